Context: an optimization exercise on an open-source flow, tuned for a short achievable clock period and few clock cycles. The choices shown serve that exercise and are no tape-out recipe. Where RTL was checked, it was by simulation tests only, not by an equivalence proof against the original. Order is by start time. A run may have started before the one above it ended, and the first run may already hold edits. The series may have gaps, and a smaller design here may also do less where the tests do not look. For runs 3 and 4, only the layout was checked, not whether the RTL still works. Power figures rest on the tool's default switching activity, not on a simulated workload.

**flow/design.v**
```verilog
module alu (
	input logic signed [31:0] a,
	input logic signed [31:0] b,
	input logic [4:0] shamt,
	input logic [3:0] op,
	output logic signed [31:0] result,
	output logic cout,
	output logic zero,
	output logic over,
	output logic neg
);
	assign zero = (result == 32'b0);
	assign neg = result[31];
	always_comb begin	
		result = 0;
		cout = 0;
		over = 0;
		case (op)
			4'b0000 : 
			begin
				{cout, result} = {1'b0, a} + {1'b0, b}; 				
				over = (~(a[31] ^ b[31])) & (a[31] ^ result[31]);
			end 
			4'b0001 : 
			begin 
				{cout, result} = {1'b0, a} - {1'b0, b}; 				
				over = (a[31] ^ b[31]) & (a[31] ^ result[31]);
			end
			4'b0010 : 
			 begin 
				result = b << shamt;
				if (shamt != 0) cout = b[32 - shamt];
			end
			4'b0011 : 
			begin 
				result = $unsigned(b) >> shamt;
				if (shamt != 0) cout = b[shamt - 1];
			end
			4'b0100 : 
			begin 
				result = b >>> shamt;
				if (shamt != 0) cout = b[shamt - 1];
			end	
			4'b0101 : result = a & b;   
			4'b0110 : result = a | b;  
			4'b0111 : result = a ^ b;  
			default : 
			begin
				result = 0;
				cout = 0;
				over = 0;
			end
		endcase
	end
endmodule 
module imm_signed(
    input logic [15:0] imm_val,
    input logic upbound,
    output logic signed [31:0] b_val
);
    always_comb begin
        if (upbound)
            b_val = {imm_val, 16'b0};             
        else 
            b_val = {{16{imm_val[15]}}, imm_val};   
    end
endmodule
module program_count(
	input logic clk,
	input logic clr,
	input logic ld,
	input logic [31:0] d,
	output logic [31:0] q
);
	always_ff @ (posedge clk) begin
		if (clr) q <= 0;
		else if (ld) q <= d;
	end
endmodule
module instr_reg(
    input logic clk,
    input logic clr_ir,
    input logic ld_ir,
    input logic [31:0] instr_data,
    output logic [31:0] IR
);
    always_ff @(posedge clk) begin
        if (clr_ir)
            IR <= 0;
        else if (ld_ir)
            IR <= instr_data;
    end
endmodule
module general_reg(
	input logic clk,
	input logic [3:0] dbg_addr,
	input logic up_reg_sel,
	input logic [4:0] rs_addr,
	input logic [4:0] rt_addr,
	input logic [4:0] rd_addr,
	input logic [31:0] data,
	input logic reg_we,
	output logic [15:0] dbg_data,
    output logic [31:0] rs_data,
    output logic [31:0] rt_data
);
    logic [31:0] Register [15:0];
	always_comb begin
	    if (up_reg_sel) dbg_data = (dbg_addr == 0) ? 0 : Register[dbg_addr][31:16];
	    else dbg_data = (dbg_addr == 0) ? 0 : Register[dbg_addr][15:0];
        rs_data = (rs_addr[3:0]==0) ? 0 : Register[rs_addr[3:0]];
        rt_data = (rt_addr[3:0]==0) ? 0 : Register[rt_addr[3:0]];
    end
    always_ff @ (posedge clk) begin
        if (reg_we && rd_addr[3:0] != 0)
            Register[rd_addr[3:0]] <= data; 
    end
endmodule
module multiplier_blk(
    input logic clk,
    input logic rst_n,
    input logic lo_hi,
    input logic valid_in,
    input logic signed [31:0] a,
    input logic signed [31:0] b,
    output logic signed [31:0] result,
    output logic valid_out
);
    logic signed [63:0] prod;
    logic lo_hi_q;
    typedef enum logic [1:0] {
        BUSY,
        DONE,
        IDLE
    }status_t;
    status_t status;
    always_ff @(posedge clk or negedge rst_n) begin
        if (!rst_n) begin
            status <= IDLE;
            prod <= 0;
            result <= 0;
            valid_out <= 0;
            lo_hi_q <= 0;
        end else begin 
            valid_out <= 0;
            if (valid_in && status != BUSY) begin
                prod <= a * b;
                lo_hi_q <= lo_hi;
                status <= BUSY;
            end else if (status == BUSY) begin
                if (lo_hi_q) result <= prod[31:0];
                else result <= prod[63:32];
                valid_out <= 1;
                status <= DONE;
            end else if (status == DONE) begin
                valid_out <= 0;
                status <= IDLE;
            end  
        end
    end
endmodule
module status_flag(
	input logic clk,
	input logic rst_n,
	input logic [3:0] clr_flag,
	input logic flag_en,
	input logic [3:0] flag_val,
	input logic mode,
	output logic [31:0] status_reg
);
	int i;
	logic [3:0] flag_stats;
	assign status_reg = {flag_stats, 27'b0, mode};
	always_ff @(posedge clk or negedge rst_n) begin
		if (!rst_n)
			flag_stats <= 0;
		else begin
			for (i = 0; i < 4; i = i + 1) begin
				if (clr_flag[i])
					flag_stats[i] <= 0;
				else if (flag_en) 
					flag_stats[i] <= flag_val[i];
			end
		end
	end
endmodule 
module datapath_multi (
    input logic clk,
    input logic rst_n,
    input logic mode,
    output logic [12:0] imem_addr,
    input logic [31:0] imem_rdata,
    output logic [12:0] dmem_addr,     
    output logic [31:0] dmem_wdata,
    output logic dmem_wen,  
    output logic dmem_en,
    input logic [31:0] dmem_rdata,
    input logic [4:0] rs_addr,
    input logic [4:0] rt_addr,
    input logic [4:0] rd_addr,
    input logic [15:0] imm_val,
    input logic upbound,
    input logic clr_pc,
    input logic ld_pc,
    input logic [1:0] pc_sel,  
    input logic clr_ir,
    input logic ld_ir,
    input logic ld_a,
    input logic ld_b,
    input logic ld_aluout,
    input logic ld_mdr,
    input logic alu_b_sel,  
    input logic use_slt,
    input logic [3:0] alu_op,
    input logic [4:0] shamt,
    input logic mul_valid_in,
    input logic lo_hi,
    input logic use_mul,  
    output logic mul_valid_out,
    input logic br_sel,  
    input logic mem_en_ctrl,
    input logic mem_wen_ctrl,  
    input logic [1:0] mem_size,
    input logic mem_unsigned,
    input logic reg_we,
    input logic [1:0] waddr_sel,  
    input logic [1:0] wdata_sel,  
    input logic [3:0] clr_flag,
    input logic flag_en,
    input logic up_reg_sel,
    input logic [3:0] dbg_reg_addr,
	output logic [15:0] dbg_reg_data,
    output logic [31:0] IR_dbg,
    output logic [31:0] PC_dbg,
    output logic [31:0] ALUOut_dbg,
    output logic [31:0] status_reg,
    output logic zero,
    output logic neg,
    output logic cout,
    output logic over
);
    logic [31:0] PC_q;
    logic [31:0] pc_d;
    logic [31:0] IR;
    logic signed [31:0] A_q;
    logic signed [31:0] B_q;
    logic signed [31:0] alu_result;
    logic [31:0] ALUOut;
    logic [31:0] register_mem;  
    assign PC_dbg = PC_q;
    assign IR_dbg = IR;
    assign ALUOut_dbg = ALUOut;
    assign imem_addr = PC_q[12:0];
    program_count PC0 (
        .clk (clk),
        .clr (clr_pc),
        .ld (ld_pc),
        .d (pc_d),
        .q (PC_q)
    );
    instr_reg IR0 (
        .clk (clk),
        .clr_ir (clr_ir),
        .ld_ir (ld_ir),
        .instr_data (imem_rdata),
        .IR (IR)
    );
    logic [25:0] jump_target26;
    assign jump_target26 = IR[25:0];
    logic signed [31:0] imm_ext;
    imm_signed IMM0 (
        .imm_val (imm_val),
        .upbound (upbound),
        .b_val (imm_ext)
    );
    logic [31:0] pc_plus4;
    assign pc_plus4 = PC_q + 4;
    logic [31:0] branch_target;
    assign branch_target = {14'b0, imm_val, 2'b00};
    logic [4:0] rs_s, rt_s, wa_s;
    assign rs_s = rs_addr[4:0];
    assign rt_s = rt_addr[4:0];
    localparam logic [4:0] LINK_REG = 5'd15;
    always_comb begin
        unique case (waddr_sel)
            2'd0: wa_s = rd_addr[4:0];
            2'd1: wa_s = rt_addr[4:0];
            2'd2: wa_s = LINK_REG;
            default: wa_s = rd_addr[4:0];
        endcase
    end
    logic [31:0] rs_data_u, rt_data_u;
    logic [31:0] rf_wdata;
    general_reg RF0 (
        .clk (clk),
        .dbg_addr(dbg_reg_addr),
	    .up_reg_sel(up_reg_sel),
        .rs_addr (rs_s),
        .rt_addr (rt_s),
        .rd_addr (wa_s),
        .data (rf_wdata),
        .reg_we (reg_we),
        .dbg_data(dbg_reg_data),
        .rs_data (rs_data_u),
        .rt_data (rt_data_u)
    );
    always_ff @(posedge clk or negedge rst_n) begin
        if (!rst_n) begin
            A_q <= 32'sd0;
            B_q <= 32'sd0;
        end else begin
            if (ld_a) A_q <= $signed(rs_data_u);
            if (ld_b) B_q <= $signed(rt_data_u);
        end
    end
    logic signed [31:0] alu_b_in;
    assign alu_b_in = (alu_b_sel) ? imm_ext : B_q;
    alu ALU0 (
        .a (A_q),
        .b (alu_b_in),
        .shamt (shamt),
        .op (alu_op),
        .result (alu_result),
        .cout (cout),
        .zero (zero),
        .over (over),
        .neg (neg)
    );
    logic signed [31:0] mul_result;
    multiplier_blk MUL0 (
        .clk (clk),
        .rst_n (rst_n),
        .lo_hi (lo_hi),
        .valid_in (mul_valid_in),
        .a (A_q),
        .b (B_q),
        .result (mul_result),
        .valid_out (mul_valid_out)
    );
    logic signed [31:0] exec_result;
    logic slt_bit;
    logic signed [31:0] alu_or_slt;
    always_comb begin
        slt_bit = (neg ^ over);
        alu_or_slt = use_slt ? $signed({31'b0, slt_bit}) : alu_result;
        exec_result = use_mul ? mul_result : alu_or_slt;
    end
    always_ff @(posedge clk or negedge rst_n) begin
        if (!rst_n) ALUOut <= 32'd0;
        else if (ld_aluout) ALUOut <= exec_result;
    end
    always_ff @(posedge clk or negedge rst_n) begin
        if (!rst_n) register_mem <= 32'd0;
        else if (ld_mdr) register_mem <= dmem_rdata;
    end
    assign dmem_en = mem_en_ctrl;
    assign dmem_wen = mem_wen_ctrl;
    assign dmem_addr = ALUOut[12:0];
    logic [1:0] byte_off;
    logic half_sel;
    assign byte_off = ALUOut[1:0];
    assign half_sel = ALUOut[1];
    logic signed [7:0] load_b;
    logic signed [15:0] load_h;
    logic signed [31:0] load_data;
    always_comb begin
        load_b = register_mem[7:0];
        load_h = register_mem[15:0];
        case (byte_off)
            2'b00: load_b = register_mem[7:0];
            2'b01: load_b = register_mem[15:8];
            2'b10: load_b = register_mem[23:16];
            2'b11: load_b = register_mem[31:24];
            default: load_b = register_mem[7:0];
        endcase
        load_h = half_sel ? register_mem[31:16] : register_mem[15:0];
        unique case (mem_size)
            2'b00: load_data = mem_unsigned ? {24'b0, $unsigned(load_b)} : {{24{load_b[7]}}, load_b};
            2'b01: load_data = mem_unsigned ? {16'b0, $unsigned(load_h)} : {{16{load_h[15]}}, load_h};
            2'b10: load_data = register_mem;
            default: load_data = register_mem;
        endcase
    end
    logic [31:0] store_word;
    always_comb begin
        store_word = B_q;
        unique case (mem_size)
            2'b10: store_word = B_q;
            2'b00: begin
                case (byte_off)
                    2'b00: store_word = {register_mem[31:8],  B_q[7:0]};
                    2'b01: store_word = {register_mem[31:16], B_q[7:0], register_mem[7:0]};
                    2'b10: store_word = {register_mem[31:24], B_q[7:0], register_mem[15:0]};
                    2'b11: store_word = {B_q[7:0], register_mem[23:0]};
                    default: store_word = {register_mem[31:8], B_q[7:0]};
                endcase
            end
            2'b01: begin
                store_word = half_sel ? {B_q[15:0], register_mem[15:0]} : {register_mem[31:16], B_q[15:0]};
            end
            default: store_word = B_q;
        endcase
    end
    assign dmem_wdata = store_word;
    status_flag SF0 (
        .clk (clk),
        .rst_n (rst_n),
        .clr_flag (clr_flag),
        .flag_en (flag_en),
        .flag_val ({neg, zero, cout, over}),
        .mode (mode),
        .status_reg (status_reg)
    );
    always_comb begin
        unique case (wdata_sel)
            2'd0: rf_wdata = ALUOut;
            2'd1: rf_wdata = load_data;
            2'd2: rf_wdata = pc_plus4;
            2'd3: rf_wdata = status_reg;
            default: rf_wdata = ALUOut;
        endcase
    end
    logic take_branch;
    assign take_branch = br_sel ? zero : ~zero; 
    always_comb begin
        unique case (pc_sel)
            2'd0: pc_d = pc_plus4;
            2'd1: pc_d = take_branch ? branch_target : pc_plus4;
            2'd2: pc_d = $unsigned(A_q);
            2'd3: pc_d = {jump_target26, 2'b00};
            default: pc_d = pc_plus4;
        endcase
    end
endmodule
module control_unit_multi (
    input logic clk,
    input logic rst_n,
    input logic mode,
    input logic [31:0] IR,
    input logic zero,
    input logic over,
    input logic carry,
    input logic neg,
    input logic mul_valid_out,
    output logic [4:0] rs_addr,
    output logic [4:0] rt_addr,
    output logic [4:0] rd_addr,
    output logic [15:0]imm_val,
    output logic upbound,
    output logic clr_pc,
    output logic ld_pc,
    output logic [1:0] pc_sel,
    output logic clr_ir,
    output logic ld_ir,
    output logic ld_a,
    output logic ld_b,
    output logic ld_aluout,
    output logic ld_mdr,
    output logic alu_b_sel,
    output logic [3:0] alu_op,
    output logic use_slt,
    output logic [4:0] shamt,
    output logic mul_valid_in,
    output logic lo_hi,
    output logic use_mul,
    output logic br_sel,
    output logic mem_en_ctrl,
    output logic mem_wen_ctrl, 
    output logic [1:0] mem_size,
    output logic mem_unsigned,
    output logic reg_we,
    output logic [1:0] waddr_sel,
    output logic [1:0] wdata_sel,
    output logic [3:0] clr_flag,
    output logic flag_en
);
    logic [5:0] opcode, funct;
    logic [4:0] shamt_dec;
    assign opcode = IR[31:26];
    assign rs_addr = IR[25:21];
    assign rt_addr = IR[20:16];
    assign rd_addr = IR[15:11];
    assign shamt_dec = IR[10:6];
    assign funct = IR[5:0];
    assign imm_val = IR[15:0];
    localparam logic [5:0] OP_RTYPE = 6'b000000;
    localparam logic [5:0] OP_JMP = 6'b000001;
    localparam logic [5:0] OP_JAL = 6'b000011;
    localparam logic [5:0] OP_BEQ = 6'b000100;
    localparam logic [5:0] OP_BNE = 6'b000101;
    localparam logic [5:0] OP_LW = 6'b000110;
    localparam logic [5:0] OP_SW = 6'b000111;
    localparam logic [5:0] OP_LB = 6'b001000;
    localparam logic [5:0] OP_LBU = 6'b001001;
    localparam logic [5:0] OP_SB = 6'b001010;
    localparam logic [5:0] OP_LH = 6'b001011;
    localparam logic [5:0] OP_LHU = 6'b001100;
    localparam logic [5:0] OP_SH = 6'b001101;
    localparam logic [5:0] OP_LUI = 6'b001110;
    localparam logic [5:0] OP_SLTI = 6'b001111;
    localparam logic [5:0] OP_ADDI = 6'b010000;
    localparam logic [5:0] OP_ANDI = 6'b010001;
    localparam logic [5:0] OP_ORI = 6'b010010;
    localparam logic [5:0] OP_XORI = 6'b010011;
    localparam logic [5:0] FN_JR = 6'b000010;
    localparam logic [5:0] FN_SLT = 6'b001111;
    localparam logic [5:0] FN_ADD = 6'b010000;
    localparam logic [5:0] FN_AND = 6'b010001;
    localparam logic [5:0] FN_OR = 6'b010010;
    localparam logic [5:0] FN_XOR = 6'b010011;
    localparam logic [5:0] FN_SUB = 6'b010100;
    localparam logic [5:0] FN_SLL = 6'b010101;
    localparam logic [5:0] FN_SRL = 6'b010110;
    localparam logic [5:0] FN_SRA = 6'b010111;
    localparam logic [5:0] FN_MULLO = 6'b011000;
    localparam logic [5:0] FN_MULHI = 6'b011001;
    localparam logic [3:0] ALU_ADD = 4'b0000;
    localparam logic [3:0] ALU_SUB = 4'b0001;
    localparam logic [3:0] ALU_SLL = 4'b0010;
    localparam logic [3:0] ALU_SRL = 4'b0011;
    localparam logic [3:0] ALU_SRA = 4'b0100;
    localparam logic [3:0] ALU_AND = 4'b0101;
    localparam logic [3:0] ALU_OR = 4'b0110;
    localparam logic [3:0] ALU_XOR = 4'b0111;
    logic is_rtype, is_nop;
    logic is_jmp, is_jal, is_branch, is_beq, is_bne, is_jr;
    logic is_alu_imm;
    logic is_load, is_store, is_store_rmw;
    logic is_mul, is_mul_lo, is_mul_hi;
    logic is_slt, is_slti;
    assign is_rtype = (opcode == OP_RTYPE);
    assign is_nop = (IR == 32'd0);
    assign is_jmp = (opcode == OP_JMP);
    assign is_jal = (opcode == OP_JAL);
    assign is_beq = (opcode == OP_BEQ);
    assign is_bne = (opcode == OP_BNE);
    assign is_branch = is_beq | is_bne;
    assign is_jr = is_rtype && (funct == FN_JR);
    assign is_load = (opcode == OP_LW) | (opcode == OP_LB)  | (opcode == OP_LBU) | (opcode == OP_LH)  | (opcode == OP_LHU);
    assign is_store = (opcode == OP_SW) | (opcode == OP_SB)  | (opcode == OP_SH);
    assign is_store_rmw = (opcode == OP_SB) | (opcode == OP_SH);
    assign is_alu_imm = (opcode == OP_ADDI) | (opcode == OP_ANDI) | (opcode == OP_ORI) | (opcode == OP_XORI) | (opcode == OP_LUI) | (opcode == OP_SLTI);
    assign is_mul_lo = is_rtype && (funct == FN_MULLO);
    assign is_mul_hi = is_rtype && (funct == FN_MULHI);
    assign is_mul = is_mul_lo | is_mul_hi;
    assign is_slt = is_rtype && (funct == FN_SLT);
    assign is_slti = (opcode == OP_SLTI);
    assign upbound = (opcode == OP_LUI);
    always_comb begin
        mem_size = 2'b10;
        mem_unsigned = 1'b0;
        unique case (opcode)
            OP_LB: begin mem_size = 2'b00; mem_unsigned = 1'b0; end
            OP_LBU: begin mem_size = 2'b00; mem_unsigned = 1'b1; end
            OP_LH: begin mem_size = 2'b01; mem_unsigned = 1'b0; end
            OP_LHU: begin mem_size = 2'b01; mem_unsigned = 1'b1; end
            OP_LW: begin mem_size = 2'b10; mem_unsigned = 1'b0; end
            OP_SB: begin mem_size = 2'b00; end
            OP_SH: begin mem_size = 2'b01; end
            OP_SW: begin mem_size = 2'b10; end
            default: begin end
        endcase
    end
    typedef enum logic [4:0] {
        S_RESET,
        S_IF,
        S_ID,
        S_EX_R,
        S_EX_I,
        S_EX_ADDR,
        S_EX_BR,
        S_JUMP,
        S_MEM_RD1,
        S_MEM_RD2,
        S_WB_LD,
        S_MEM_WR,
        S_RMW_RD1,
        S_RMW_RD2,
        S_RMW_WR,
        S_MUL_START,
        S_MUL_WAIT1,
        S_MUL_CAP,
        S_WB_R
    } state_t;
    state_t state, state_n;
    always_ff @(posedge clk or negedge rst_n) begin
        if (!rst_n) state <= S_RESET;
        else state <= state_n;
    end
    always_comb begin
        clr_pc = 1'b0;
        ld_pc = 1'b0;
        pc_sel = 2'd0;
        clr_ir = 1'b0;
        ld_ir = 1'b0;
        ld_a = 1'b0;
        ld_b = 1'b0;
        ld_aluout = 1'b0;
        use_slt = 1'b0;
        ld_mdr = 1'b0;
        alu_b_sel = 1'b0;
        alu_op = ALU_ADD;
        shamt = 5'd0;
        mul_valid_in = 1'b0;
        lo_hi = 1'b0;
        use_mul = 1'b0;
        br_sel = 1'b0;
        mem_en_ctrl = 1'b0;
        mem_wen_ctrl = 1'b0;
        reg_we = 1'b0;
        waddr_sel = 2'd0;
        wdata_sel = 2'd0;
        clr_flag = 4'b0000;
        flag_en = 1'b0;
        state_n = state;
        unique case (state)
            S_RESET: begin
                clr_pc  = 1'b1;
                clr_ir  = 1'b1;
                state_n = S_IF;
            end
            S_IF: begin
                ld_ir   = 1'b1;
                state_n = S_ID;
            end
            S_ID: begin
                ld_a = 1'b1;
                ld_b = 1'b1;
                if (is_nop) begin
                    ld_pc = 1'b1;
                    pc_sel = 2'd0;
                    state_n = S_IF;                    
                end else if (is_jmp | is_jal) state_n = S_JUMP;
                else if (is_jr | is_branch) state_n = S_EX_BR;
                else if (is_load | is_store) state_n = S_EX_ADDR;
                else if (is_mul) state_n = S_MUL_START;
                else if (is_alu_imm) state_n = S_EX_I;
                else if (is_rtype) state_n = S_EX_R;
                else begin
                    ld_pc = 1'b1;
                    pc_sel = 2'd0;
                    state_n = S_IF;
                end
            end
            S_EX_R: begin
                alu_b_sel = 1'b0;
                shamt = shamt_dec;
                unique case (funct)
                    FN_ADD: alu_op = ALU_ADD;
                    FN_SUB: alu_op = ALU_SUB;
                    FN_AND: alu_op = ALU_AND;
                    FN_OR : alu_op = ALU_OR;
                    FN_XOR: alu_op = ALU_XOR;
                    FN_SLL: alu_op = ALU_SLL;
                    FN_SRL: alu_op = ALU_SRL;
                    FN_SRA: alu_op = ALU_SRA;
                    FN_SLT: begin
                        alu_op = ALU_SUB;
                        use_slt = 1'b1; 
                    end
                    default: alu_op = ALU_ADD;
                endcase
                use_mul = 1'b0;
                ld_aluout = 1'b1;
                if (!(funct == FN_SLT)) flag_en = 1'b1;
                state_n = S_WB_R;
            end
            S_EX_I: begin
                alu_b_sel = 1'b1;
                shamt = 5'd0;
                unique case (opcode)
                    OP_ADDI: alu_op = ALU_ADD;
                    OP_ANDI: alu_op = ALU_AND;
                    OP_ORI : alu_op = ALU_OR;
                    OP_XORI: alu_op = ALU_XOR;
                    OP_LUI : alu_op = ALU_ADD;
                    OP_SLTI: begin
                        alu_op = ALU_SUB;
                        use_slt = 1'b1;
                    end
                    default: alu_op = ALU_ADD;
                endcase
                use_mul = 1'b0;
                ld_aluout = 1'b1;
                if (opcode != OP_SLTI) flag_en = 1'b1;
                state_n = S_WB_R;
            end
            S_EX_BR: begin
                if (is_jr) begin
                    ld_pc = 1'b1;
                    pc_sel = 2'd2;
                    state_n = S_IF;
                end else begin
                    alu_b_sel = 1'b0;
                    alu_op = ALU_SUB;
                    br_sel = is_beq ? 1'b1 : 1'b0;
                    ld_pc = 1'b1;
                    pc_sel = 2'd1;
                    state_n = S_IF;
                end
            end
            S_JUMP: begin
                ld_pc = 1'b1;
                pc_sel = 2'd3;
                if (is_jal) begin
                    reg_we = 1'b1;
                    waddr_sel = 2'd2;  
                    wdata_sel = 2'd2;  
                end
                state_n = S_IF;
            end
            S_EX_ADDR: begin
                alu_b_sel = 1'b1;
                alu_op = ALU_ADD;
                use_mul = 1'b0;
                ld_aluout = 1'b1;
                if (is_load) state_n = S_MEM_RD1;
                else if (is_store) state_n = (is_store_rmw ? S_RMW_RD1 : S_MEM_WR);
                else state_n = S_IF;
            end
            S_MEM_RD1: begin
                mem_en_ctrl = 1'b1;
                mem_wen_ctrl = 1'b0;
                state_n = S_MEM_RD2;
            end
            S_MEM_RD2: begin
                ld_mdr = 1'b1;
                state_n = S_WB_LD;
            end
            S_WB_LD: begin
                reg_we = 1'b1;
                waddr_sel = 2'd1;  
                wdata_sel = 2'd1;  
                ld_pc = 1'b1;
                pc_sel = 2'd0;
                state_n = S_IF;
            end
            S_MEM_WR: begin
                mem_en_ctrl = 1'b1;
                mem_wen_ctrl = 1'b1;  
                ld_pc = 1'b1;
                pc_sel = 2'd0;
                state_n = S_IF;
            end
            S_RMW_RD1: begin
                mem_en_ctrl = 1'b1;
                mem_wen_ctrl = 1'b0;
                state_n = S_RMW_RD2;
            end
            S_RMW_RD2: begin
                ld_mdr = 1'b1;
                state_n = S_RMW_WR;
            end
            S_RMW_WR: begin
                mem_en_ctrl = 1'b1;
                mem_wen_ctrl = 1'b1;
                ld_pc = 1'b1;
                pc_sel = 2'd0;
                state_n = S_IF;
            end
            S_MUL_START: begin
                use_mul = 1'b1;
                mul_valid_in = 1'b1;
                lo_hi = is_mul_lo ? 1'b1 : 1'b0;
                state_n = S_MUL_WAIT1;
            end
            S_MUL_WAIT1: begin
                use_mul = 1'b1;
                lo_hi = is_mul_lo ? 1'b1 : 1'b0;
                state_n = S_MUL_CAP;
            end
            S_MUL_CAP: begin
                use_mul = 1'b1;
                lo_hi = is_mul_lo ? 1'b1 : 1'b0;
                ld_aluout = 1'b1;
                state_n = S_WB_R;
            end
            S_WB_R: begin
                reg_we = 1'b1;
                wdata_sel = 2'd0;
                if (is_alu_imm) waddr_sel = 2'd1;
                else waddr_sel = 2'd0;
                ld_pc = 1'b1;
                pc_sel = 2'd0;
                state_n = S_IF;
            end
            default: state_n = S_IF;
        endcase
    end
endmodule
module cpu_top (
    input logic clk,
    input logic rst_n,
    input logic mode,
    input logic [3:0] REG_addr_dbg,
    input logic reg_sel_dbg,
    output logic [12:0] imem_addr,
    input logic [31:0] imem_rdata,
    output logic [12:0] dmem_addr,
    output logic [31:0] dmem_wdata,
    output logic dmem_wen,
    output logic dmem_en,
    input logic [31:0] dmem_rdata,
    output logic [31:0] status_reg,
    output logic [15:0] REG_dbg
);
    logic [31:0] PC_dbg;
    logic [31:0] IR_dbg;
    logic [31:0] ALUOut_dbg;
    logic zero, over, carry, neg;
    logic mul_valid_out;
    logic [4:0] rs_addr, rt_addr, rd_addr;
    logic [15:0] imm_val;
    logic upbound;
    logic clr_pc, ld_pc;
    logic [1:0] pc_sel;
    logic clr_ir, ld_ir;
    logic ld_a, ld_b, ld_aluout, ld_mdr;
    logic alu_b_sel;
    logic [3:0] alu_op;
    logic use_slt;
    logic [4:0] shamt;
    logic mul_valid_in;
    logic lo_hi;
    logic use_mul;
    logic br_sel;
    logic mem_en_ctrl;
    logic mem_wen_ctrl;
    logic [1:0]  mem_size;
    logic mem_unsigned;
    logic reg_we;
    logic [1:0] waddr_sel;
    logic [1:0] wdata_sel;
    logic [3:0] clr_flag;
    logic flag_en;
    datapath_multi DP (
        .clk (clk),
        .rst_n (rst_n),
        .mode (mode),
        .imem_addr (imem_addr),
        .imem_rdata (imem_rdata),
        .dmem_addr (dmem_addr),
        .dmem_wdata (dmem_wdata),
        .dmem_wen (dmem_wen),
        .dmem_en (dmem_en),
        .dmem_rdata (dmem_rdata),
        .rs_addr (rs_addr),
        .rt_addr (rt_addr),
        .rd_addr (rd_addr),
        .imm_val (imm_val),
        .upbound (upbound),
        .clr_pc (clr_pc),
        .ld_pc (ld_pc),
        .pc_sel (pc_sel),
        .clr_ir (clr_ir),
        .ld_ir (ld_ir),
        .ld_a (ld_a),
        .ld_b (ld_b),
        .ld_aluout (ld_aluout),
        .ld_mdr (ld_mdr),
        .alu_b_sel (alu_b_sel),
        .use_slt (use_slt),
        .alu_op (alu_op),
        .shamt (shamt),
        .mul_valid_in (mul_valid_in),
        .lo_hi (lo_hi),
        .use_mul (use_mul),
        .mul_valid_out (mul_valid_out),
        .br_sel (br_sel),
        .mem_en_ctrl (mem_en_ctrl),
        .mem_wen_ctrl (mem_wen_ctrl),
        .mem_size (mem_size),
        .mem_unsigned (mem_unsigned),
        .reg_we (reg_we),
        .waddr_sel (waddr_sel),
        .wdata_sel (wdata_sel),
        .clr_flag (clr_flag),
        .flag_en (flag_en),
        .up_reg_sel(reg_sel_dbg),
        .dbg_reg_addr(REG_addr_dbg),
        .dbg_reg_data(REG_dbg),
        .IR_dbg (IR_dbg),
        .PC_dbg (PC_dbg),
        .ALUOut_dbg (ALUOut_dbg),
        .status_reg (status_reg),
        .zero (zero),
        .neg (neg),
        .cout (carry),
        .over (over)
    );
    control_unit_multi CU (
        .clk (clk),
        .rst_n (rst_n),
        .mode (mode),
        .IR (IR_dbg),
        .zero (zero),
        .over (over),
        .carry (carry),
        .neg (neg),
        .mul_valid_out (mul_valid_out),
        .rs_addr (rs_addr),
        .rt_addr (rt_addr),
        .rd_addr (rd_addr),
        .imm_val (imm_val),
        .upbound (upbound),
        .clr_pc (clr_pc),
        .ld_pc (ld_pc),
        .pc_sel (pc_sel),
        .clr_ir (clr_ir),
        .ld_ir (ld_ir),
        .ld_a (ld_a),
        .ld_b (ld_b), 
        .ld_aluout (ld_aluout),
        .ld_mdr (ld_mdr),
        .alu_b_sel (alu_b_sel),
        .alu_op (alu_op),
        .use_slt (use_slt),
        .shamt (shamt),
        .mul_valid_in (mul_valid_in),
        .lo_hi (lo_hi),
        .use_mul (use_mul),
        .br_sel (br_sel),
        .mem_en_ctrl (mem_en_ctrl),
        .mem_wen_ctrl (mem_wen_ctrl),
        .mem_size (mem_size),
        .mem_unsigned (mem_unsigned),
        .reg_we (reg_we),
        .waddr_sel (waddr_sel),
        .wdata_sel (wdata_sel),
        .clr_flag (clr_flag),
        .flag_en (flag_en)
    );
endmodule
```
**flow/run.sh**
```bash
#!/bin/bash
# synth_recipe.tcl (not shown) runs the flow's synth.tcl, then flattens the netlist and writes it again
# the make line also repeats each setting of config.mk as NAME=value (left out here)
make -C /OpenROAD-flow-scripts/flow DESIGN_CONFIG=/design/flow/config.mk WORK_HOME=/design/flow/orfs CLKGATE_MAP_FILE= SYNTH_SCRIPT=/design/flow/synth_recipe.tcl finish
```
**flow/config.mk**
```make
export PLATFORM = sky130hd
export DESIGN_NAME = cpu_top
export DESIGN_NICKNAME = cpu_top
export VERILOG_FILES = /design/flow/design.v
export SDC_FILE = /design/flow/constraint.sdc
export NUM_CORES = 4
export LEC_CHECK = 0
export CAP_MARGIN = 20
export CORE_MARGIN = 2
export CORE_UTILIZATION = 40
export SLEW_MARGIN = 20
```
**flow/constraint.sdc**
```tcl
create_clock -name core_clock -period 12.0 [get_ports {clk}]
set_input_delay 2.4000 -clock core_clock [delete_from_list [all_inputs] [get_ports {clk}]]
set_output_delay 2.4000 -clock core_clock [all_outputs]
set_load 0.01 [all_outputs]
```
==> flow_summary.yaml, run 1 <==
detailed_routing:
  via_per_inst: 6.223
  drcViolationCount: 0
  finalWirelength_mm: 379.5
  drtAntennaViolNets: 0
  drt_iter0_markers: 9178
  first_pass_iters: 8
  post_drt_wl_per_cell_microns: 32.10
  vias: 73582
global_route:
  grt_pass1_vias: 75285
  grt_start_max_net_pins: 126
  grt_use_total_pct: 32.75
  antenna_found_initial: 27
  overflow: 0
  grt_pass1_wl_mm: 542.5
place:
  dp_hpwl_mm: 281.7
  place_worst_setup_slack_ns: 2.442
  io_buffers: 150
  gp_congestion: 1.052
  place_area_sq_um: 95120
floorplanning:
  ios: 180
  die-area_sq_um: 229200
  start_util_pct: 40.16
  coreArea_sq_um: 224500
  die_w_microns: 478.7
  die_h_microns: 478.7
  rows: 174
critical_path:
  critical_path_buf_inv_count: 6
  path_delay_family: "adder cells"
  critical_path.max_stage_delay_ns: 0.93
  regToRegSetupSlack_ns: 2.29
  cp.arrival_ns: 10.26
  path_common_cell: "fa_1"
  path_max_fanout: 17
  cp_data_required_time_ns: 12.55
  r2r-start: "DP.A_q[31]"
  regToRegEndpoint: "DP.MUL0.prod[63]"
  path_class: "reg2reg"
  startpoint_type: "register"
  ff2ff_path_depth: 26
  cpMaxStageDelayCell: "fa_1"
  end_kind: "register"
finish:
  register_area_sq_um: 22910
  drive_above_1_share_pct: 11.55
  multiInputGateArea_sq_um: 60530
  syn2layout_area_growth_pct: 9.327
  largest_register_ffs: 512
  final_nets: 10186
  n_fill_cell: 21144
  stdcell_area_sq_um: 98560
clock_tree:
  cts-htree-levels: 3
  postCtsHoldBufs: 0
  clk_pin_slew_worst_paths_ns: 0.07
  post_cts_buffers: 0
  cts_root_buffer: "clkbuf_16"
  cts_sinks: 827
  cts_tree: "built"
  cts_resized: 0
  cts_buffer_depth: 3
  clkLatencyLatePin_ns: 0.78
  cts_buffers: 94
synthesis:
  async_flop_share_pct: 28.54
  yosysWarningCount: 9
  synthFlopType: "edfxtp_1"
  syn_inst: 8853
  seq_area_frac_synth_pct: 25.36
  synth_edf_count: 512
  netlist_area_sq_um: 90150
  synth_cell_types: 113
  avgSynthCellArea_sq_um: 10.18
  synth-seq-cells: 827
run_status:
  status: "complete, no violations"
sta:
  hold_violations: 0
  grt_setup_unrepaired: "false"
  finalClockSkew_ns: 0.09018
  setup_viol: 0
  worst_slack_ns: 2.286
  fmax_ghz: 0.1029
  worst_pin_slew_ns: 1.204
  relSlewSlack_pct: 19.72
  tns_ns: 0
  fin_crit_sh_pct: 80.95
  period_minus_slack_ns: 9.714
  drv_slew: 0
min_path:
  hp-start: "DP.IR0.IR[9]"
  min_delay_worst_endpoint: "DP.IR0.IR[9]"
  hold_path_depth: 2
  hp-class: "reg2reg"
run:
  drv_cap: 0
cells by family after synthesis:
logic type,after synthesis,synth area share (%)
buffers and inverters,1864,8.122
and+or+nand+nor,2426,12.79
AOI/OAI and AO/OA,1523,10.90
muxes,700,13.37
adders and majority gates,1372,28.07
xor gates and xnor gates,140,1.381
other,1,0.004160
DFF,827,25.36
placed cells by master, fill, tap and decap left out, types with 36 or more instances in the layout:
| master | n |
|---|---|
| nor4_1 | 49 |
| inv_1 | 1175 |
| clkdlybuf4s50_1 | 145 |
| mux2_2 | 60 |
| dfrtp_1 | 217 |
| o221ai_1 | 54 |
| and2_1 | 532 |
| mux2i_1 | 242 |
| a221oi_1 | 37 |
| nand2_1 | 932 |
| a21oi_1 | 347 |
| a21o_1 | 61 |
| clkbuf_16 | 96 |
| xor2_1 | 42 |
| mux4_2 | 396 |
| ha_1 | 288 |
| nand2b_1 | 38 |
| o21ai_0 | 368 |
| xnor2_1 | 96 |
| fa_1 | 1084 |
| o22ai_1 | 150 |
| a31oi_1 | 73 |
| and3_1 | 36 |
| nand3_1 | 110 |
| nor2_1 | 451 |
| a211oi_1 | 44 |
| o211ai_1 | 63 |
| dfxtp_1 | 71 |
| nor3_1 | 98 |
| edfxtp_1 | 512 |
| conb_1 | 59 |
| a22oi_1 | 43 |
| buf_4 | 254 |
synth_stat cells (22+ instances only):
cell | n | area, sq um
and2_1 | 532 | 3328
dfxtp_1 | 79 | 1582
nor3_1 | 106 | 530.5
mux4_2 | 396 | 8919
mux2_2 | 60 | 675.7
mux2i_1 | 242 | 2422
ha_1 | 288 | 3603
edfxtp_1 | 512 | 15370
and3_1 | 36 | 225.2
nor4_1 | 50 | 312.8
xnor2_1 | 97 | 849.6
buf_2 | 41 | 205.2
fa_1 | 1084 | 21700
xor2_1 | 42 | 367.9
nand2b_1 | 39 | 244.0
o221ai_1 | 54 | 473.0
o31ai_1 | 22 | 165.2
clkbuf_1 | 497 | 1866
nand2_1 | 934 | 3506
nand3_1 | 111 | 555.5
buf_4 | 58 | 435.4
a21oi_1 | 351 | 1757
nor2_1 | 476 | 1787
a221oi_1 | 37 | 324.1
nand4_1 | 31 | 193.9
inv_1 | 1175 | 4410
o211ai_1 | 63 | 473.0
a21o_1 | 61 | 457.9
o22ai_1 | 150 | 938.4
o21bai_1 | 27 | 202.7
o21ai_0 | 371 | 1857
buf_1 | 76 | 285.3
dfrtp_1 | 235 | 5881
a31oi_1 | 74 | 462.9
a211oi_1 | 45 | 337.8
a22oi_1 | 43 | 322.8
layer usage:
layer / track usage, % / vias up / part of all wire [%]
met1: 41.32 / 37624 / 37
met5: 0 / - / 0.043
met2: 49.99 / 4779 / 44
met4: 22.84 / 26 / 8.5
li1: - / 29883 / -
met3: 7.382 / 1270 / 11
worst max-delay path by stage:
stage                           from                to  slack (ns)  cells after the start
final                     DP.A_q[31]  DP.MUL0.prod[63]        2.29                     26
after global routing      DP.A_q[31]  DP.MUL0.prod[61]        1.86                     26
after global placement    DP.A_q[31]  DP.MUL0.prod[63]        2.55                     26
after CTS                 DP.A_q[31]  DP.MUL0.prod[63]        2.32                     24
after detailed placement  DP.A_q[31]  DP.MUL0.prod[63]        2.44                     24
after floorplan           DP.A_q[31]  DP.MUL0.prod[57]        3.50                     27
area by class of cell:
type	count	share of cell area [%]
inverters	1185	4.513
multi-input cells	6220	61.42
clock buffers	116	2.625
diodes	11	0.02793
clock inverters	60	0.7287
flip-flops and latches	827	23.24
well taps	2992	3.798
repair buffers	414	3.644
worst reg2reg max path, cell delays in order (launching register included):
cell and delay [ns]:
dfrtp_1 0.72, buf_4 0.37, nand2_1 0.20, inv_1 0.12
fa_1 0.39, inv_1 0.23, fa_1 0.56, fa_1 0.57
inv_1 0.07, fa_1 0.93, inv_1 0.43, fa_1 0.59
inv_1 0.06, fa_1 0.55, fa_1 0.43, fa_1 0.48
ha_1 0.36, a21o_1 0.21, a21o_1 0.18, a21o_1 0.21
or4b_2 0.62, a211oi_1 0.32, nor2_1 0.15, a21oi_1 0.27
o21ai_0 0.17, xnor2_1 0.19, o21ai_0 0.09
per-stage QoR:
| step | util, % | hold slack, ns | std cells |
|---|---|---|---|
| finish | 43.91 | 0.4434 | 11825 |
| floorplan | - | 0.4311 | 8911 |
| global route | 43.90 | 0.4767 | 11814 |
| detailed placement | 42.38 | 0.4383 | 11635 |
| global placement | 42.36 | 0.4339 | 11633 |
| CTS | 43.85 | 0.4463 | 11811 |
Testbench counts, summed over its fixed seeds: cycles 178,520.
Power of run 1 is not shown: default switching activity piles up to over one toggle a cycle in this logic, so the estimate is an artifact.
==> run 2: too many edits to list; what changed since run 1 <==
flow/design.v: 933 -> 4227 lines; modules unchanged: 0
  alu: edited, 55 -> 37 lines
  imm_signed: edited, 12 -> 7 lines
  program_count: edited, 12 -> 18 lines
  instr_reg: edited, 14 -> 24 lines
  general_reg: edited, 25 -> 33 lines
  mul_csa: new, 3855 lines, shown in part
  status_flag: edited, 25 -> 12 lines
  datapath_multi: edited, 248 -> 22 lines
  control_unit_multi: edited, 356 -> 69 lines
  cpu_top: edited, 143 -> 150 lines
  removed: multiplier_blk
==> module alu as of run 2 <==
module alu (
    input  logic [31:0] a,
    input  logic [31:0] b,
    input  logic [31:0] link,
    input  logic [4:0]  shamt,
    input  logic [9:0]  cls,
    output logic [31:0] result,
    output logic [3:0]  nzcv
);
    logic [32:0] sum, dif, sl;
    logic [32:0] sr, sa;
    logic va, vs, c, v, z;
    assign sum = {1'b0, a} + {1'b0, b};
    assign dif = {1'b0, a} - {1'b0, b};
    assign va = (a[31] == b[31]) & (sum[31] != a[31]);
    assign vs = (a[31] != b[31]) & (dif[31] != a[31]);
    assign sl = {1'b0, b} << shamt;
    assign sr = {b, 1'b0} >> shamt;
    assign sa = $signed({b, 1'b0}) >>> shamt;
    always_comb begin
        result = ({32{cls[0]}} & sum[31:0])
               | ({32{cls[1]}} & dif[31:0])
               | ({32{cls[2]}} & {31'b0, dif[31] ^ vs})
               | ({32{cls[3]}} & (a & b))
               | ({32{cls[4]}} & (a | b))
               | ({32{cls[5]}} & (a ^ b))
               | ({32{cls[6]}} & sl[31:0])
               | ({32{cls[7]}} & sr[32:1])
               | ({32{cls[8]}} & sa[32:1])
               | ({32{cls[9]}} & link);
        c = (cls[0] & sum[32]) | (cls[1] & dif[32]) | (cls[6] & sl[32])
          | (cls[7] & sr[0]) | (cls[8] & sa[0]);
        v = (cls[0] & va) | (cls[1] & vs);
    end
    assign z = (result == 32'd0);
    assign nzcv = {result[31], z, c, v};
endmodule
==> module imm_signed as of run 2 <==
module imm_signed (
    input  logic [15:0] imm_val,
    input  logic        upbound,
    output logic [31:0] b_val
);
    assign b_val = upbound ? {imm_val, 16'b0} : {{16{imm_val[15]}}, imm_val};
endmodule
==> module program_count as of run 2 <==
module program_count (
    input  logic [31:0] pc,
    input  logic [31:0] ins,
    input  logic        jump,
    input  logic        bne,
    input  logic        jr,
    input  logic [31:0] ras,
    output logic [31:0] pc4,
    output logic [31:0] next
);
    assign pc4 = pc + 32'd4;
    always_comb begin
        if (jump) next = {4'b0, ins[25:0], 2'b00};
        else if (bne) next = {14'b0, ins[15:0], 2'b00};
        else if (jr) next = ras;
        else next = pc4;
    end
endmodule
==> module instr_reg as of run 2 <==
module instr_reg (
    input  logic [31:0] word,
    input  logic [1:0]  off,
    input  logic [1:0]  msize,
    input  logic        munsigned,
    output logic [31:0] data
);
    logic [7:0] b;
    logic [15:0] h;
    always_comb begin
        case (off)
            2'd0: b = word[7:0];
            2'd1: b = word[15:8];
            2'd2: b = word[23:16];
            default: b = word[31:24];
        endcase
        h = off[1] ? word[31:16] : word[15:0];
        case (msize)
            2'd0: data = {{24{b[7] & ~munsigned}}, b};
            2'd1: data = {{16{h[15] & ~munsigned}}, h};
            default: data = word;
        endcase
    end
endmodule
==> module general_reg as of run 2 <==
module general_reg (
    input  logic        clk,
    input  logic [3:0]  rs_addr,
    input  logic [3:0]  rt_addr,
    output logic [31:0] rs_data,
    output logic [31:0] rt_data,
    input  logic        we_e,
    input  logic [3:0]  wa_e,
    input  logic [31:0] wd_e,
    input  logic        we_w,
    input  logic [3:0]  wa_w,
    input  logic [31:0] wd_w,
    input  logic [3:0]  dbg_addr,
    input  logic        dbg_sel,
    output logic [15:0] dbg_data
);
    logic [511:0] R;
    assign R[31:0] = 32'd0;
    genvar i;
    generate
        for (i = 1; i < 16; i = i + 1) begin : g_r
            logic [31:0] q;
            always_ff @(posedge clk) begin
                if (we_e && wa_e == i) q <= wd_e;
                else if (we_w && wa_w == i) q <= wd_w;
            end
            assign R[i*32 +: 32] = q;
        end
    endgenerate
    assign rs_data = R[rs_addr*32 +: 32];
    assign rt_data = R[rt_addr*32 +: 32];
    assign dbg_data = R[{dbg_addr, dbg_sel}*16 +: 16];
endmodule
==> module mul_csa as of run 2, first 133 of 3855 lines <==
module mul_csa (
    input logic [31:0] a,
    input logic [31:0] b,
    output logic [63:0] s,
    output logic [63:0] c
);
  logic s1;
  logic k2;
  logic s3;
  logic k4;
  logic s5;
  logic k6;
  logic s7;
  logic k8;
  logic s9;
  logic k10;
  logic s11;
  logic k12;
  logic s13;
  logic k14;
  logic s15;
  logic k16;
  logic s17;
  logic k18;
  logic s19;
  logic k20;
  logic s21;
  logic k22;
  logic s23;
  logic k24;
  logic s25;
  logic k26;
  logic s27;
  logic k28;
  logic s29;
  logic k30;
  logic s31;
  logic k32;
  logic s33;
  logic k34;
  logic s35;
  logic k36;
  logic s37;
  logic k38;
  logic s39;
  logic k40;
  logic s41;
  logic k42;
  logic s43;
  logic k44;
  logic s45;
  logic k46;
  logic s47;
  logic k48;
  logic s49;
  logic k50;
  logic s51;
  logic k52;
  logic s53;
  logic k54;
  logic s55;
  logic k56;
  logic s57;
  logic k58;
  logic s59;
  logic k60;
  logic s61;
  logic k62;
  logic s63;
  logic k64;
  logic s65;
  logic k66;
  logic s67;
  logic k68;
  logic s69;
  logic k70;
  logic s71;
  logic k72;
  logic s73;
  logic k74;
  logic s75;
  logic k76;
  logic s77;
  logic k78;
  logic s79;
  logic k80;
  logic s81;
  logic k82;
  logic s83;
  logic k84;
  logic s85;
  logic k86;
  logic s87;
  logic k88;
  logic s89;
  logic k90;
  logic s91;
  logic k92;
  logic s93;
  logic k94;
  logic s95;
  logic k96;
  logic s97;
  logic k98;
  logic s99;
  logic k100;
  logic s101;
  logic k102;
  logic s103;
  logic k104;
  logic s105;
  logic k106;
  logic s107;
  logic k108;
  logic s109;
  logic k110;
  logic s111;
  logic k112;
  logic s113;
  logic k114;
  logic s115;
  logic k116;
  logic s117;
  logic k118;
  logic s119;
  logic k120;
  logic s121;
  logic k122;
  logic s123;
  logic k124;
  logic s125;
  logic k126;
  logic s127;
==> module status_flag as of run 2 <==
module status_flag (
    input  logic       clk,
    input  logic       rst_n,
    input  logic       en,
    input  logic [3:0] nzcv,
    output logic [3:0] flags
);
    always_ff @(posedge clk or negedge rst_n) begin
        if (!rst_n) flags <= 4'd0;
        else if (en) flags <= nzcv;
    end
endmodule
==> module datapath_multi as of run 2 <==
module datapath_multi (
    input  logic [31:0] word,
    input  logic [31:0] sdata,
    input  logic [1:0]  off,
    input  logic [1:0]  msize,
    output logic [31:0] merged
);
    always_comb begin
        merged = word;
        if (msize == 2'd1) begin
            if (off[1]) merged[31:16] = sdata[15:0];
            else merged[15:0] = sdata[15:0];
        end else begin
            case (off)
                2'd0: merged[7:0] = sdata[7:0];
                2'd1: merged[15:8] = sdata[7:0];
                2'd2: merged[23:16] = sdata[7:0];
                default: merged[31:24] = sdata[7:0];
            endcase
        end
    end
endmodule
==> module control_unit_multi as of run 2 <==
module control_unit_multi (
    input  logic [31:0] ins,
    output logic        uses_rs,
    output logic        uses_rt,
    output logic        wr_e,       
    output logic        wr_w,       
    output logic [3:0]  wd,         
    output logic        jump,       
    output logic        jal,
    output logic        beq,
    output logic        bne,
    output logic        jr,
    output logic        ld,
    output logic        sw,
    output logic        rmw,        
    output logic        mem,
    output logic        mul,
    output logic        mul_lo,
    output logic        set_flags,
    output logic        use_imm,
    output logic        lui,
    output logic [9:0]  cls,        
    output logic [1:0]  msize,
    output logic        munsigned
);
    logic [5:0] op, fn, code;
    logic rtype, nop, r_alu, i_alu, alu;
    logic c_slt, c_and, c_or, c_xor, c_sub, c_sll, c_srl, c_sra, c_add;
    assign op = ins[31:26];
    assign fn = ins[5:0];
    assign rtype = (op == 6'h00);
    assign nop = (ins == 32'd0);
    assign jr = rtype & (fn == 6'h02);
    assign mul = rtype & ((fn == 6'h18) | (fn == 6'h19));
    assign mul_lo = (fn == 6'h18);
    assign r_alu = rtype & ~nop & ~jr & ~mul;
    assign i_alu = (op == 6'h0e) | (op == 6'h0f) | (op == 6'h10) | (op == 6'h11) | (op == 6'h12) | (op == 6'h13);
    assign alu = r_alu | i_alu;
    assign code = rtype ? fn : op;
    assign lui = (op == 6'h0e);
    assign c_slt = alu & (code == 6'h0f);
    assign c_and = alu & (code == 6'h11);
    assign c_or  = alu & (code == 6'h12);
    assign c_xor = alu & (code == 6'h13);
    assign c_sub = r_alu & (fn == 6'h14);
    assign c_sll = r_alu & (fn == 6'h15);
    assign c_srl = r_alu & (fn == 6'h16);
    assign c_sra = r_alu & (fn == 6'h17);
    assign c_add = alu & ~(c_slt | c_and | c_or | c_xor | c_sub | c_sll | c_srl | c_sra);
    assign jump = (op == 6'h01) | (op == 6'h03);
    assign jal = (op == 6'h03);
    assign beq = (op == 6'h04);
    assign bne = (op == 6'h05);
    assign ld = (op == 6'h06) | (op == 6'h08) | (op == 6'h09) | (op == 6'h0b) | (op == 6'h0c);
    assign sw = (op == 6'h07);
    assign rmw = (op == 6'h0a) | (op == 6'h0d);
    assign mem = ld | sw | rmw;
    assign msize = ((op == 6'h06) | (op == 6'h07)) ? 2'd2 :
                   ((op == 6'h0b) | (op == 6'h0c) | (op == 6'h0d)) ? 2'd1 : 2'd0;
    assign munsigned = (op == 6'h09) | (op == 6'h0c);
    assign set_flags = alu & ~c_slt;
    assign use_imm = i_alu;
    assign cls = {jal, c_sra, c_srl, c_sll, c_xor, c_or, c_and, c_slt, c_sub, c_add};
    assign wd = jal ? 4'd15 : (rtype ? ins[14:11] : ins[19:16]);
    assign uses_rs = alu | ld | sw | rmw | beq | bne | jr | mul;
    assign uses_rt = r_alu | mul | beq | bne | sw | rmw;
    assign wr_e = (alu | jal) & (wd != 4'd0);
    assign wr_w = (ld | mul) & (wd != 4'd0);
endmodule
==> module cpu_top as of run 2 <==
module cpu_top (
    input  logic        clk,
    input  logic        rst_n,
    input  logic        mode,
    input  logic [3:0]  REG_addr_dbg,
    input  logic        reg_sel_dbg,
    output logic [12:0] imem_addr,
    input  logic [31:0] imem_rdata,
    output logic [12:0] dmem_addr,
    output logic [31:0] dmem_wdata,
    output logic        dmem_wen,
    output logic        dmem_en,
    input  logic [31:0] dmem_rdata,
    output logic [31:0] status_reg,
    output logic [15:0] REG_dbg
);
    logic [31:0] pc_f, ras;
    logic [31:0] ins;
    assign ins = imem_rdata;
    assign imem_addr = pc_f[12:0];
    logic f_uses_rs, f_uses_rt, f_wr_e, f_wr_w, f_jump, f_jal, f_beq, f_bne, f_jr;
    logic f_ld, f_sw, f_rmw, f_mem, f_mul, f_mul_lo, f_flags, f_use_imm, f_lui, f_munsigned;
    logic [3:0] f_wd;
    logic [9:0] f_cls;
    logic [1:0] f_msize;
    control_unit_multi DEC (
        .ins(ins), .uses_rs(f_uses_rs), .uses_rt(f_uses_rt), .wr_e(f_wr_e), .wr_w(f_wr_w),
        .wd(f_wd), .jump(f_jump), .jal(f_jal), .beq(f_beq), .bne(f_bne), .jr(f_jr),
        .ld(f_ld), .sw(f_sw), .rmw(f_rmw), .mem(f_mem), .mul(f_mul), .mul_lo(f_mul_lo),
        .set_flags(f_flags), .use_imm(f_use_imm), .lui(f_lui), .cls(f_cls),
        .msize(f_msize), .munsigned(f_munsigned)
    );
    logic [3:0] f_rs, f_rt;
    assign f_rs = ins[24:21];
    assign f_rt = ins[19:16];
    logic [31:0] f_imm, f_pc4, f_next;
    imm_signed IMM (.imm_val(ins[15:0]), .upbound(f_lui), .b_val(f_imm));
    program_count PCN (
        .pc(pc_f), .ins(ins), .jump(f_jump), .bne(f_bne), .jr(f_jr), .ras(ras),
        .pc4(f_pc4), .next(f_next)
    );
    logic        e_valid;
    logic        e_wr_e, e_wr_w, e_flags, e_jr, e_beq, e_bne, e_ld, e_sw, e_rmw, e_mul, e_mul_lo;
    logic        e_use_imm, e_munsigned;
    logic [3:0]  e_wd;
    logic [9:0]  e_cls;
    logic [4:0]  e_shamt;
    logic [1:0]  e_msize;
    logic [31:0] e_a, e_b, e_imm, e_pc4, e_jrpred;
    logic        e_fa_e, e_fa_w, e_fb_e, e_fb_w;
    logic [31:0] r_e, r_w;           
    logic        w_we, w_ld, w_mul_lo, w_rmw, w_munsigned;
    logic [3:0]  w_wd;
    logic [1:0]  w_off, w_msize;
    logic [63:0] w_ms, w_mc;
    logic [31:0] w_sdata;
    logic [12:0] w_addr;
    logic        w2_valid;
    logic [12:0] w2_addr;
    logic [31:0] w2_data;
    logic [31:0] rs_val, rt_val, res_e, res_w;
    logic        we_e;
    general_reg RF (
        .clk(clk), .rs_addr(f_rs), .rt_addr(f_rt), .rs_data(rs_val), .rt_data(rt_val),
        .we_e(we_e), .wa_e(e_wd), .wd_e(res_e),
        .we_w(w_we), .wa_w(w_wd), .wd_w(res_w),
        .dbg_addr(REG_addr_dbg), .dbg_sel(reg_sel_dbg), .dbg_data(REG_dbg)
    );
    logic stall, redirect;
    logic [31:0] redir_pc;
    assign stall = (e_valid & e_wr_w & ((f_uses_rs & (f_rs == e_wd)) | (f_uses_rt & (f_rt == e_wd))))
                 | (f_mem & ((e_valid & e_rmw) | w_rmw));
    always_ff @(posedge clk or negedge rst_n) begin
        if (!rst_n) begin
            pc_f <= 32'd0;
            e_valid <= 1'b0;
        end else begin
            if (redirect) pc_f <= redir_pc;
            else if (!stall) pc_f <= f_next;
            e_valid <= ~redirect & ~stall;
        end
    end
    always_ff @(posedge clk) begin
        if (~redirect & ~stall & f_jal) ras <= f_pc4;
        e_wr_e <= f_wr_e; e_wr_w <= f_wr_w; e_flags <= f_flags; e_jr <= f_jr;
        e_beq <= f_beq; e_bne <= f_bne; e_ld <= f_ld; e_sw <= f_sw; e_rmw <= f_rmw;
        e_mul <= f_mul; e_mul_lo <= f_mul_lo; e_use_imm <= f_use_imm;
        e_munsigned <= f_munsigned; e_msize <= f_msize;
        e_wd <= f_wd; e_cls <= f_cls; e_shamt <= ins[10:6];
        e_a <= rs_val; e_b <= rt_val; e_imm <= f_imm; e_pc4 <= f_pc4; e_jrpred <= ras;
        e_fa_e <= e_valid & e_wr_e & (f_rs == e_wd);
        e_fb_e <= e_valid & e_wr_e & (f_rt == e_wd);
        e_fa_w <= w_we & (f_rs == w_wd);
        e_fb_w <= w_we & (f_rt == w_wd);
    end
    logic [31:0] opA, opB, op2;
    assign opA = e_fa_e ? r_e : (e_fa_w ? r_w : e_a);
    assign opB = e_fb_e ? r_e : (e_fb_w ? r_w : e_b);
    assign op2 = e_use_imm ? e_imm : opB;
    logic [3:0] nzcv;
    alu ALU (
        .a(opA), .b(op2), .link(e_pc4), .shamt(e_shamt), .cls(e_cls),
        .result(res_e), .nzcv(nzcv)
    );
    assign we_e = e_valid & e_wr_e;
    logic [3:0] flags;
    status_flag SF (.clk(clk), .rst_n(rst_n), .en(e_valid & e_flags), .nzcv(nzcv), .flags(flags));
    assign status_reg = {flags, 27'b0, mode};
    logic br_mis, jr_mis;
    assign br_mis = e_valid & ((e_beq & (opA == opB)) | (e_bne & (opA == opB)));
    assign jr_mis = e_valid & e_jr & (opA != e_jrpred);
    assign redirect = br_mis | jr_mis;
    assign redir_pc = e_jr ? opA : (e_bne ? e_pc4 : {14'b0, e_imm[15:0], 2'b00});
    logic [12:0] e_addr;
    assign e_addr = opA[12:0] + e_imm[12:0];
    assign dmem_en = w2_valid | (e_valid & (e_ld | e_sw | e_rmw));
    assign dmem_wen = w2_valid | (e_valid & e_sw);
    assign dmem_addr = w2_valid ? w2_addr : e_addr;
    assign dmem_wdata = w2_valid ? w2_data : opB;
    logic [63:0] m_s, m_c;
    mul_csa MUL (.a(opA), .b(opB), .s(m_s), .c(m_c));
    always_ff @(posedge clk or negedge rst_n) begin
        if (!rst_n) begin
            w_we <= 1'b0;
            w_rmw <= 1'b0;
            w2_valid <= 1'b0;
        end else begin
            w_we <= e_valid & e_wr_w;
            w_rmw <= e_valid & e_rmw;
            w2_valid <= w_rmw;
        end
    end
    always_ff @(posedge clk) begin
        w_ld <= e_ld; w_mul_lo <= e_mul_lo; w_munsigned <= e_munsigned; w_msize <= e_msize;
        w_wd <= e_wd; w_off <= e_addr[1:0]; w_addr <= e_addr; w_sdata <= opB;
        w_ms <= m_s; w_mc <= m_c;
        r_e <= res_e;
        r_w <= res_w;
    end
    logic [31:0] ld_data, merged;
    logic [63:0] prod;
    instr_reg LDX (.word(dmem_rdata), .off(w_off), .msize(w_msize), .munsigned(w_munsigned), .data(ld_data));
    assign prod = w_ms + w_mc;
    assign res_w = w_ld ? ld_data : (w_mul_lo ? prod[31:0] : prod[63:32]);
    datapath_multi MRG (.word(dmem_rdata), .sdata(w_sdata), .off(w_off), .msize(w_msize), .merged(merged));
    always_ff @(posedge clk) begin
        w2_addr <= w_addr;
        w2_data <= merged;
    end
endmodule
==> run 2 against run 1 <==
Core utilization grew 0.65 points. Via count grew 10%. Clock-buffer cell count grew 63. Register-to-register slack lost 0.06 ns. Highest routed layer unchanged. Flip-flop and latch count grew 194. Largest cell class unchanged. Cell count grew 6.2%. Critical path depth grew 1. Final area grew 3.9%.
==> flow_summary.yaml, run 2 <==
run_status:
  status: "complete, no violations"
sta:
  drv_slew: 0
  setup_viol: 0
  fin_crit_sh_pct: 81.48
  hold_violations: 0
  period_minus_slack_ns: 9.778
  grt_setup_unrepaired: "false"
  fmax_ghz: 0.1023
  tns_ns: 0
  finalClockSkew_ns: 0.08998
  worst_pin_slew_ns: 1.279
  relSlewSlack_pct: 14.09
  whs_ns: 0.3158
clock_tree:
  cts_buffers: 130
  cts_root_buffer: "clkbuf_16"
  cts_tree: "built"
  cts-htree-levels: 4
  post_cts_buffers: 0
  clk_pin_slew_worst_paths_ns: 0.06
  cts_resized: 0
  clkLatencyLatePin_ns: 0.85
  cts_buffer_depth: 3
  cts_sinks: 1021
  postCtsHoldBufs: 0
detailed_routing:
  first_pass_iters: 7
  via_per_inst: 6.448
  drt_iter0_markers: 12025
  post_drt_wl_per_cell_microns: 36.61
  finalWirelength_mm: 459.8
  drtAntennaViolNets: 0
  vias: 80972
  drcViolationCount: 0
global_route:
  grt_pass1_vias: 79319
  overflow: 0
  grt_use_total_pct: 38.42
  grt_pass1_wl_mm: 631.7
  antenna_found_initial: 64
  grt_start_max_net_pins: 85
place:
  io_buffers: 150
  gp_congestion: 1.069
  dp_hpwl_mm: 333.9
  place_area_sq_um: 97750
floorplanning:
  coreArea_sq_um: 229900
  rows: 176
  ios: 180
  die_w_microns: 484.8
  die_h_microns: 484.8
  die-area_sq_um: 235100
  start_util_pct: 40.23
synthesis:
  synth.most_common_cell: "inv_1"
  seq_area_frac_synth_pct: 27.86
  avgSynthCellArea_sq_um: 9.703
  yosysTopAreaCellShare_pct: 19.57
  synth_edf_count: 512
  synth-seq-cells: 1021
  synthTopCellsByArea: "fa_1 20%, edfxtp_1 17%, dfxtp_1 10%, mux4_2 9.1%, inv_1 4.6%"
  synth_top_area_cell: "fa_1"
  synth_cell_types: 119
  syn_inst: 9531
  synth_common_cells: "1140 x inv_1, 1114 x nor2_1, 904 x fa_1"
  synthFlopType: "edfxtp_1"
  netlist_area_sq_um: 92480
  async_flop_share_pct: 3.918
  yosysWarningCount: 7
critical_path:
  path_class: "reg2reg"
  startpoint_type: "register"
  path_max_fanout: 30
  cp.arrival_ns: 10.34
  end_kind: "register"
  cp_data_required_time_ns: 12.56
finish:
  drive_above_1_share_pct: 13.15
  layout_common_cells: "1139 x inv_1, 1105 x nor2_1, 904 x fa_1"
  largest_register_ffs: 480
  multiInputGateArea_sq_um: 59940
  stdcell_area_sq_um: 102400
  final_nets: 10586
  register_area_sq_um: 25780
  final_common_cell: "inv_1"
  n_fill_cell: 21845
  syn2layout_area_growth_pct: 10.76
run:
  drv_cap: 0
min_path:
  hp-class: "reg2reg"
run 2: cell count changes after synthesis, moves of 54 or more:
cell,previous run,this run
nand2_1,934,870
buf_1,76,135
dfxtp_1,79,469
clkbuf_1,497,568
ha_1,288,234
o21ai_0,371,506
a21oi_1,351,449
o22ai_1,150,55
nor2_1,476,1114
fa_1,1084,904
mux2i_1,242,373
mux2_2,60,145
and2_1,532,12
dfrtp_1,235,40
run 2: cell families after synthesis:
| family | after synthesis | share of synthesized area [%] |
|---|---|---|
| compound gates | 1795 | 12.55 |
| xor+xnor | 170 | 1.610 |
| fa+ha+maj | 1138 | 22.73 |
| buf+inv | 1960 | 8.257 |
| flops | 1021 | 27.86 |
| mux | 911 | 15.19 |
| other cells | 1 | 0.004055 |
| simple gates | 2535 | 11.79 |
run 2: per-layer routing:
metal / track usage (%) / up-vias / routed length, microns
li1: - / 32151 / -
met1: 47.34 / 40561 / 162500
met2: 55.26 / 6482 / 192600
met3: 11.83 / 1746 / 58090
met4: 31.60 / 32 / 46360
met5: 0 / - / 215
run 2: final timing paths:
check                           from                to  slack, ns  depth (start not counted)
min reg2reg                w_addr[2]        w2_addr[2]       0.32                          0
max in group asynchronous      rst_n          w2_valid       9.59                          2
max reg2reg                   e_fb_w  RF.g_r[11].q[31]       2.22                         27
max                           e_fb_w  RF.g_r[11].q[31]       2.22                         27
min in group asynchronous      rst_n       SF.flags[1]       1.76                          2
min                        w_addr[2]        w2_addr[2]       0.32                          0
run 2: layout make-up:
| type | instances | area share, % |
|---|---|---|
| tap | 3026 | 3.696 |
| inverter | 1183 | 4.337 |
| clock inverter | 61 | 0.8049 |
| multi-input combinational | 6576 | 58.52 |
| sequential | 1021 | 25.17 |
| clock buffer | 179 | 3.608 |
| antenna | 47 | 0.1148 |
| timing repair buffer | 464 | 3.754 |
run 2: metrics by stage:
step	setup WS, ns	utilization, %	std cells
floorplan	5.289	-	9557
global placement	2.575	42.52	12266
detailed placement	2.483	42.52	12267
CTS	2.431	44.49	12507
global route	1.846	44.53	12530
finish	2.222	44.56	12557
run 2: worst max-delay path: stages (launching register included):
cell	delay (ns)
dfxtp_2	1.07
buf_4	0.35
mux2i_1	0.21
nand2_1	0.11
o21ai_4	0.09
buf_4	0.50
inv_1	0.26
a21boi_0	0.82
ha_1	0.50
clkinv_1	0.38
a21oi_1	0.24
o31ai_1	0.12
a41oi_1	0.23
a21oi_1	0.15
and3_1	0.22
nor4_1	0.50
o21ai_0	0.19
a221oi_1	0.43
nor2_1	0.10
nor2_1	0.15
o21bai_1	0.09
fa_1	0.49
a22oi_1	0.20
nand3_1	0.10
a221o_1	0.28
nor3_2	0.72
inv_1	0.54
mux2_2	0.43
Testbench counts for the RTL of run 2, summed over its fixed seeds: cycles 46,008.
Power of run 2 is not shown: the default activity estimate is doubtful for this run.
==> run 3: changes to the inputs <==
--- a/flow/design.v
+++ b/flow/design.v
@@ -4125,5 +4125,3 @@
     logic [1:0]  e_msize;
-    logic [31:0] e_a, e_b, e_imm, e_pc4, e_jrpred;
-    logic        e_fa_e, e_fa_w, e_fb_e, e_fb_w;
-    logic [31:0] r_e, r_w;           
+    logic [31:0] e_a, e_b, e_op2, e_imm, e_pc4, e_jrpred;
     logic        w_we, w_ld, w_mul_lo, w_rmw, w_munsigned;
@@ -4148,3 +4146,4 @@
     assign stall = (e_valid & e_wr_w & ((f_uses_rs & (f_rs == e_wd)) | (f_uses_rt & (f_rt == e_wd))))
-                 | (f_mem & ((e_valid & e_rmw) | w_rmw));
+                 | (f_mem & w_rmw)
+                 | (f_sw & e_valid & e_rmw);
     always_ff @(posedge clk or negedge rst_n) begin
@@ -4166,12 +4165,17 @@
         e_wd <= f_wd; e_cls <= f_cls; e_shamt <= ins[10:6];
-        e_a <= rs_val; e_b <= rt_val; e_imm <= f_imm; e_pc4 <= f_pc4; e_jrpred <= ras;
-        e_fa_e <= e_valid & e_wr_e & (f_rs == e_wd);
-        e_fb_e <= e_valid & e_wr_e & (f_rt == e_wd);
-        e_fa_w <= w_we & (f_rs == w_wd);
-        e_fb_w <= w_we & (f_rt == w_wd);
+        e_a <= f_a; e_b <= f_b; e_op2 <= f_use_imm ? f_imm : f_b;
+        e_imm <= f_imm; e_pc4 <= f_pc4; e_jrpred <= ras;
     end
+    logic [31:0] f_a, f_b;
+    logic fa_e, fb_e, fa_w, fb_w;
+    assign fa_e = e_valid & e_wr_e & (f_rs == e_wd);
+    assign fb_e = e_valid & e_wr_e & (f_rt == e_wd);
+    assign fa_w = w_we & (f_rs == w_wd);
+    assign fb_w = w_we & (f_rt == w_wd);
+    assign f_a = fa_e ? res_e : (fa_w ? res_w : rs_val);
+    assign f_b = fb_e ? res_e : (fb_w ? res_w : rt_val);
     logic [31:0] opA, opB, op2;
-    assign opA = e_fa_e ? r_e : (e_fa_w ? r_w : e_a);
-    assign opB = e_fb_e ? r_e : (e_fb_w ? r_w : e_b);
-    assign op2 = e_use_imm ? e_imm : opB;
+    assign opA = e_a;
+    assign opB = e_b;
+    assign op2 = e_op2;
     logic [3:0] nzcv;
@@ -4213,4 +4217,2 @@
         w_ms <= m_s; w_mc <= m_c;
-        r_e <= res_e;
-        r_w <= res_w;
     end
@@ -4218,6 +4220,8 @@
     logic [63:0] prod;
-    instr_reg LDX (.word(dmem_rdata), .off(w_off), .msize(w_msize), .munsigned(w_munsigned), .data(ld_data));
+    logic [31:0] mword;
+    assign mword = (w2_valid && w2_addr[12:2] == w_addr[12:2]) ? w2_data : dmem_rdata;
+    instr_reg LDX (.word(mword), .off(w_off), .msize(w_msize), .munsigned(w_munsigned), .data(ld_data));
     assign prod = w_ms + w_mc;
     assign res_w = w_ld ? ld_data : (w_mul_lo ? prod[31:0] : prod[63:32]);
-    datapath_multi MRG (.word(dmem_rdata), .sdata(w_sdata), .off(w_off), .msize(w_msize), .merged(merged));
+    datapath_multi MRG (.word(mword), .sdata(w_sdata), .off(w_off), .msize(w_msize), .merged(merged));
     always_ff @(posedge clk) begin
--- a/flow/config.mk
+++ b/flow/config.mk
@@ -10,2 +10,3 @@
 export CORE_UTILIZATION = 40
+export SETUP_SLACK_MARGIN = 5
 export SLEW_MARGIN = 20
==> run 3 against run 2 <==
Still clean. First-iteration DRC count is 13% lower. Via count shrank 3.0%. Global-route usage shrank 3.3 points. Non-clock buffer count decreased by 39. Critical path type is now in2out. Largest cell class unchanged.
==> flow_summary.yaml, run 3 <==
global_route:
  grt_use_total_pct: 35.15
  grt_pass1_vias: 79040
  overflow: 0
  grt_pass1_wl_mm: 591.4
  antenna_found_initial: 44
  grt_start_max_net_pins: 92
synthesis:
  netlist_area_sq_um: 92370
  syn_inst: 9297
  synth.most_common_cell: "inv_1"
  synth_common_cells: "1102 x inv_1, 904 x fa_1, 854 x nand2_1"
  yosysTopAreaCellShare_pct: 19.59
  synthFlopType: "edfxtp_1"
  synth_top_area_cell: "fa_1"
  seq_area_frac_synth_pct: 26.74
  synth_edf_count: 512
  synth-seq-cells: 968
  async_flop_share_pct: 4.132
  synthTopCellsByArea: "fa_1 20%, edfxtp_1 17%, dfxtp_1 9.0%, mux4_2 8.6%, mux2i_1 5.6%"
  yosysWarningCount: 7
  synth_cell_types: 104
  avgSynthCellArea_sq_um: 9.935
sta:
  finalClockSkew_ns: 0.1230
  tns_ns: 0
  relSlewSlack_pct: 14.47
  worst_slack_ns: 5.011
  period_minus_slack_ns: 6.989
  grt_setup_unrepaired: "true"
  drv_slew: 0
  worst_pin_slew_ns: 1.283
  fmax_ghz: 0.1431
  setup_viol: 0
  hold_violations: 0
  fin_crit_sh_pct: 58.24
finish:
  register_area_sq_um: 24770
  largest_register_ffs: 480
  final_common_cell: "inv_1"
  n_fill_cell: 21821
  syn2layout_area_growth_pct: 10.16
  drive_above_1_share_pct: 12.80
  final_nets: 10278
  multiInputGateArea_sq_um: 61030
  final_cells: 12233
  layout_common_cells: "1102 x inv_1, 904 x fa_1, 843 x nand2_1"
floorplanning:
  start_util_pct: 40.18
  die-area_sq_um: 234800
  rows: 176
  die_w_microns: 484.5
  coreArea_sq_um: 229900
  ios: 180
  die_h_microns: 484.5
clock_tree:
  cts_sinks: 968
  cts_root_buffer: "clkbuf_16"
  cts-htree-levels: 3
  cts_buffers: 110
  clkLatencyLatePin_ns: 0.87
  cts_buffer_depth: 3
  clk_pin_slew_worst_paths_ns: 0.05
  cts_tree: "built"
run_status:
  status: "complete, no violations"
place:
  placed_cells_incl_taps: 11968
  io_buffers: 150
  gp_congestion: 1.023
  dp_hpwl_mm: 282.6
  place_worst_setup_slack_ns: 3.792
detailed_routing:
  drcViolationCount: 0
  vias: 78563
  drt_iter0_markers: 10519
  via_per_inst: 6.422
  finalWirelength_mm: 419.7
  drtAntennaViolNets: 0
  first_pass_iters: 8
  post_drt_wl_per_cell_microns: 34.31
run:
  drv_cap: 0
critical_path:
  path_class: "in2out"
  end_kind: "output pin"
  cp.arrival_ns: 4.59
  startpoint_type: "primary input"
  path_max_fanout: 12
  cp_data_required_time_ns: 9.60
min_path:
  hp-class: "reg2reg"
==> run 3: changes by cell type after synthesis, sizes merged, moves of 45 or more <==
cell / previous run / this run
and2: 14 / 691
buf: 209 / 164
clkbuf: 568 / 629
dfxtp: 469 / 416
inv: 1152 / 1105
mux2i: 377 / 520
nor2: 1114 / 355
o21ai: 531 / 445
==> run 3: cell families after synthesis <==
kind of cell,Yosys count,synth area share [%]
adder cells (fa/ha/maj),1138,22.76
AND/OR/NAND/NOR,2387,12.82
XOR/XNOR,178,1.688
multiplexers,1003,15.81
other,1,0.004060
AO/OA/AOI/OAI,1721,12.10
buffers and inverters,1901,8.072
flip-flops,968,26.74
==> run 3: worst max-delay path: stages <==
cell and delay (ns):
clkbuf_4 0.24, or2_4 0.29, buf_4 0.22, o221ai_1 0.27, o22ai_1 0.14, nor2_1 0.13
nand2_1 0.10, o31ai_4 0.15, clkdlybuf4s50_1 0.61
==> run 3: final cells by class <==
class	instances	area share, %
Multi-Input combinational cell	6455	59.98
Timing Repair Buffer	425	3.797
Clock buffer	141	3.027
Clock inverter	67	0.9321
Inverter	1108	4.087
Antenna cell	43	0.1058
Tap cell	3026	3.721
Sequential cell	968	24.35
==> run 3: per-layer routing <==
layer / part of all wire [%] / vias up / routed length, microns / track usage [%]
met1: 35 / 39697 / 148500 / 42.79
met5: 0.037 / - / 155 / 0
met2: 43 / 5784 / 181000 / 52.17
met4: 9.3 / 24 / 39140 / 27.58
met3: 12 / 1632 / 50990 / 10.29
li1: - / 31426 / - / -
==> run 3: path summary, 6_finish.rpt <==
path,from,cells past startpoint,end,slack [ns]
hold / removal,e_mul_lo,0,w_mul_lo,0.33
min in group asynchronous,rst_n,2,SF.flags[3],1.75
setup reg to reg,e_a[19],25,SF.flags[2],5.18
max in group asynchronous,rst_n,2,w2_valid,9.66
hold reg to reg,e_mul_lo,0,w_mul_lo,0.33
setup / recovery,REG_addr_dbg[1],9,REG_dbg[5],5.01
==> run 3: repair_timing <==
| item | CTS | global route |
|---|---|---|
| endpoints found under the setup margin | 18 | 18 |
| pin swaps | 2 | 4 |
| hold buffers | 0 | 0 |
| hold endpoints to repair | 0 | 0 |
| cloned | 5 | 4 |
| gates resized for setup | 37 | 34 |
| buffers inserted | 3 | 1 |
==> run 3: metrics by stage <==
stage | utilization, % | hold WS [ns] | cell area, sq um
finish | 44.26 | 0.3331 | 101800
global route | 44.22 | 0.3503 | 101700
CTS | 44.11 | 0.3377 | 101400
detailed placement | 42.22 | 0.3240 | 97070
global placement | 42.22 | 0.3177 | 97060
floorplan | - | 0.3096 | 92470
Power of run 3 is not shown: the default activity estimate is doubtful for this run.
==> run 4: changes to the inputs <==
--- a/flow/design.v
+++ b/flow/design.v
@@ -4113,5 +4113,7 @@
     logic [31:0] f_imm, f_pc4, f_next;
+    logic f_taken;
+    assign f_taken = (f_bne & (f_rs != f_rt)) | (f_beq & (f_rs == f_rt));
     imm_signed IMM (.imm_val(ins[15:0]), .upbound(f_lui), .b_val(f_imm));
     program_count PCN (
-        .pc(pc_f), .ins(ins), .jump(f_jump), .bne(f_bne), .jr(f_jr), .ras(ras),
+        .pc(pc_f), .ins(ins), .jump(f_jump), .bne(f_taken), .jr(f_jr), .ras(ras),
         .pc4(f_pc4), .next(f_next)
@@ -4120,3 +4122,3 @@
     logic        e_wr_e, e_wr_w, e_flags, e_jr, e_beq, e_bne, e_ld, e_sw, e_rmw, e_mul, e_mul_lo;
-    logic        e_use_imm, e_munsigned;
+    logic        e_use_imm, e_munsigned, e_pred;
     logic [3:0]  e_wd;
@@ -4145,5 +4147,8 @@
     logic [31:0] redir_pc;
+    logic e_mv, w2_busy;
+    assign e_mv = e_valid & (e_ld | e_sw | e_rmw);
+    assign w2_busy = (w2_valid & e_mv) | w_rmw;      
     assign stall = (e_valid & e_wr_w & ((f_uses_rs & (f_rs == e_wd)) | (f_uses_rt & (f_rt == e_wd))))
-                 | (f_mem & w_rmw)
-                 | (f_sw & e_valid & e_rmw);
+                 | (f_mem & e_valid & e_rmw & w2_busy)
+                 | (f_sw & ((e_valid & e_rmw) | w2_busy));
     always_ff @(posedge clk or negedge rst_n) begin
@@ -4161,3 +4166,3 @@
         e_wr_e <= f_wr_e; e_wr_w <= f_wr_w; e_flags <= f_flags; e_jr <= f_jr;
-        e_beq <= f_beq; e_bne <= f_bne; e_ld <= f_ld; e_sw <= f_sw; e_rmw <= f_rmw;
+        e_beq <= f_beq; e_bne <= f_bne; e_pred <= f_taken; e_ld <= f_ld; e_sw <= f_sw; e_rmw <= f_rmw;
         e_mul <= f_mul; e_mul_lo <= f_mul_lo; e_use_imm <= f_use_imm;
@@ -4190,12 +4195,12 @@
     logic br_mis, jr_mis;
-    assign br_mis = e_valid & ((e_beq & (opA == opB)) | (e_bne & (opA == opB)));
+    assign br_mis = e_valid & (e_beq | e_bne) & ((e_beq ~^ (opA == opB)) ^ e_pred);
     assign jr_mis = e_valid & e_jr & (opA != e_jrpred);
     assign redirect = br_mis | jr_mis;
-    assign redir_pc = e_jr ? opA : (e_bne ? e_pc4 : {14'b0, e_imm[15:0], 2'b00});
+    assign redir_pc = e_jr ? opA : (e_pred ? e_pc4 : {14'b0, e_imm[15:0], 2'b00});
     logic [12:0] e_addr;
     assign e_addr = opA[12:0] + e_imm[12:0];
-    assign dmem_en = w2_valid | (e_valid & (e_ld | e_sw | e_rmw));
-    assign dmem_wen = w2_valid | (e_valid & e_sw);
-    assign dmem_addr = w2_valid ? w2_addr : e_addr;
-    assign dmem_wdata = w2_valid ? w2_data : opB;
+    assign dmem_en = e_mv | w2_valid;
+    assign dmem_wen = e_mv ? e_sw : 1'b1;
+    assign dmem_addr = e_mv ? e_addr : w2_addr;
+    assign dmem_wdata = e_mv ? opB : w2_data;
     logic [63:0] m_s, m_c;
@@ -4210,3 +4215,4 @@
             w_rmw <= e_valid & e_rmw;
-            w2_valid <= w_rmw;
+            if (w_rmw) w2_valid <= 1'b1;
+            else if (!e_mv) w2_valid <= 1'b0;
         end
@@ -4227,4 +4233,6 @@
     always_ff @(posedge clk) begin
-        w2_addr <= w_addr;
-        w2_data <= merged;
+        if (w_rmw) begin
+            w2_addr <= w_addr;
+            w2_data <= merged;
+        end
     end
==> flow/flow/run.sh (new file) <==
#!/bin/bash
set -euo pipefail
bash standard.sh SETUP_SLACK_MARGIN=6.5 finish > standard.log 2>&1
==> flow/standard.sh (new file) <==
#!/bin/bash
# synth_recipe.tcl (not shown) runs the flow's synth.tcl, then flattens the netlist and writes it again
# the make line also repeats each setting of config.mk as NAME=value (left out here)
make -C /OpenROAD-flow-scripts/flow DESIGN_CONFIG=/design/flow/config.mk WORK_HOME=/design/flow/orfs CLKGATE_MAP_FILE= SYNTH_SCRIPT=/design/flow/synth_recipe.tcl "${@:-finish}"
--- a/flow/config.mk
+++ b/flow/config.mk
@@ -10,3 +10,2 @@
 export CORE_UTILIZATION = 40
-export SETUP_SLACK_MARGIN = 5
 export SLEW_MARGIN = 20
removed: flow/run.sh
==> run 4 against run 3 <==
Still clean. Synthesized cell count is 1.5% higher. Setup slack improved by 0.50 ns. Core utilization is 0.93 points higher. Critical path depth down 1. Hold slack got worse by 0.0043 ns. First-iteration DRC count is 5.9% higher. Clock skew is 0.039 ns lower. Cell count grew 2.1%. Via count grew 1.8%. Die area rose by 0.87%. Non-clock buffer count is 127 higher. Critical endpoint is now REG_dbg[7]. Largest cell class unchanged.
==> flow_summary.yaml, run 4 <==
critical_path:
  path_class: "in2out"
  cp_data_required_time_ns: 9.60
  path_max_fanout: 4
  startpoint_type: "primary input"
  cp.arrival_ns: 4.09
  ff2ff_path_depth: 11
  end_kind: "output pin"
  regToRegSetupSlack_ns: 6.31
synthesis:
  syn_inst: 9432
  netlist_area_sq_um: 93180
  yosysTopAreaCellShare_pct: 19.42
  seq_area_frac_synth_pct: 27.02
  avgSynthCellArea_sq_um: 9.879
  yosysWarningCount: 7
  synth.most_common_cell: "inv_1"
  synth-seq-cells: 969
  synth_edf_count: 557
  synth_cell_types: 107
  synth_common_cells: "1111 x inv_1, 1035 x nand2_1, 904 x fa_1"
  synthFlopType: "edfxtp_1"
  synthTopCellsByArea: "fa_1 19%, edfxtp_1 18%, mux4_2 8.9%, dfxtp_1 8.0%, and2_1 4.7%"
  async_flop_share_pct: 4.128
  synth_top_area_cell: "fa_1"
power:
  vdd_drop_max_mv: 0.5483
  power.density_nw_per_um2: 297.4
  power_mw: 31.19
  leakagePower_nw: 43.24
finish:
  final_cells: 12486
  stdcell_area_sq_um: 104900
  syn2layout_area_growth_pct: 12.57
  n_fill_cell: 21621
  utilization_pct: 45.19
  largest_register_ffs: 480
  drive_above_1_share_pct: 15.84
  layout_common_cells: "1106 x inv_1, 1008 x nand2_1, 902 x fa_1"
  final_common_cell: "inv_1"
  final_nets: 10536
floorplanning:
  start_util_pct: 40.15
  die_h_microns: 486.6
  ios: 180
  die_w_microns: 486.6
  coreArea_sq_um: 232100
  rows: 177
  die-area_sq_um: 236800
sta:
  drv_slew: 0
  finalClockSkew_ns: 0.08439
  grt_setup_unrepaired: "true"
  fin_crit_sh_pct: 54.10
  period_minus_slack_ns: 6.492
  worst_pin_slew_ns: 1.358
  hold_violations: 0
  whs_ns: 0.3288
  worst_slack_ns: 5.508
  relSlewSlack_pct: 8.926
  fmax_ghz: 0.1540
  tns_ns: 0
  setup_viol: 0
clock_tree:
  clk_pin_slew_worst_paths_ns: 0.06
  cts_root_buffer: "clkbuf_16"
  cts_tree: "built"
  clkLatencyLatePin_ns: 0.82
  cts-htree-levels: 3
  cts_sinks: 969
  cts_buffer_depth: 3
  cts_buffers: 107
  postCtsHoldBufs: 0
global_route:
  grt_pass1_wl_mm: 601.9
  grt_use_total_pct: 35.62
  grt_pass1_vias: 79453
  antenna_found_initial: 41
  grt_start_max_net_pins: 64
  overflow: 0
detailed_routing:
  finalWirelength_mm: 430.4
  drtAntennaViolNets: 0
  via_per_inst: 6.408
  post_drt_wl_per_cell_microns: 34.47
  drt_iter0_markers: 11137
  drcViolationCount: 0
  vias: 80011
  first_pass_iters: 9
run:
  drv_cap: 0
run_status:
  status: "complete, no violations"
place:
  gp_congestion: 1.035
  place_area_sq_um: 98010
  dp_hpwl_mm: 288.2
  placed_cells_incl_taps: 12113
  io_buffers: 150
  place_worst_setup_slack_ns: 3.899
min_path:
  hp-class: "reg2reg"
  hold_path_depth: 0
==> run 4: area by class of cell <==
| type | count | area [sq um] | area share [%] |
|---|---|---|---|
| multi-input combinational | 6579 | 62310 | 59.41 |
| sequential | 969 | 25280 | 24.10 |
| timing repair buffer | 552 | 5512 | 5.255 |
| inverter | 1117 | 4199 | 4.003 |
| tap | 3043 | 3807 | 3.630 |
| clock buffer | 153 | 3065 | 2.923 |
| clock inverter | 49 | 651.9 | 0.6215 |
| antenna | 24 | 60.06 | 0.05726 |
==> run 4: final timing paths <==
check                                start          end
hold / removal                  e_msize[0]   w_msize[0]
hold reg to reg                 e_msize[0]   w_msize[0]
setup reg to reg                e_shamt[0]  SF.flags[2]
min in group asynchronous            rst_n  SF.flags[2]
setup / recovery           REG_addr_dbg[0]   REG_dbg[7]
max in group asynchronous            rst_n        w_rmw
==> run 4: where the power goes <==
group / switching, mW / total [mW] / leakage, nW / internal, mW
clock: 1.57 / 3.60 / 1.82 / 2.03
sequential: 0.455 / 5.67 / 8.66 / 5.21
combinational: 13.6 / 21.9 / 32.8 / 8.31
==> run 4: per-layer routing <==
metal,track usage [%],up-vias,wire [microns],part of all wire [%]
met5,0,-,195,0.045
met2,53.19,6051,185600,43
met4,26.40,20,38760,9.0
met3,10.26,1649,53310,12
li1,-,32029,-,-
met1,43.80,40262,152500,35
==> run 4: critical path, cell delays in order <==
cell and delay (ns):
buf_16 0.10, buf_12 0.12, buf_12 0.12, mux4_2 0.51, a221oi_2 0.25, a211oi_1 0.10, a21o_1 0.25, clkdlybuf4s15_2 0.24
==> run 4: what timing repair did <==
action	4_1_cts	5_1_grt
cloned	17	6
gates resized for setup	302	173
setup endpoints to repair	158	155
pin swaps	54	85
setup buffers	91	33
endpoints found under the hold margin	0	0
==> run 4: logic make-up after synthesis <==
logic type      share of synthesized area, %
other cells                         0.004024
mux                                    15.14
simple gates                           13.47
compound gates                         12.21
buf+inv                                8.010
xor+xnor                               1.589
flops                                  27.02
fa+ha+maj                              22.56
==> run 5: changes to the inputs <==
--- a/flow/design.v
+++ b/flow/design.v
@@ -34,3 +34,14 @@
     end
-    assign z = (result == 32'd0);
+    logic z_add, z_sub, z_and, z_or, z_xor, z_sh;
+    logic [31:0] lmask, rmask;
+    assign z_add = &(~(a ^ b ^ {a[30:0] | b[30:0], 1'b0}));
+    assign z_sub = (a == b);
+    assign z_and = ~|(a & b);
+    assign z_or  = ~|(a | b);
+    assign z_xor = (a == b);
+    assign lmask = 32'hffffffff >> shamt;           
+    assign rmask = 32'hffffffff << shamt;           
+    assign z_sh = cls[6] ? ~|(b & lmask) : (~|(b & rmask) & ~(cls[8] & b[31]));
+    assign z = (cls[0] & z_add) | (cls[1] & z_sub) | (cls[3] & z_and) | (cls[4] & z_or)
+             | (cls[5] & z_xor) | ((cls[6] | cls[7] | cls[8]) & z_sh);
     assign nzcv = {result[31], z, c, v};
@@ -117,3 +128,65 @@
     assign rt_data = R[rt_addr*32 +: 32];
-    assign dbg_data = R[{dbg_addr, dbg_sel}*16 +: 16];
+    dbg_mux DBG (.regs(R), .addr(dbg_addr), .sel(dbg_sel), .data(dbg_data));
+endmodule
+module dbg_mux (
+    input  logic [511:0] regs,
+    input  logic [3:0]   addr,
+    input  logic         sel,
+    output logic [15:0]  data
+);
+    logic [4:0] a, an;
+    assign a = {addr, sel};
+    genvar i, j, k;
+    generate
+        for (i = 0; i < 5; i = i + 1) begin : g_inv
+            g_inv u (.a(a[i]), .y(an[i]));
+        end
+        logic [3:0] pa_n;
+        logic [7:0] pb_n;
+        for (k = 0; k < 4; k = k + 1) begin : g_pa
+            g_nand2 u (.a(k[0] ? a[1] : an[1]), .b(k[1] ? a[2] : an[2]), .y(pa_n[k]));
+        end
+        for (k = 0; k < 8; k = k + 1) begin : g_pb
+            g_nand3 u (.a(k[0] ? a[0] : an[0]), .b(k[1] ? a[3] : an[3]), .c(k[2] ? a[4] : an[4]), .y(pb_n[k]));
+        end
+        logic [31:0] dsel;
+        for (k = 2; k < 32; k = k + 1) begin : g_dsel
+            g_nor2 u (.a(pa_n[(k >> 1) & 3]), .b(pb_n[((k >> 3) << 1) | (k & 1)]), .y(dsel[k]));
+        end
+        assign dsel[1:0] = 2'b00;
+        for (j = 0; j < 16; j = j + 1) begin : g_bit
+            logic [14:0] p_n;    
+            logic [3:0]  q;      
+            logic [1:0]  r_n;
+            for (i = 0; i < 15; i = i + 1) begin : g_p
+                g_aoi22 u (.a(dsel[2 + 2*i]), .b(regs[(2 + 2*i)*16 + j]),
+                           .c(dsel[3 + 2*i]), .d(regs[(3 + 2*i)*16 + j]), .y(p_n[i]));
+            end
+            g_nand4 u_q0 (.a(p_n[0]), .b(p_n[1]), .c(p_n[2]), .d(p_n[3]), .y(q[0]));
+            g_nand4 u_q1 (.a(p_n[4]), .b(p_n[5]), .c(p_n[6]), .d(p_n[7]), .y(q[1]));
+            g_nand4 u_q2 (.a(p_n[8]), .b(p_n[9]), .c(p_n[10]), .d(p_n[11]), .y(q[2]));
+            g_nand3 u_q3 (.a(p_n[12]), .b(p_n[13]), .c(p_n[14]), .y(q[3]));
+            g_nor2 u_r0 (.a(q[0]), .b(q[1]), .y(r_n[0]));
+            g_nor2 u_r1 (.a(q[2]), .b(q[3]), .y(r_n[1]));
+            g_nand2 u_o (.a(r_n[0]), .b(r_n[1]), .y(data[j]));
+        end
+    endgenerate
+endmodule
+module g_inv (input logic a, output logic y);
+    assign y = ~a;
+endmodule
+module g_nand2 (input logic a, b, output logic y);
+    assign y = ~(a & b);
+endmodule
+module g_nand3 (input logic a, b, c, output logic y);
+    assign y = ~(a & b & c);
+endmodule
+module g_nand4 (input logic a, b, c, d, output logic y);
+    assign y = ~(a & b & c & d);
+endmodule
+module g_nor2 (input logic a, b, output logic y);
+    assign y = ~(a | b);
+endmodule
+module g_aoi22 (input logic a, b, c, d, output logic y);
+    assign y = ~((a & b) | (c & d));
 endmodule
@@ -4113,4 +4186,10 @@
     logic [31:0] f_imm, f_pc4, f_next;
-    logic f_taken;
-    assign f_taken = (f_bne & (f_rs != f_rt)) | (f_beq & (f_rs == f_rt));
+    logic f_taken, f_zpred, f_zval, e_zadd, e_zsub;
+    assign e_zadd = &(~(e_a ^ e_op2 ^ {e_a[30:0] | e_op2[30:0], 1'b0}));
+    assign e_zsub = (e_a == e_op2);
+    assign f_zpred = e_valid & e_wr_e & (e_cls[0] | e_cls[1])
+                   & (((f_rs == e_wd) & (f_rt == 4'd0)) | ((f_rt == e_wd) & (f_rs == 4'd0)));
+    assign f_zval = e_cls[0] ? e_zadd : e_zsub;
+    assign f_taken = f_zpred ? ((f_bne & ~f_zval) | (f_beq & f_zval))
+                             : ((f_bne & (f_rs != f_rt)) | (f_beq & (f_rs == f_rt)));
     imm_signed IMM (.imm_val(ins[15:0]), .upbound(f_lui), .b_val(f_imm));
@@ -4127,3 +4206,3 @@
     logic [1:0]  e_msize;
-    logic [31:0] e_a, e_b, e_op2, e_imm, e_pc4, e_jrpred;
+    logic [31:0] e_a, e_b, e_op2, e_imm, e_pc, e_pc4, e_jrpred;
     logic        w_we, w_ld, w_mul_lo, w_rmw, w_munsigned;
@@ -4151,4 +4230,3 @@
     assign stall = (e_valid & e_wr_w & ((f_uses_rs & (f_rs == e_wd)) | (f_uses_rt & (f_rt == e_wd))))
-                 | (f_mem & e_valid & e_rmw & w2_busy)
-                 | (f_sw & ((e_valid & e_rmw) | w2_busy));
+                 | (f_mem & e_valid & e_rmw & w2_busy);
     always_ff @(posedge clk or negedge rst_n) begin
@@ -4171,3 +4249,3 @@
         e_a <= f_a; e_b <= f_b; e_op2 <= f_use_imm ? f_imm : f_b;
-        e_imm <= f_imm; e_pc4 <= f_pc4; e_jrpred <= ras;
+        e_imm <= f_imm; e_pc <= pc_f; e_pc4 <= f_pc4; e_jrpred <= ras;
     end
@@ -4197,7 +4275,14 @@
     assign jr_mis = e_valid & e_jr & (opA != e_jrpred);
-    assign redirect = br_mis | jr_mis;
-    assign redir_pc = e_jr ? opA : (e_pred ? e_pc4 : {14'b0, e_imm[15:0], 2'b00});
+    assign redirect = br_mis | jr_mis | replay;
+    assign redir_pc = e_sw ? e_pc : e_jr ? opA : (e_pred ? e_pc4 : {14'b0, e_imm[15:0], 2'b00});
     logic [12:0] e_addr;
     assign e_addr = opA[12:0] + e_imm[12:0];
-    assign dmem_en = e_mv | w2_valid;
+    logic mbox, replay, pend;
+    logic [12:2] mb_c;
+    assign pend = w_rmw | w2_valid;
+    assign mb_c = {e_a[11:2] & e_imm[11:2],
+                   (e_a[1] & e_imm[1]) | ((e_a[1] | e_imm[1]) & e_a[0] & e_imm[0])};
+    assign mbox = &(e_a[12:2] ^ e_imm[12:2] ^ mb_c);
+    assign replay = e_valid & e_sw & mbox & pend;
+    assign dmem_en = e_mv ? ~(e_sw & mbox & pend) : w2_valid;
     assign dmem_wen = e_mv ? e_sw : 1'b1;
@@ -4205,2 +4290,4 @@
     assign dmem_wdata = e_mv ? opB : w2_data;
+    logic sw_now;
+    assign sw_now = e_valid & e_sw & ~(mbox & pend);
     logic [63:0] m_s, m_c;
@@ -4215,4 +4302,4 @@
             w_rmw <= e_valid & e_rmw;
-            if (w_rmw) w2_valid <= 1'b1;
-            else if (!e_mv) w2_valid <= 1'b0;
+            if (w_rmw) w2_valid <= ~(sw_now & (e_addr[12:2] == w_addr[12:2]));
+            else if (!e_mv || (sw_now && e_addr[12:2] == w2_addr[12:2])) w2_valid <= 1'b0;
         end
--- a/flow/config.mk
+++ b/flow/config.mk
@@ -11 +11,2 @@
 export SLEW_MARGIN = 20
+export SYNTH_HIERARCHICAL = 1
==> run 5 against run 4 <==
Area after synthesis is 6.8% higher. Die area increased by 6.8%. Setup slack gained 0.078 ns. First-iteration DRC count up 20%. Sequential share of layout area is 0.95 points lower. Sequential power increased by 6.2%. Non-clock buffer count increased by 110. Critical endpoint is now REG_dbg[14].
==> flow_summary.yaml, run 5 <==
sta:
  worst_pin_slew_ns: 1.252
  period_minus_slack_ns: 6.414
  finalClockSkew_ns: 0.07796
  fmax_ghz: 0.1559
  hold_violations: 0
  tns_ns: 0
  drv_slew: 0
  grt_setup_unrepaired: "true"
  relSlewSlack_pct: 16.52
  fin_crit_sh_pct: 53.45
  setup_viol: 0
detailed_routing:
  vias: 88057
  drtAntennaViolNets: 0
  finalWirelength_mm: 511.3
  first_pass_iters: 9
  drcViolationCount: 0
  via_per_inst: 6.538
  drt_iter0_markers: 13408
  post_drt_wl_per_cell_microns: 37.96
finish:
  drive_above_1_share_pct: 21.71
  utilization_pct: 45.23
  syn2layout_area_growth_pct: 12.67
  largest_register_ffs: 480
  layout_common_cells: "1144 x inv_1, 897 x fa_1, 868 x nand2_1"
  final_common_cell: "inv_1"
  final_nets: 11177
power:
  leakagePower_nw: 44.85
  power.density_nw_per_um2: 331.3
  power_mw: 37.16
  vdd_drop_max_mv: 0.8909
critical_path:
  path_max_fanout: 7
  end_kind: "output pin"
  path_class: "in2out"
  startpoint_type: "primary input"
  cp.arrival_ns: 4.01
  cp_data_required_time_ns: 9.60
clock_tree:
  clk_pin_slew_worst_paths_ns: 0.06
  cts_buffers: 119
  cts_root_buffer: "clkbuf_16"
  postCtsHoldBufs: 0
  cts_tree: "built"
  cts_buffer_depth: 3
  clkLatencyLatePin_ns: 0.86
  cts_sinks: 1004
  cts-htree-levels: 3
global_route:
  antenna_found_initial: 63
  grt_use_total_pct: 39.60
  grt_pass1_wl_mm: 700.7
  overflow: 0
  grt_pass1_vias: 87331
  grt_start_max_net_pins: 75
place:
  io_buffers: 150
  dp_hpwl_mm: 342.6
  gp_congestion: 1.070
run:
  drv_cap: 0
synthesis:
  yosysWarningCount: 13
  avgSynthCellArea_sq_um: 9.937
  syn_inst: 10018
  netlist_area_sq_um: 99550
floorplanning:
  rows: 183
  ios: 180
  die_w_microns: 502.9
  die_h_microns: 502.9
  coreArea_sq_um: 248000
  die-area_sq_um: 252900
  start_util_pct: 40.15
min_path:
  hp-class: "reg2reg"
run_status:
  status: "complete, no violations"
[run 5: through the flow]
| stage | hold slack (ns) | std cells | setup slack [ns] | instance area [sq um] |
|---|---|---|---|---|
| global placement | 0.3109 | 12944 | 3.997 | 103800 |
| global route | 0.3309 | 13441 | 5.534 | 112100 |
| detailed placement | 0.3185 | 12945 | 3.956 | 103800 |
| CTS | 0.3233 | 13351 | 5.661 | 111100 |
| finish | 0.3293 | 13469 | 5.586 | 112200 |
| floorplan | 0.3096 | 10045 | 6.168 | 100000 |
[run 5: repair_timing]
item / 4_1_cts / 5_1_grt
gates resized for setup: 416 / 129
cloned: 6 / 5
pin swaps: 124 / 95
setup endpoints to repair: 235 / 170
setup buffers: 173 / 36
[run 5: final cells by class]
type,instances,area (sq um)
Antenna cell,76,190.2
Clock buffer,152,3212
Clock inverter,75,795.8
Fill cell,23299,135800
Inverter,1169,4436
Multi-Input combinational cell,7001,66430
Sequential cell,1004,25980
Tap cell,3330,4167
Timing Repair Buffer,662,6968
[run 5: power by group]
group | leakage (nW) | internal [mW] | switching (mW)
Clock | 1.93 | 2.12 | 1.72
Sequential | 8.93 | 5.56 | 0.453
Combinational | 34.0 | 11.1 | 16.2
Total | 44.9 | 18.8 | 18.4
[run 5: critical path, stage by stage]
cell	delay, ns
buf_12	0.11
clkinvlp_4	0.08
buf_6	0.13
nand3_4	0.15
nor2_4	0.33
buf_6	0.22
a22oi_2	0.09
nand3_1	0.11
nor2_1	0.06
nand2_2	0.16
buf_6	0.14
[run 5: worst paths after layout]
kind | end | startpoint | depth (start not counted) | slack [ns]
setup / recovery | REG_dbg[14] | reg_sel_dbg | 11 | 5.59
hold / removal | w_msize[1] | e_msize[1] | 0 | 0.33
setup reg to reg | e_op2[31] | e_a[0] | 24 | 6.31
hold reg to reg | w_msize[1] | e_msize[1] | 0 | 0.33
max in group asynchronous | e_valid | rst_n | 2 | 9.79
min in group asynchronous | SF.flags[2] | rst_n | 2 | 1.68
[run 5: layer usage]
metal / vias to the layer above / track usage (%) / routed length, microns
li1: 34238 / - / -
met3: 1850 / 12.01 / 68050
met1: 44578 / 50.78 / 187700
met5: - / 0 / 214
met2: 7363 / 56.79 / 211700
met4: 28 / 27.80 / 43700
Testbench counts for the RTL of run 5, summed over its fixed seeds: cycles 42,690.
==> run 6: changes to the inputs <==
--- a/flow/design.v
+++ b/flow/design.v
@@ -109,5 +109,3 @@
     input  logic [31:0] wd_w,
-    input  logic [3:0]  dbg_addr,
-    input  logic        dbg_sel,
-    output logic [15:0] dbg_data
+    output logic [511:0] regs
 );
@@ -128,3 +126,3 @@
     assign rt_data = R[rt_addr*32 +: 32];
-    dbg_mux DBG (.regs(R), .addr(dbg_addr), .sel(dbg_sel), .data(dbg_data));
+    assign regs = R;
 endmodule
@@ -4059,2 +4057,31 @@
 endmodule
+module dbg_regs (
+    input  logic        clk,
+    input  logic        rst_n,
+    input  logic        we_e,
+    input  logic [3:0]  wa_e,
+    input  logic [31:0] wd_e,
+    input  logic        we_w,
+    input  logic [3:0]  wa_w,
+    input  logic [31:0] wd_w,
+    input  logic [3:0]  dbg_addr,
+    input  logic        dbg_sel,
+    output logic [15:0] dbg_data
+);
+    logic [511:0] D;
+    assign D[31:0] = 32'd0;
+    genvar i;
+    generate
+        for (i = 1; i < 16; i = i + 1) begin : g_d
+            logic [31:0] q;
+            always_ff @(posedge clk or negedge rst_n) begin
+                if (!rst_n) q <= 32'd0;
+                else if (we_e && wa_e == i) q <= wd_e;
+                else if (we_w && wa_w == i) q <= wd_w;
+            end
+            assign D[i*32 +: 32] = q;
+        end
+    endgenerate
+    dbg_mux DBG (.regs(D), .addr(dbg_addr), .sel(dbg_sel), .data(dbg_data));
+endmodule
 module datapath_multi (
@@ -4221,2 +4248,7 @@
         .we_e(we_e), .wa_e(e_wd), .wd_e(res_e),
+        .we_w(w_we), .wa_w(w_wd), .wd_w(res_w), .regs()
+    );
+    dbg_regs DRF (
+        .clk(clk), .rst_n(rst_n),
+        .we_e(we_e), .wa_e(e_wd), .wd_e(res_e),
         .we_w(w_we), .wa_w(w_wd), .wd_w(res_w),
==> run 6 against run 5 <==
Still clean. Global-route usage decreased by 1.2 points. Cell count increased by 25%. Clock skew increased by 0.012 ns. Non-clock buffer count increased by 70. Routed wire length increased by 21%.
==> flow_summary.yaml, run 6 <==
clock_tree:
  cts_tree: "built"
  cts_sinks: 1484
  cts_buffers: 176
  cts-htree-levels: 4
  cts_buffer_depth: 4
  clkLatencyLatePin_ns: 0.94
  clk_pin_slew_worst_paths_ns: 0.06
  cts_root_buffer: "clkbuf_16"
critical_path:
  path_class: "in2out"
  worstSetupStartpoint: "REG_addr_dbg[3]"
  r2r-start: "e_op2[3]"
  end_kind: "output pin"
  path_delay_family: "simple AND/OR/NAND/NOR gates"
  ff2ff_path_depth: 12
  path_max_fanout: 7
  startpoint_type: "primary input"
  regToRegEndpoint: "RF.g_r[13].q[18]"
  critical_path_buf_inv_count: 5
  path_common_cell: "buf_12"
  critical_path.max_stage_delay_ns: 0.21
  cpMaxStageDelayCell: "nand3_4"
  regToRegSetupSlack_ns: 6.31
  cp_num_cells: 11
  crit_end: "REG_dbg[7]"
  cp.arrival_ns: 4.00
  cp_data_required_time_ns: 9.60
  crit_chain: "buf_12, clkinvlp_4, nand3_4, nor2_4, buf_12, buf_8, a22oi_2, nand4_1, nor2_1, nand2_2, buf_6"
finish:
  final_nets: 13778
  register_area_sq_um: 38020
  multiInputGateArea_sq_um: 77610
  n_fill_cell: 29381
  drive_above_1_share_pct: 19.07
  layout_common_cells: "1141 x inv_1, 1123 x nand2_1, 906 x fa_1"
  stdcell_area_sq_um: 138900
  syn2layout_area_growth_pct: 11.92
  final_common_cell: "inv_1"
detailed_routing:
  finalWirelength_mm: 620.2
  drtAntennaViolNets: 0
  post_drt_wl_per_cell_microns: 36.82
  via_per_inst: 6.563
  first_pass_iters: 8
  drt_iter0_markers: 15804
  drcViolationCount: 0
  vias: 110540
sta:
  hold_violations: 0
  grt_setup_unrepaired: "true"
  drv_slew: 0
  finalClockSkew_ns: 0.08968
  period_minus_slack_ns: 6.400
  tns_ns: 0
  fin_crit_sh_pct: 53.33
  worst_pin_slew_ns: 1.305
  setup_viol: 0
  fmax_ghz: 0.1563
  relSlewSlack_pct: 12.24
floorplanning:
  coreArea_sq_um: 308800
  die_w_microns: 561.0
  die-area_sq_um: 314700
  start_util_pct: 40.18
  die_h_microns: 561.0
  ios: 180
  rows: 204
place:
  dp_hpwl_mm: 406.5
  gp_congestion: 1.083
  place_area_sq_um: 128800
  io_buffers: 150
run:
  drv_cap: 0
global_route:
  grt_start_max_net_pins: 161
  overflow: 0
  grt_pass1_wl_mm: 859.7
  grt_pass1_vias: 107918
  grt_use_total_pct: 38.36
  antenna_found_initial: 68
synthesis:
  netlist_area_sq_um: 124100
  yosysWarningCount: 14
  syn_inst: 12882
  avgSynthCellArea_sq_um: 9.632
min_path:
  hp-class: "reg2reg"
run_status:
  status: "complete, no violations"
==> run 6: what timing repair did <==
item	4_1_cts	5_1_grt
endpoints found under the hold margin	0	0
gates resized for setup	466	100
pin swaps	144	84
gates cloned	14	4
setup endpoints to repair	436	193
hold buffers	0	0
setup buffers	140	32
==> run 6: worst min path at each step <==
stage / cells after the start / start / slack (ns) / to
floorplan: 0 / e_msize[0] / 0.31 / w_msize[0]
global placement: 0 / e_msize[1] / 0.31 / w_msize[1]
detailed placement: 0 / e_msize[0] / 0.31 / w_msize[0]
CTS: 0 / e_msize[0] / 0.33 / w_msize[0]
global route: 0 / e_msize[0] / 0.33 / w_msize[0]
finish: 0 / e_msize[0] / 0.33 / w_msize[0]
==> run 6: per-layer routing <==
metal	share of wire [%]	wire length, microns	GRT usage [%]	vias up
li1	-	-	-	44234
met1	36	223600	47.53	55570
met2	42	262500	56.71	8489
met3	12	74570	10.79	2235
met4	9.6	59460	29.12	12
met5	0.0092	57	0	-
==> run 6: layout make-up <==
cell class,instances,share of cell area [%]
multi-input cells,8993,55.88
flip-flops and latches,1484,27.38
repair buffers,732,5.510
clock buffers,250,3.719
well taps,4120,3.712
inverters,1169,3.198
clock inverters,68,0.5442
diodes,25,0.04505
repair inverters,2,0.01081
==> run 6: metrics by stage <==
| step | worst slack, ns | hold slack [ns] | util, % | cells |
|---|---|---|---|---|
| 3_5_place_dp | 4.110 | 0.3136 | 41.69 | 16306 |
| 3_3_place_gp | 4.107 | 0.3111 | 41.68 | 16304 |
| 5_1_grt | 5.586 | 0.3321 | 44.95 | 16823 |
| 6_report | 5.600 | 0.3277 | 44.97 | 16843 |
| 4_1_cts | 5.688 | 0.3264 | 44.68 | 16778 |
| 2_1_floorplan | 6.168 | 0.3096 | - | 12909 |
Testbench counts for the RTL of run 6, summed over its fixed seeds: cycles 42,690.
Power of run 6 is not shown: the default activity estimate is doubtful for this run.
==> run 7: changes to the inputs <==
==> flow/flow/run.sh (replaced) <==
#!/bin/bash
set -euo pipefail
bash standard.sh synth > synth.log 2>&1
DU="$(awk '/export DONT_USE_CELLS \+=/{f=1; next} f{print; if ($0 !~ /\\$/) f=0}' \
      "$FLOW_HOME/platforms/sky130hd/config.mk" | tr -d '\\' | tr -s ' \n' ' ')"
DU="$DU sky130_fd_sc_hd__clkinvlp_2 sky130_fd_sc_hd__clkinvlp_4"
bash standard.sh SETUP_SLACK_MARGIN=6.5 "DONT_USE_CELLS=$DU" finish > standard.log 2>&1
==> run 7 against run 6 <==
Routed wire length about the same. Clock-buffer cell count decreased by 10. Register-to-register slack improved by 0.06 ns. Non-clock buffer count increased by 7. Flip-flop and latch count unchanged. Fmax increased by 2.9%. Hold slack got worse by 0.0025 ns. Global-route usage about the same. Largest cell class unchanged. Highest routed layer unchanged.
==> flow_summary.yaml, run 7 <==
synthesis:
  netlist_area_sq_um: 124100
  yosysWarningCount: 14
  syn_inst: 12882
  avgSynthCellArea_sq_um: 9.632
sta:
  worst_slack_ns: 5.783
  finalClockSkew_ns: 0.1374
  relSlewSlack_pct: 15.64
  worst_pin_slew_ns: 1.261
  fmax_ghz: 0.1609
  tns_ns: 0
  period_minus_slack_ns: 6.217
  drv_slew: 0
  fin_crit_sh_pct: 51.81
  hold_violations: 0
  grt_setup_unrepaired: "true"
  setup_viol: 0
  whs_ns: 0.3252
detailed_routing:
  vias: 111624
  wl_met2_mm: 259.5
  top_layer: "met5"
  via_per_inst: 6.617
  drcViolationCount: 0
  drtAntennaViolNets: 0
  met3_length_mm: 77.53
  wl_met1_mm: 224.9
  post_drt_wl_per_cell_microns: 36.77
  first_pass_iters: 9
  drt_iter0_markers: 16305
  finalWirelength_mm: 620.2
critical_path:
  regToRegSetupSlack_ns: 6.37
  path_class: "in2out"
  path_max_fanout: 5
  cp.arrival_ns: 3.82
  crit_chain: "buf_12, nand2_8, buf_12, nor2_4, buf_12, buf_16, a22oi_2, nand4_1, nor2_2, nand2_2, buf_6"
  cpMaxStageDelayCell: "a22oi_2"
  end_kind: "output pin"
  startpoint_type: "primary input"
  critical_path.max_stage_delay_ns: 0.19
  cp_data_required_time_ns: 9.60
  path_common_cell: "buf_12"
place:
  io_buffers: 150
  gp_congestion: 1.066
  placed_cells_incl_taps: 16305
  place_worst_setup_slack_ns: 3.971
  dp_hpwl_mm: 401.2
clock_tree:
  cts_root_buffer: "clkbuf_16"
  clkLatencyLatePin_ns: 0.96
  cts_tree: "built"
  cts-htree-levels: 4
  cts_buffers: 182
  clk_pin_slew_worst_paths_ns: 0.06
  cts_sinks: 1484
  cts_buffer_depth: 4
min_path:
  hp-class: "reg2reg"
floorplanning:
  die-area_sq_um: 314700
  die_h_microns: 561.0
  coreArea_sq_um: 308800
  start_util_pct: 40.18
  ios: 180
  die_w_microns: 561.0
  rows: 204
finish:
  final_nets: 13791
  layout_common_cells: "1136 x inv_1, 1128 x nand2_1, 900 x fa_1"
  syn2layout_area_growth_pct: 12.10
  final_cells: 16869
  n_fill_cell: 29486
  final_common_cell: "inv_1"
  drive_above_1_share_pct: 19.35
global_route:
  grt_use_total_pct: 38.40
  grt_start_max_net_pins: 141
  overflow: 0
  antenna_found_initial: 67
  grt_pass1_vias: 108164
  grt_pass1_wl_mm: 860.3
run:
  drv_cap: 0
run_status:
  status: "complete, no violations"
## run 7: critical path, delay by kind of cell
family | cells | cell delay (ns)
AOI/OAI and AO/OA | 1 | 0.19
buffers and inverters | 5 | 0.66
and+or+nand+nor | 5 | 0.56
## run 7: timing repair
| action | in CTS | in global routing |
|---|---|---|
| buffers inserted | 160 | 19 |
| hold endpoints to repair | 0 | 0 |
| setup endpoints to repair | 462 | 331 |
| gates cloned | 15 | 3 |
| resized for setup | 532 | 124 |
| hold buffers | 0 | 0 |
| pin swaps | 149 | 74 |
## run 7: worst paths after layout
| kind | start | end | cells past startpoint |
|---|---|---|---|
| worst max register to register | e_shamt[0] | e_op2[3] | 12 |
| max in group asynchronous | rst_n | w_rmw | 3 |
| worst min-delay path | e_msize[1] | w_msize[1] | 0 |
| worst max-delay path | REG_addr_dbg[1] | REG_dbg[7] | 11 |
| worst min register to register | e_msize[1] | w_msize[1] | 0 |
| min in group asynchronous | rst_n | DRF.g_d[12].q[5] | 1 |
## run 7: final cells by class
| type | count | area, sq um | area share, % |
|---|---|---|---|
| timing repair buffer | 739 | 7542 | 5.422 |
| clock buffer | 240 | 5119 | 3.680 |
| tap | 4120 | 5155 | 3.706 |
| sequential | 1484 | 38020 | 27.34 |
| clock inverter | 86 | 804.5 | 0.5784 |
| antenna | 36 | 90.09 | 0.06477 |
| multi-input combinational | 8995 | 77900 | 56.01 |
| inverter | 1169 | 4462 | 3.208 |
## run 7: per-layer routing
layer	track usage, %	vias to the layer above
met2	55.71	8953
met1	47.91	55944
met4	29.35	30
met5	0.2108	-
li1	-	44315
met3	11.52	2382
## run 7: through the flow
step                utilization (%)  cell area [sq um]
finish                        45.04             139100
global route                  45.02             139000
CTS                           44.76             138200
detailed placement            41.71             128800
global placement              41.71             128800
floorplan                         -             124600
Power of run 7 is not shown: the default activity estimate is doubtful for this run.
==> run 8: changes to the inputs <==
--- a/flow/flow/run.sh
+++ b/flow/flow/run.sh
@@ -6,2 +6,2 @@
 DU="$DU sky130_fd_sc_hd__clkinvlp_2 sky130_fd_sc_hd__clkinvlp_4"
-bash standard.sh SETUP_SLACK_MARGIN=6.5 "DONT_USE_CELLS=$DU" finish > standard.log 2>&1
+bash standard.sh SETUP_SLACK_MARGIN=7.5 "DONT_USE_CELLS=$DU" finish > standard.log 2>&1
==> run 8 against run 7 <==
Still clean. Die area did not move. Routed wire length rose by 1.2%. First-iteration DRC count rose by 11%. Hold slack worse by 0.028 ns. Via count up 2.4%. Setup slack got worse by 0.090 ns. Clock skew shrank 0.019 ns. Flip-flop and latch count unchanged. Highest routed layer unchanged.
==> flow_summary.yaml, run 8 <==
finish:
  final_nets: 14046
  utilization_pct: 48.23
  layout_common_cells: "1026 x nand2_1, 999 x inv_1, 687 x fa_1"
  register_area_sq_um: 38080
  multiInputGateArea_sq_um: 82710
  final_common_cell: "nand2_1"
  syn2layout_area_growth_pct: 20.05
  n_fill_cell: 28145
  drive_above_1_share_pct: 27.88
run_status:
  status: "complete, no violations"
synthesis:
  syn_inst: 12882
  avgSynthCellArea_sq_um: 9.632
  yosysWarningCount: 14
  netlist_area_sq_um: 124100
clock_tree:
  cts_buffers: 176
  cts_sinks: 1484
  cts-htree-levels: 4
  cts_buffer_depth: 4
  cts_tree: "built"
  clkLatencyLatePin_ns: 0.96
  cts_root_buffer: "clkbuf_16"
  clk_pin_slew_worst_paths_ns: 0.06
critical_path:
  cp_data_required_time_ns: 9.60
  regToRegEndpoint: "w_mc[32]"
  path_max_fanout: 7
  startpoint_type: "primary input"
  regToRegSetupSlack_ns: 6.42
  cp.arrival_ns: 3.91
  end_kind: "output pin"
  crit_end: "REG_dbg[11]"
  path_class: "in2out"
  worstSetupStartpoint: "reg_sel_dbg"
  r2r-start: "e_a[0]"
  ff2ff_path_depth: 21
  critical_path.max_stage_delay_ns: 0.25
  crit_chain: "buf_12, inv_16, nand3_4, nor2_4, buf_12, buf_6, a22oi_2, nand4_1, nor2_2, nand2_2, buf_6"
  cpMaxStageDelayCell: "a22oi_2"
detailed_routing:
  post_drt_wl_per_cell_microns: 36.67
  first_pass_iters: 11
  finalWirelength_mm: 627.6
  vias: 114310
  drcViolationCount: 0
  drtAntennaViolNets: 0
  via_per_inst: 6.680
  drt_iter0_markers: 18146
floorplanning:
  ios: 180
  start_util_pct: 40.18
  die_h_microns: 561.0
  die_w_microns: 561.0
  coreArea_sq_um: 308800
  rows: 204
  die-area_sq_um: 314700
sta:
  worst_pin_slew_ns: 1.445
  setup_viol: 0
  relSlewSlack_pct: 3.659
  whs_ns: 0.2972
  hold_violations: 0
  drv_slew: 0
  grt_setup_unrepaired: "true"
  finalClockSkew_ns: 0.1189
  tns_ns: 0
  fin_crit_sh_pct: 52.56
  fmax_ghz: 0.1586
  period_minus_slack_ns: 6.307
run:
  drv_cap: 0
power:
  clock_power_share_pct: 11.4
  p_comb_share_pct: 70.2
  p_int_mw: 25.58
  swShare_pct: 48.56
  leakagePower_nw: 57.46
  vdd_drop_max_mv: 0.9991
  p_switching_mw: 24.14
  power.density_nw_per_um2: 333.8
  pwr-share-seq_pct: 18.4
global_route:
  grt_pass1_wl_mm: 864.2
  grt_pass1_vias: 110703
  antenna_found_initial: 63
  grt_use_total_pct: 38.30
  grt_start_max_net_pins: 154
  overflow: 0
place:
  io_buffers: 150
  dp_hpwl_mm: 378.8
  gp_congestion: 1.058
min_path:
  hp-class: "reg2reg"
-- run 8: worst min path at each step --
stage,to,slack (ns),cells past startpoint,from
6_report,w_msize[0],0.30,0,e_msize[0]
5_1_grt,w_msize[0],0.33,0,e_msize[0]
4_1_cts,w_msize[0],0.29,0,e_msize[0]
3_5_place_dp,w_msize[0],0.33,0,e_msize[0]
3_3_place_gp,w_msize[0],0.33,0,e_msize[0]
2_1_floorplan,w_msize[0],0.31,0,e_msize[0]
-- run 8: power by group through the flow --
stage / registers [mW] / logic [mW] / clock network (mW)
after floorplan: 8.56 / 24.9 / 0
after global placement: 9.18 / 29.7 / 0
after detailed placement: 9.13 / 29.6 / 0
after CTS: 9.05 / 32.5 / 5.65
after global routing: 9.17 / 37.4 / 5.84
final: 9.15 / 34.9 / 5.67
-- run 8: critical path, delay by kind of cell --
kind            cells  cell delay, ns
simple gates        5            0.65
buf+inv             5            0.60
compound gates      1            0.25
-- run 8: stage by stage --
step | setup slack (ns) | power, mW | cells | cell area (sq um)
2_1_floorplan | 6.280 | 33.41 | 12909 | 125500
3_3_place_gp | 4.011 | 38.86 | 16247 | 128800
3_5_place_dp | 3.990 | 38.69 | 16248 | 128800
4_1_cts | 5.868 | 47.17 | 16911 | 143100
5_1_grt | 5.732 | 52.40 | 17085 | 148900
6_report | 5.693 | 49.72 | 17112 | 149000
-- run 8: timing repair --
action	in CTS	in global routing
resized for setup	1520	978
buffers inserted	307	133
pin swaps	404	443
cloned	49	29
endpoints found under the setup margin	1113	764
hold buffers	0	0
-- run 8: final cells by class --
class	count	share of cell area, %
Antenna cell	37	0.06216
Inverter	1169	3.045
Multi-Input combinational cell	9003	55.52
Sequential cell	1484	25.56
Clock buffer	243	3.471
Clock inverter	64	0.4426
Timing Repair inverter	1	0.003360
Timing Repair Buffer	991	8.428
Tap cell	4120	3.461
-- run 8: layer usage --
metal / track usage (%) / vias up / part of all wire [%]
met5: 0.1205 / - / 0.034
met4: 30.43 / 28 / 9.8
met3: 11.60 / 2761 / 14
met2: 56.34 / 9574 / 42
met1: 46.62 / 57066 / 35
li1: - / 44881 / -
==> run 9: changes to the inputs <==
--- a/flow/design.v
+++ b/flow/design.v
@@ -134,29 +134,29 @@
 );
-    logic [4:0] a, an;
-    assign a = {addr, sel};
+    logic [3:0] an;
     genvar i, j, k;
     generate
-        for (i = 0; i < 5; i = i + 1) begin : g_inv
-            g_inv u (.a(a[i]), .y(an[i]));
+        for (i = 0; i < 4; i = i + 1) begin : g_inv
+            g_inv u (.a(addr[i]), .y(an[i]));
         end
-        logic [3:0] pa_n;
-        logic [7:0] pb_n;
+        logic [3:0] pa_n, pb_n;
         for (k = 0; k < 4; k = k + 1) begin : g_pa
-            g_nand2 u (.a(k[0] ? a[1] : an[1]), .b(k[1] ? a[2] : an[2]), .y(pa_n[k]));
+            g_nand2 ua (.a(k[0] ? addr[0] : an[0]), .b(k[1] ? addr[1] : an[1]), .y(pa_n[k]));
+            g_nand2 ub (.a(k[0] ? addr[2] : an[2]), .b(k[1] ? addr[3] : an[3]), .y(pb_n[k]));
         end
-        for (k = 0; k < 8; k = k + 1) begin : g_pb
-            g_nand3 u (.a(k[0] ? a[0] : an[0]), .b(k[1] ? a[3] : an[3]), .c(k[2] ? a[4] : an[4]), .y(pb_n[k]));
+        logic [15:0] d;      
+        for (k = 1; k < 16; k = k + 1) begin : g_d
+            g_nor2 u (.a(pa_n[k & 3]), .b(pb_n[k >> 2]), .y(d[k]));
         end
-        logic [31:0] dsel;
-        for (k = 2; k < 32; k = k + 1) begin : g_dsel
-            g_nor2 u (.a(pa_n[(k >> 1) & 3]), .b(pb_n[((k >> 3) << 1) | (k & 1)]), .y(dsel[k]));
-        end
-        assign dsel[1:0] = 2'b00;
+        assign d[0] = 1'b0;
         for (j = 0; j < 16; j = j + 1) begin : g_bit
-            logic [14:0] p_n;    
-            logic [3:0]  q;      
-            logic [1:0]  r_n;
-            for (i = 0; i < 15; i = i + 1) begin : g_p
-                g_aoi22 u (.a(dsel[2 + 2*i]), .b(regs[(2 + 2*i)*16 + j]),
-                           .c(dsel[3 + 2*i]), .d(regs[(3 + 2*i)*16 + j]), .y(p_n[i]));
+            logic [15:0] m;      
+            logic [7:0]  p_n;
+            logic [1:0]  q;
+            logic        r_n;
+            assign m[0] = 1'b0;
+            for (i = 1; i < 16; i = i + 1) begin : g_m
+                g_mux2i u (.a0(~regs[(2*i)*16 + j]), .a1(~regs[(2*i+1)*16 + j]), .s(sel), .y(m[i]));
+            end
+            for (i = 0; i < 8; i = i + 1) begin : g_p
+                g_aoi22 u (.a(d[2*i]), .b(m[2*i]), .c(d[2*i+1]), .d(m[2*i+1]), .y(p_n[i]));
             end
@@ -164,7 +164,4 @@
             g_nand4 u_q1 (.a(p_n[4]), .b(p_n[5]), .c(p_n[6]), .d(p_n[7]), .y(q[1]));
-            g_nand4 u_q2 (.a(p_n[8]), .b(p_n[9]), .c(p_n[10]), .d(p_n[11]), .y(q[2]));
-            g_nand3 u_q3 (.a(p_n[12]), .b(p_n[13]), .c(p_n[14]), .y(q[3]));
-            g_nor2 u_r0 (.a(q[0]), .b(q[1]), .y(r_n[0]));
-            g_nor2 u_r1 (.a(q[2]), .b(q[3]), .y(r_n[1]));
-            g_nand2 u_o (.a(r_n[0]), .b(r_n[1]), .y(data[j]));
+            g_nor2 u_r (.a(q[0]), .b(q[1]), .y(r_n));
+            g_inv u_o (.a(r_n), .y(data[j]));
         end
@@ -172,2 +169,5 @@
 endmodule
+module g_mux2i (input logic a0, a1, s, output logic y);
+    assign y = ~(s ? a1 : a0);
+endmodule
 module g_inv (input logic a, output logic y);
==> run 9 against run 8 <==
Highest routed layer unchanged. Global-route usage down 1.9 points. Sequential share of layout area up 0.16 points. Non-clock buffer count down 85. Die area up 2.0%. Area after synthesis up 2.0%. Fmax up 2.4%. Clock skew up 0.020 ns.
==> flow_summary.yaml, run 9 <==
floorplanning:
  die_w_microns: 566.5
  die-area_sq_um: 320900
  die_h_microns: 566.5
  start_util_pct: 40.18
  rows: 206
  coreArea_sq_um: 315000
  ios: 180
clock_tree:
  clkLatencyLatePin_ns: 0.93
  clk_pin_slew_worst_paths_ns: 0.06
  cts_sinks: 1484
  cts_root_buffer: "clkbuf_16"
  cts_buffer_depth: 4
  cts_buffers: 178
  cts-htree-levels: 4
  cts_tree: "built"
sta:
  finalClockSkew_ns: 0.1392
  fin_crit_sh_pct: 51.34
  relSlewSlack_pct: 15.32
  period_minus_slack_ns: 6.160
  grt_setup_unrepaired: "true"
  hold_violations: 0
  setup_viol: 0
  tns_ns: 0
  worst_pin_slew_ns: 1.270
  drv_slew: 0
  fmax_ghz: 0.1623
critical_path:
  regToRegSetupSlack_ns: 6.18
  startpoint_type: "primary input"
  critical_path_buf_inv_count: 5
  end_kind: "output pin"
  path_class: "in2out"
  r2r-start: "e_a[7]"
  ff2ff_path_depth: 38
  path_delay_family: "buffers and inverters"
  critical_path.max_stage_delay_ns: 0.23
  cp_data_required_time_ns: 9.60
  crit_chain: "buf_16, buf_16, buf_4, mux2i_1, a22oi_2, nand4_1, nor2_4, inv_1, buf_2"
  path_max_fanout: 8
  regToRegEndpoint: "pc_f[12]"
  cpMaxStageDelayCell: "nor2_4"
  cp.arrival_ns: 3.76
  path_common_cell: "buf_16"
min_path:
  hp-start: "e_msize[0]"
  hp-class: "reg2reg"
  hold_path_depth: 0
  min_delay_worst_endpoint: "w_msize[0]"
finish:
  syn2layout_area_growth_pct: 17.03
  n_fill_cell: 29377
  final_common_cell: "inv_1"
  layout_common_cells: "1505 x inv_1, 1049 x nand2_1, 731 x fa_1"
  drive_above_1_share_pct: 23.10
  final_nets: 14531
synthesis:
  syn_inst: 13423
  netlist_area_sq_um: 126600
  avgSynthCellArea_sq_um: 9.428
  yosysWarningCount: 14
detailed_routing:
  first_pass_iters: 9
  via_per_inst: 6.465
  finalWirelength_mm: 606.0
  drtAntennaViolNets: 0
  vias: 114021
  post_drt_wl_per_cell_microns: 34.36
  drt_iter0_markers: 17059
  drcViolationCount: 0
global_route:
  overflow: 0
  grt_pass1_vias: 110864
  grt_use_total_pct: 36.35
  grt_start_max_net_pins: 157
  grt_pass1_wl_mm: 845.3
  antenna_found_initial: 53
place:
  dp_hpwl_mm: 365.8
  gp_congestion: 1.035
  io_buffers: 150
run:
  drv_cap: 0
run_status:
  status: "complete, no violations"
==> run 9: layer usage <==
layer  track usage, %  routed length [microns]  vias up
met5          0.02975                      156        -
met4            26.63                    55750       26
met3            10.68                    80600     2297
met2            53.22                   254300     9109
met1            45.50                   215200    56830
li1                 -                        -    45759
==> run 9: through the flow <==
| step | instances | setup slack [ns] | hold slack, ns | util [%] | cell area, sq um |
|---|---|---|---|---|---|
| CTS | 17507 | 5.837 | 0.3317 | 46.09 | 145200 |
| global placement | 16863 | 4.073 | 0.3113 | 41.68 | 131300 |
| finish | 17637 | 5.840 | 0.3342 | 47.02 | 148100 |
| global route | 17613 | 5.812 | 0.3381 | 47.00 | 148000 |
| detailed placement | 16863 | 4.005 | 0.3179 | 41.68 | 131300 |
| floorplan | 13481 | 6.344 | 0.3096 | - | 127900 |
==> run 9: worst max path at each step <==
stage / from / endpoint / cells after the start / slack (ns)
floorplan: REG_addr_dbg[1] / REG_dbg[0] / 7 / 6.34
global placement: reg_sel_dbg / REG_dbg[1] / 8 / 4.07
CTS: reg_sel_dbg / REG_dbg[10] / 9 / 5.84
detailed placement: reg_sel_dbg / REG_dbg[1] / 8 / 4.00
global route: reg_sel_dbg / REG_dbg[15] / 9 / 5.81
finish: reg_sel_dbg / REG_dbg[15] / 9 / 5.84
==> run 9: area by class of cell <==
cell class | instances | area, sq um | share of cell area [%]
clock buffers | 231 | 4925 | 3.325
repair inverters | 2 | 22.52 | 0.01521
diodes | 30 | 75.07 | 0.05069
well taps | 4160 | 5205 | 3.514
repair buffers | 906 | 11210 | 7.568
flip-flops and latches | 1484 | 38100 | 25.72
inverters | 1664 | 6381 | 4.309
clock inverters | 85 | 1069 | 0.7215
multi-input cells | 9075 | 81120 | 54.77
==> run 9: worst reg2reg max path, delay by kind of cell (launching register included) <==
| family | cells | cell delay [ns] |
|---|---|---|
| buffers and inverters | 28 | 3.09 |
| AO/OA/AOI/OAI | 4 | 0.45 |
| AND/OR/NAND/NOR | 4 | 0.92 |
| adder cells (fa/ha/maj) | 2 | 0.69 |
| flip-flops | 1 | 0.46 |
==> run 9: what timing repair did <==
| action | CTS | global route |
|---|---|---|
| hold buffers | 0 | 0 |
| gates cloned | 55 | 19 |
| endpoints found under the setup margin | 1130 | 870 |
| resized for setup | 1386 | 462 |
| pin swaps | 379 | 239 |
| buffers inserted | 273 | 80 |
Testbench counts for the RTL of run 9, summed over its fixed seeds: cycles 42,690.
Power of run 9 is not shown: the default activity estimate is doubtful for this run.

port drivers added, routing unchanged:
In the flow no input, the clock included, has a driving cell. The finished layouts below were timed again as built, in two steps.
Step 1, drivers: a clkbuf_16 drives clk and a buf_2 each remaining input, both assumed.
Step 2 adds t to the input delays and takes it off the output delays; t is the mean of the earliest and latest rising clock arrival at the registers after step 1. Input paths then give back, and output paths get back, about the clock's delay inside the block.
Slacks: ideal / step 1 / step 2; pairs: ideal / step 1.
run	t, ns	slack for setup (ns)	hold slack, ns	worst data-port slew with drivers (ns)	cell pins on the clock port's net
run 1	0.831	2.286 / 2.286 / 2.286	0.443 / 0.443 / 0.443	0.10	1
run 2	0.901	2.222 / 2.222 / 2.222	0.316 / 0.316 / 0.316	0.14	1
run 3	0.903	5.011 / 4.759 / 4.759	0.333 / 0.333 / 0.333	0.29	1
run 4	0.863	5.508 / 5.174 / 5.174	0.329 / 0.329 / 0.329	0.37	1
run 5	0.928	5.586 / 5.534 / 5.512	0.329 / 0.329 / 0.329	0.08	1
run 6	1.009	5.600 / 5.525 / 5.430	0.328 / 0.328 / 0.328	0.08	1
run 7	0.997	5.783 / 5.704 / 5.321	0.325 / 0.325 / 0.325	0.08	1
run 8	0.998	5.693 / 5.627 / 5.627	0.297 / 0.297 / 0.297	0.31	1
run 9	0.965	5.840 / 5.429 / 5.429	0.334 / 0.334 / 0.334	0.52	1
After both steps every run listed still meets setup and hold. The setup slack of run 7, which loses most, moves by -0.079 ns with the drivers and by -0.462 ns with both steps.
